Background: an optimization exercise with open tools, aiming at small area. Do not read the settings as production practice.
RTL that was checked went through simulation tests only; none was proved equivalent to the original.
Runs are listed by start time; runs that overlapped did not see each other's results, and the first one shown may already differ from the original design.
Not every run is shown, and edits may drop behaviour that the tests do not exercise.
Function not checked in run 9: the RTL went through the layout flow alone.
Power is estimated from default activity; no workload was simulated.

==> flow/design.v <==
module alu(
   A,    
   B,    
   op,    
   imm,    
   Out    
   );
   input [16-1:0] A,B;
   input [2:0] op;
   input [3:0] imm;
   output [16-1:0] Out;
   reg [16-1:0] Out; 
   reg [2*16 -1:0] tmp;       
always @(A or B or op or imm)
begin
   case(op)
       3'b000: Out = A + B;
       3'b001: Out = A - B;
       3'b010: Out = A & B;
       3'b011:  Out = A | B;
       3'b100: Out = A << imm;
       3'b101: Out = A >> imm;
       3'b110: Out = $signed(A) >>> imm;
       3'b111:  begin
              tmp = {A, A} << imm;
              Out = tmp[2*16 -1:16];              
             end
       default: Out = 0;              
   endcase
end
endmodule
module Reg_File (
	input Clock,
	input Reset,
	input Wen,
	input [4-1:0] RAddr1, 
	input [4-1:0] RAddr2, 
	input [4-1:0] WAddr, 
	input [16-1:0] WData, 
	output [16-1:0] RData1,
	output [16-1:0] RData2
	);
	reg [16-1:0] RegFile[0:15];
	always@(posedge Clock or negedge Reset)
		if(!Reset)
			begin
				RegFile[0]  <= 0;
				RegFile[1]  <= 0;
				RegFile[2]  <= 0;
				RegFile[3]  <= 0;
				RegFile[4]  <= 0;
				RegFile[5]  <= 0;
				RegFile[6]  <= 0;
				RegFile[7]  <= 0;
				RegFile[8]  <= 0;
				RegFile[9]  <= 0;
				RegFile[10]  <= 0;
				RegFile[11]  <= 0;
				RegFile[12]  <= 0;
				RegFile[13]  <= 0;
				RegFile[14]  <= 0;
				RegFile[15]  <= 0;
			end
		else
			RegFile[WAddr] <= ((Wen == 1) && (WAddr != 0)) ? WData : RegFile[WAddr];
	assign RData1 = RegFile[RAddr1];
	assign RData2 = RegFile[RAddr2];
endmodule  
module Control(
  control_input, 
  WriteEn,
  ALUOp
  );
  input [3:0] control_input;
  output WriteEn;
  output [2:0] ALUOp;
  reg WriteEn;
  reg [2:0] ALUOp;
  always@(control_input)
  begin
    WriteEn = control_input[3];
    ALUOp = control_input[2:0];
  end
endmodule
module datapath (
	input		  clk,
	input		  rst,
	input  [16-1:0] Instruction,
	input  [16-1:0] DataInit,
	input		  InitSel,
	output [16-1:0] ALUOut
);
wire		WriteEn;
wire [2:0]	ALUOp;
wire [16-1:0] RData1;
wire [16-1:0] RData2;
wire [16-1:0] WData;
assign WData = InitSel ? ALUOut : DataInit;
Control Control_inst (
		.control_input(Instruction[15:12]),
		.ALUOp(ALUOp),
		.WriteEn(WriteEn)
);
alu alu_inst (
		.A(RData1),
		.B(RData2),
		.op(ALUOp),
		.imm(Instruction[3:0]),
		.Out(ALUOut)
);
Reg_File Reg_File_inst (
		.Clock(clk),
		.Reset(rst),
		.Wen(WriteEn),
		.RAddr1(Instruction[7:4]),
		.RAddr2(Instruction[3:0]),
		.WAddr(Instruction[11:8]),
		.WData(WData),
		.RData1(RData1),
		.RData2(RData2)
);
endmodule  
==> flow/run.sh <==
#!/bin/bash
# synth_recipe.tcl (not shown) runs the flow's synth.tcl, then flattens the netlist and writes it again
# the make line also repeats each setting of config.mk as NAME=value (left out here)
make -C /OpenROAD-flow-scripts/flow DESIGN_CONFIG=/design/flow/config.mk WORK_HOME=/design/flow/orfs CLKGATE_MAP_FILE= SYNTH_SCRIPT=/design/flow/synth_recipe.tcl finish
==> flow/config.mk <==
export PLATFORM = sky130hd
export DESIGN_NAME = datapath
export DESIGN_NICKNAME = datapath
export VERILOG_FILES = /design/flow/design.v
export SDC_FILE = /design/flow/constraint.sdc
export NUM_CORES = 4
export LEC_CHECK = 0
export CAP_MARGIN = 20
export CORE_MARGIN = 2
export CORE_UTILIZATION = 40
export PLACE_DENSITY = 0.55
export SLEW_MARGIN = 20
==> flow/constraint.sdc <==
create_clock -name core_clock -period 12.0 [get_ports {clk}]
set_input_delay 2.4000 -clock core_clock [delete_from_list [all_inputs] [get_ports {clk}]]
set_output_delay 2.4000 -clock core_clock [all_outputs]
set_load 0.01 [all_outputs]
==> notes.md, run 1 <==
- P per Cell Area: 169 mW/mm2
- Final WS setup: 0.881 ns
- Final Hold Fails: 0
- Largest registers: Reg_File_inst.RegFile x256
- Worst reg2reg endpoint: Reg_File_inst.RegFile[1][13]
- Core footprint: 0.0515 mm2
- Total congestion overflow: 0
- Finished Layout Cells: 3,242
- Setup violators final: 0
- Slew margin rel.: 0.144
- Clock slew at reported path FFs: 0.07 ns
- GRT Total Usage: 0.447
- Reg with most FFs: Reg_File_inst.RegFile
- CTS resizes: 0
- Hold Crit Class: reg2reg
- Post-Synthesis Cells: 2,600
- Inst Count DP: 3,185
- Die Ht: 233 um
- Die extent in x: 233 um
- Fin area: 0.0231 mm2
- WP data required: 9.60 ns
- Hold_sp: Reg_File_inst.RegFile[0][5]
- Worst R2R Start: Reg_File_inst.RegFile[9][0]
- Antenna violations before repair: 2
- WS Path Type: in2out
- Syn Nets: 2,650
- Proportion of synthesized flip-flops having asynchronous set or reset: 1.00
- TritonCTS Buffers: 28
- Synth Register Bits: 256
- Avg Cell Area, Syn: 8.05 um2
- Synth area leader: dfrtp_1
- Via Count: 24,000
- I/O pins: 51
- Final core occ: 0.448
- R2R depth: 20
- Syn. warnings: 4
- Initial drt markers: 3,972
- First-pass GRT wire length: 173 mm
- Actual slew at the worst max-slew pin: 1.28 ns
- Worst hold margin: 0.481 ns
- Initial core utilization: 0.406
- Site Rows: 83
- DRT Pass-1 Iters: 5
- Yosys top cell area share: 0.306
- Worst reg2reg setup slack: 5.51 ns
- Largest register FFs: 256
- PortBufs: 50
- Top cells by area, synth: dfrtp_1 31%, a21oi_1 5.8%, nor2_1 5.5%
- Library cells used by synthesis: 102
- # nets final: 2,588
- Crit. End Element: output pin
- Max Slew Vio Count: 0
- Worst-Skew Late Latency: 0.62 ns
- P_leak: 8.91 nW
- Clk_skew: 0.0250 ns
- H-tree depth: 1
- RSZ-0062 raised after global routing: no
- Hold Path Depth: 0
- Worst-path fanout max: 46
- Top_reg_cell synth: dfrtp_1
- Routed WL: 123 mm
- Vias in the first global route: 22,500
- DPL Wire Length: 90.4 mm
- Hold endpoint: Reg_File_inst.RegFile[0][5]
- DRC: 0
- CP startpoint kind: input port
- Max-cap violation count: 0
- Share of cells above drive strength 1: 0.129
- Worst IR Drop VDD: 0.000143 V
- Mapped Area: 0.0209 mm2
- Clock Root Buffer: clkbuf_16
- Dpl ws: 1.13 ns
- GP Congestion: 1.11
- Die area: 0.0542 mm2
- Setup TNS Final: 0 ns
- DR vias/cell: 7.41
- Register area share after synthesis: 0.306
- Status: complete, no violations
- Clock Path Buffers: 3
- Clock sinks: 256
- Number of synthesized flops with an enable pin: 0
- Period utilization: 0.927
- TritonCTS clock tree: yes
- Pin count of the biggest net entering global routing: 114
- # Post-CTS Setup Buffers: 0
- DRT antenna net count: 0
- Fmax: 89.9 MHz
- Placed inst area: 0.0220 mm2
- Layout area overhead: 10.3%
- Fin crit period: 11.12 ns
- WL/cell: 37.8 um
- Synth top cells by count: 305 x nor2_1, 256 x dfrtp_1, 244 x a21oi_1
- Most frequent cell after synthesis: nor2_1
- Power Total: 3.89 mW
- CTS Hold Buffers Added: 0
- Critical Path AT: 8.72 ns
-- placed cells by master, fill, tap and decap left out, types with 26 or more instances in the layout --
master	count
a211oi_1	55
a21oi_1	240
a221oi_1	29
a22o_1	28
a22oi_1	132
a31oi_1	57
buf_4	113
clkbuf_16	28
clkdlybuf4s50_1	41
dfrtp_1	256
inv_1	28
mux2_2	46
mux2i_1	65
nand2_1	162
nand2b_1	26
nand3_1	98
nand3b_1	41
nand4_1	35
nor2_1	295
nor2b_1	28
nor3_1	49
o21ai_0	129
o22ai_1	29
-- how the worst max path moves through the flow --
stage	slack [ns]	start	end
after detailed placement	1.13	Instruction[1]	ALUOut[15]
after CTS	1.09	Instruction[1]	ALUOut[15]
after global placement	1.17	Instruction[1]	ALUOut[15]
after floorplan	2.83	Instruction[3]	ALUOut[15]
final	0.88	Instruction[1]	ALUOut[15]
after global routing	0.80	Instruction[1]	ALUOut[15]
-- worst max-delay path, stage by stage --
cell,delay [ns]
buf_4,0.46
buf_4,0.34
nor3b_1,0.08
buf_4,0.21
a32o_1,0.23
nor4_1,0.49
a21oi_1,0.41
a2111oi_4,0.45
or4b_4,0.55
or2_2,0.35
o21ai_0,0.20
xor2_1,0.17
ha_1,0.31
a21o_1,0.22
a21o_1,0.18
a21oi_1,0.20
o2111a_1,0.21
a211oi_1,0.07
xnor2_1,0.40
a211o_1,0.20
clkdlybuf4s50_1,0.53
-- power by group --
group	switching, mW	total (mW)	internal [mW]
clock	0.401	0.906	0.505
sequential	0.391	1.46	1.07
combinational	0.963	1.52	0.560
-- layout make-up --
type,count,area [um2]
clock buffer,36,781
multi-input combinational,2056,13400
inverter,33,124
clock inverter,15,163
sequential,256,6410
antenna,3,7.51
fill,5203,28400
timing repair buffer,163,1360
tap,680,851
-- layer usage --
layer,share of wire,vias up,track usage
met5,0.000098,-,0
met4,0.074,2,0.273
met3,0.12,474,0.121
met2,0.41,1991,0.643
met1,0.39,11700,0.594
li1,-,9822,-
-- kinds of logic (layout without fill, tap and decap cells) --
kind of cell | count (synthesis) | count (layout) | share of synthesized area
xor gates and xnor gates | 24 | 24 | 0.0100
other | 0 | 3 | 0
and+or+nand+nor | 891 | 891 | 0.212
buffers and inverters | 288 | 247 | 0.0626
AOI/OAI and AO/OA | 992 | 992 | 0.327
adders and majority gates | 24 | 24 | 0.0136
muxes | 125 | 125 | 0.0686
DFF | 256 | 256 | 0.306
==> inputs of run 2 (changes only) <==
==> flow/design.v (replaced) <==
module alu(
   input  [15:0] A,      
   input  [15:0] B,      
   input  [2:0]  op,     
   input  [3:0]  imm,    
   output reg [15:0] Out
   );
   reg [31:0] tmp;
always @(*)
begin
   tmp = 32'd0;
   case(op)
       3'd0: Out = A + B;
       3'd1: Out = A - B;
       3'd2: Out = A & B;
       3'd3: Out = A | B;
       3'd4: Out = A << imm;
       3'd5: Out = A >> imm;
       3'd6: Out = $signed(A) >>> imm;
       default: begin
              tmp = {A, A} << imm;
              Out = tmp[31:16];
             end
   endcase
end
endmodule
module Reg_File (
	input         Clock,
	input         Reset,
	input         Wen,
	input  [3:0]  RAddr1,
	input  [3:0]  RAddr2,
	input  [3:0]  WAddr,
	input  [15:0] WData,
	output [15:0] RData1,
	output [15:0] RData2
	);
	reg  [15:0] R [1:15];
	reg  [15:1] valid;
	wire [15:1] wsel;
	wire [15:0] rd1 [0:15];
	wire [15:0] rd2 [0:15];
	assign rd1[0] = 16'd0;
	assign rd2[0] = 16'd0;
	genvar i;
	generate
		for (i = 1; i < 16; i = i + 1) begin : g_reg
			assign wsel[i] = Wen & (WAddr == i);
			always @(posedge Clock or negedge Reset)
				if (!Reset)
					valid[i] <= 1'b0;
				else if (wsel[i])
					valid[i] <= 1'b1;
			always @(posedge Clock)
				if (wsel[i])
					R[i] <= WData;
			assign rd1[i] = rd1[i-1] | ({16{valid[i] & (RAddr1 == i)}} & R[i]);
			assign rd2[i] = rd2[i-1] | ({16{valid[i] & (RAddr2 == i)}} & R[i]);
		end
	endgenerate
	assign RData1 = rd1[15];
	assign RData2 = rd2[15];
endmodule
module Control(
  input  [3:0] control_input,
  output       WriteEn,
  output [2:0] ALUOp
  );
  assign WriteEn = control_input[3];
  assign ALUOp   = control_input[2:0];
endmodule
module datapath (
	input         clk,
	input         rst,
	input  [15:0] Instruction,
	input  [15:0] DataInit,
	input         InitSel,
	output [15:0] ALUOut
);
wire        WriteEn;
wire [2:0]  ALUOp;
wire [15:0] RData1;
wire [15:0] RData2;
wire [15:0] WData;
assign WData = InitSel ? ALUOut : DataInit;
Control Control_inst (
		.control_input(Instruction[15:12]),
		.ALUOp(ALUOp),
		.WriteEn(WriteEn)
);
alu alu_inst (
		.A(RData1),
		.B(RData2),
		.op(ALUOp),
		.imm(Instruction[3:0]),
		.Out(ALUOut)
);
Reg_File Reg_File_inst (
		.Clock(clk),
		.Reset(rst),
		.Wen(WriteEn),
		.RAddr1(Instruction[7:4]),
		.RAddr2(Instruction[3:0]),
		.WAddr(Instruction[11:8]),
		.WData(WData),
		.RData1(RData1),
		.RData2(RData2)
);
endmodule
==> run 2 against run 1 <==
Wire length is 43% lower. Sequential cell count shrank 1. Sequential power down 28%. Worst setup slack worse by 0.14 ns. Cell count shrank 39%. Core utilization rose by 1.4 points. Fmax decreased by 1.3%. Non-clock buffer count shrank 54. First-iteration DRC count is 28% lower. Largest cell class is now registers.
==> notes.md, run 2 <==
- Status: complete, no violations
- Yosys top cell area share: 0.467 (+0.161)
- Pin count of the biggest net entering global routing: 38 (-67%)
- P per Cell Area: 149 mW/mm2 (-11%)
- Avg Cell Area, Syn: 11.0 um2 (+36%)
- GP Congestion: 1.01 (-8.4%)
- CTS resizes: 0 (unchanged)
- Initial core utilization: 0.408 (+0.00154)
- Clock Root Buffer: clkbuf_16
- Top_reg_cell synth: edfxtp_1
- Power Total: 2.61 mW (-33%)
- Synth Register Bits: 255 (-0.39%)
- Fmax: 88.8 MHz (-1.3%)
- Synth area leader: edfxtp_1
- DRT Pass-1 Iters: 6 (+1)
- CP startpoint kind: input port
- Proportion of synthesized flip-flops having asynchronous set or reset: 0.0588 (-0.941)
- Worst-path fanout max: 22 (-52%)
- Library cells used by synthesis: 90 (-12%)
- Setup violators final: 0 (unchanged)
- I/O pins: 51 (unchanged)
- DRC: 0 (unchanged)
- Number of synthesized flops with an enable pin: 240 (+240)
- Die Ht: 200 um (-14%)
- Syn. warnings: 3 (-1)
- Reg with most FFs: Reg_File_inst.R
- PortBufs: 50 (unchanged)
- First-pass GRT wire length: 99.8 mm (-42%)
- GRT Total Usage: 0.341 (-0.106)
- TritonCTS Buffers: 26 (-7.1%)
- Most frequent cell after synthesis: edfxtp_1
- R2R depth: 19 (-5.0%)
- Met2 Usage GRT: 0.523 (-0.120)
- Hold Crit Class: reg2reg
- Met1 usage in global routing: 0.445 (-0.150)
- Hold Path Depth: 1 (+1)
- Critical Path Start: Instruction[4]
- H-tree depth: 1 (unchanged)
- WP data required: 9.60 ns (about the same)
- RSZ-0062 raised after global routing: no
- Worst IR Drop VDD: 0.0000940 V (-34%)
- Final Hold Fails: 0 (unchanged)
- Clock sinks: 255 (-0.39%)
- Vias in the first global route: 13,600 (-39%)
- WS Path Type: in2out
- Period utilization: 0.939 (+0.0120)
- Largest register FFs: 240 (-6.3%)
- Max Slew Vio Count: 0 (unchanged)
- Core footprint: 0.0378 mm2 (-27%)
- Hold_sp: Reg_File_inst.valid[14]
- Fin crit period: 11.26 ns (+0.144 ns)
- Synth top cells by count: 240 x edfxtp_1, 127 x a22oi_1, 109 x nand2_1
- Syn Nets: 1,459 (-45%)
- Worst reg2reg setup slack: 5.75 ns (+0.24 ns)
- Slew margin rel.: 0.181 (+0.0378)
- P_leak: 6.16 nW (-31%)
- Post-Synthesis Cells: 1,405 (-46%)
- Total congestion overflow: 0 (unchanged)
- Layout area overhead: 13.4%
- Setup TNS Final: 0 ns (unchanged)
- Share of cells above drive strength 1: 0.150 (+0.0202)
- Fill cells: 3,551 (-32%)
- Worst reg2reg endpoint: Reg_File_inst.R[12][7]
- Die area: 0.0402 mm2 (-26%)
- DPL Wire Length: 49.0 mm (-46%)
- DR vias/cell: 7.12 (-3.8%)
- Commonest non-fill, non-tap cell in the layout: edfxtp_1
- Hold endpoint: Reg_File_inst.valid[14]
- TritonCTS clock tree: yes
- Clk_skew: 0.0211 ns (-0.00385 ns)
- Finished Layout Cells: 1,970 (-39%)
- Inst Count DP: 1,921 (-40%)
- Clock slew at reported path FFs: 0.06 ns (about the same)
- Register area share after synthesis: 0.491 (+0.185)
- Most Crowded Layer GR: met2
- Die extent in x: 200 um (-14%)
- CTS Hold Buffers Added: 0 (unchanged)
- Actual slew at the worst max-slew pin: 1.21 ns (-0.0655 ns)
- Site Rows: 71 (-14%)
- WL/cell: 35.5 um (-6.2%)
- Worst-Skew Late Latency: 0.55 ns (-0.07 ns)
- # Post-CTS Setup Buffers: 0 (unchanged)
- Largest registers: Reg_File_inst.R x240, Reg_File_inst.valid x15
- Crit. End Element: output pin
- Antenna violations before repair: 3 (+1)
- Mapped Area: 0.0154 mm2 (-26%)
- Initial drt markers: 2,850 (-28%)
- Via Count: 14,000 (-42%)
- Critical Path AT: 8.86 ns (+0.14 ns)
- Top cells by area, synth: edfxtp_1 47%, a22oi_1 6.2%, mux4_2 4.5%
- # nets final: 1,492 (-42%)
- Clock Path Buffers: 3 (unchanged)
- DRT antenna net count: 0 (unchanged)
- Worst R2R Start: Reg_File_inst.valid[13]
- Max-cap violation count: 0 (unchanged)
- Grt met3 use: 0.0907 (-0.0307)
- Most frequent cells in the layout: 240 x edfxtp_1, 127 x a22oi_1, 109 x nand2_1
- Routed WL: 69.9 mm (-43%)
-- run 2: logic make-up after synthesis --
family                   after synthesis  share of synthesized area
AND/OR/NAND/NOR                      527                      0.188
AO/OA/AOI/OAI                        382                      0.185
flip-flops                           255                      0.491
buffers and inverters                130                     0.0357
multiplexers                          64                     0.0682
XOR/XNOR                              24                     0.0136
adder cells (fa/ha/maj)               23                     0.0185
-- run 2: through the flow --
step                      setup slack, ns  instance area (um2)  hold slack, ns  utilization
after floorplan                      2.98                15400           0.447            -
after global placement               1.29                16600           0.515        0.440
after detailed placement             1.01                16600           0.506        0.440
after CTS                           0.986                17500           0.522        0.462
after global routing                0.457                17500           0.534        0.462
final                               0.736                17500           0.541        0.462
-- run 2: worst max-delay path by stage --
stage               depth (start not counted)  slack (ns)         end
finish                                     18        0.74  ALUOut[15]
global route                               18        0.46  ALUOut[15]
CTS                                        19        0.99  ALUOut[12]
detailed placement                         18        1.01  ALUOut[15]
global placement                           20        1.29  ALUOut[12]
floorplan                                  23        2.98  ALUOut[15]
-- run 2: power by group --
part           internal (mW)  leakage (nW)  switching (mW)  total [mW]
Sequential              1.03          2.34          0.0251        1.05
Combinational          0.262          3.41           0.478       0.739
Clock                  0.450         0.416           0.368       0.818
Total                   1.74          6.16           0.871        2.61
-- run 2: critical path, stage by stage --
cell,delay [ns]
clkdlybuf4s50_1,0.91
nor4bb_1,1.02
and2_1,0.69
a22oi_1,0.19
nand4_1,0.32
or2_1,0.33
ha_1,0.29
nor2b_1,0.13
o21a_1,0.17
o21ai_0,0.40
a211oi_1,0.17
o31ai_1,0.44
o21ai_0,0.13
a31oi_1,0.21
or2_2,0.13
mux2i_1,0.08
o31ai_1,0.24
clkdlybuf4s50_1,0.59
-- run 2: final cells by class --
cell class                      instances  area, um2  share of cell area
Antenna cell                            1       2.50            0.000143
Clock buffer                           30        707              0.0404
Clock inverter                         18        149             0.00851
Inverter                               26       97.6             0.00558
Multi-Input combinational cell       1020       7390               0.423
Sequential cell                       255       7580               0.433
Tap cell                              511        639              0.0365
Timing Repair Buffer                  109        923              0.0528
-- run 2: metal layers --
metal  vias up  routed length [um]
li1       5720                   -
met1      6820               26100
met2      1192               30400
met3       302                8870
met4         2                4590
met5         -                  13
==> inputs of run 3 (changes only) <==
--- a/flow/design.v
+++ b/flow/design.v
@@ -5,22 +5,38 @@
    input  [3:0]  imm,    
-   output reg [15:0] Out
+   output [15:0] Out
    );
-   reg [31:0] tmp;
-always @(*)
-begin
-   tmp = 32'd0;
-   case(op)
-       3'd0: Out = A + B;
-       3'd1: Out = A - B;
-       3'd2: Out = A & B;
-       3'd3: Out = A | B;
-       3'd4: Out = A << imm;
-       3'd5: Out = A >> imm;
-       3'd6: Out = $signed(A) >>> imm;
-       default: begin
-              tmp = {A, A} << imm;
-              Out = tmp[31:16];
-             end
-   endcase
-end
+   wire        sub = op[0];
+   wire [15:0] bx  = B ^ {16{sub}};
+   wire [15:0] sum = A + bx + {15'd0, sub};
+   wire right = op[1] ^ op[0];           
+   wire rot   = op[1] & op[0];           
+   wire fill  = op[1] & ~op[0] & A[15];  
+   wire [15:0] x0, x1, x2, x3, x4, y;
+   genvar i;
+   generate
+      for (i = 0; i < 16; i = i + 1) begin : g_rev
+         assign x0[i] = right ? A[15-i] : A[i];
+         assign y[i]  = right ? x4[15-i] : x4[i];
+      end
+   endgenerate
+   function [15:0] stage(input [15:0] x, input en, input integer s,
+                         input r, input f);
+      integer k;
+      begin
+         for (k = 0; k < 16; k = k + 1)
+            if (!en)
+               stage[k] = x[k];
+            else if (k >= s)
+               stage[k] = x[k-s];
+            else
+               stage[k] = r ? x[k-s+16] : f;
+      end
+   endfunction
+   assign x1 = stage(x0, imm[0], 1, rot, fill);
+   assign x2 = stage(x1, imm[1], 2, rot, fill);
+   assign x3 = stage(x2, imm[2], 4, rot, fill);
+   assign x4 = stage(x3, imm[3], 8, rot, fill);
+   assign Out = op[2]          ? y :
+                (op[1:0] == 2'd2) ? (A & B) :
+                (op[1:0] == 2'd3) ? (A | B) : sum;
 endmodule
==> run 3 against run 2 <==
Die area is 6.7% lower. Critical path type unchanged. Non-clock buffer count down 1. First-iteration DRC count is 28% lower. Register-to-register slack gained 0.51 ns. Clock power is essentially flat. Wire length decreased by 19%. Sequential share of layout area grew 3.0 points. Largest power group unchanged. Hold slack improved by 0.0064 ns. Via count is 13% lower. Sequential power about the same. Total power decreased by 5.8%.
==> notes.md, run 3 <==
- Clock Root Buffer: clkbuf_16
- Actual slew at the worst max-slew pin: 1.06 ns (-0.155 ns)
- Top_reg_cell synth: edfxtp_1
- Fill cells: 3,203 (-9.8%)
- Setup TNS Final: 0 ns (unchanged)
- Clock slew at reported path FFs: 0.06 ns (about the same)
- Final Hold Fails: 0 (unchanged)
- Syn. warnings: 3 (unchanged)
- Die Ht: 194 um (-3.4%)
- Share of cells above drive strength 1: 0.149 (-0.000935)
- Most frequent cells in the layout: 240 x edfxtp_1, 159 x a22oi_1, 63 x nand2_1
- Library cells used by synthesis: 88 (-2.2%)
- # nets final: 1,304 (-13%)
- Synth top cells by count: 240 x edfxtp_1, 159 x a22oi_1, 63 x nand2_1
- Initial core utilization: 0.405 (-0.00259)
- Hold Crit Class: reg2reg
- Core footprint: 0.0355 mm2 (-6.2%)
- Yosys top cell area share: 0.501 (+0.0343)
- Mapped Area: 0.0144 mm2 (-6.8%)
- P per Cell Area: 150 mW/mm2 (+0.74%)
- Worst-path fanout max: 15 (-32%)
- CTS Hold Buffers Added: 0 (unchanged)
- Clock Path Buffers: 3 (unchanged)
- GRT Total Usage: 0.296 (-0.0451)
- WL/cell: 32.8 um (-7.7%)
- Post-Synthesis Cells: 1,209 (-14%)
- WS Path Type: in2out
- Simple logic cell fraction of the synthesized area: 0.148 (-0.0398)
- DRT Pass-1 Iters: 8 (+2)
- Antenna cells: 0 (-1)
- Layout area overhead: 13.7%
- Via Count: 12,200 (-13%)
- TritonCTS Buffers: 27 (+3.8%)
- Syn Nets: 1,261 (-14%)
- Synth Register Bits: 255 (unchanged)
- Top cells by area, synth: edfxtp_1 50%, a22oi_1 8.3%, mux4_2 2.7%
- WP data required: 9.60 ns (about the same)
- Antenna violations before repair: 0 (-3)
- Total congestion overflow: 0 (unchanged)
- PortBufs: 50 (unchanged)
- Reg area: 0.00758 mm2 (unchanged)
- DRT antenna net count: 0 (unchanged)
- Number of synthesized flops with an enable pin: 240 (unchanged)
- Avg Cell Area, Syn: 11.9 um2 (+8.3%)
- Fmax: 90.0 MHz (+1.3%)
- Pin count of the biggest net entering global routing: 27 (-29%)
- Power Total: 2.46 mW (-5.8%)
- Mux cell area share after synthesis: 0.0554 (-0.0128)
- Multi-input logic area: 0.00631 mm2 (-15%)
- Max-cap violation count: 0 (unchanged)
- CTS resizes: 0 (unchanged)
- RSZ-0062 raised after global routing: no
- Crit. End Element: output pin
- Clock sinks: 255 (unchanged)
- Critical Path AT: 8.71 ns (-0.15 ns)
- Die extent in x: 194 um (-3.4%)
- Vias in the first global route: 11,700 (-14%)
- Status: complete, no violations
- Slew margin rel.: 0.296 (+0.114)
- Clk_skew: 0.0155 ns (-0.00558 ns)
- Worst-Skew Late Latency: 0.56 ns (about the same)
- Compound-Gate Fraction of Synth Area: 0.199 (+0.0138)
- Site Rows: 69 (-2.8%)
- Final core occ: 0.461 (-0.00133)
- I/O pins: 51 (unchanged)
- Setup violators final: 0 (unchanged)
- Synth area leader: edfxtp_1
- P_leak: 5.46 nW (-11%)
- Largest register FFs: 240 (unchanged)
- Max Slew Vio Count: 0 (unchanged)
- DRC: 0 (unchanged)
- Adder-Cell Fraction of Synth Area: 0.0153 (-0.00317)
- Period utilization: 0.926 (-0.0125)
- DR vias/cell: 7.04 (-1.2%)
- Worst IR Drop VDD: 0.000106 V (+12%)
- DPL Wire Length: 38.4 mm (-22%)
- GP Congestion: 0.957 (-5.4%)
- Reg with most FFs: Reg_File_inst.R
- Die area: 0.0375 mm2 (-6.7%)
- Fin crit period: 11.11 ns (-0.150 ns)
- CP startpoint kind: input port
- Initial drt markers: 2,059 (-28%)
- First-pass GRT wire length: 81.6 mm (-18%)
- Proportion of synthesized flip-flops having asynchronous set or reset: 0.0588 (unchanged)
- Commonest non-fill, non-tap cell in the layout: edfxtp_1
- TritonCTS clock tree: yes
- Largest family of logic cells by synthesized area: compound AO/OA/AOI/OAI gates
- Register area share after synthesis: 0.527 (+0.0360)
- # Post-CTS Setup Buffers: 0 (unchanged)
- H-tree depth: 1 (unchanged)
- Most frequent cell after synthesis: edfxtp_1
- Routed WL: 56.8 mm (-19%)
- Post-synthesis xor/xnor area fraction: 0.0158 (+0.00222)
- Largest registers: Reg_File_inst.R x240, Reg_File_inst.valid x15
==> run 3: cell count changes after synthesis, moves of 17 or more <==
cell / delta
nand2_1: -46
nor2_1: -39
and3_1: -38
a22oi_1: +32
o22ai_1: -17
==> run 3: area by class of cell <==
| cell class | instances | area share |
|---|---|---|
| Sequential cell | 255 | 0.464 |
| Multi-Input combinational cell | 837 | 0.386 |
| Timing Repair Buffer | 108 | 0.0572 |
| Clock buffer | 33 | 0.0427 |
| Tap cell | 461 | 0.0353 |
| Clock inverter | 16 | 0.00994 |
| Inverter | 23 | 0.00528 |
==> run 3: path summary, 6_finish.rpt <==
check,start,to,slack [ns],depth (start not counted)
max in group asynchronous,rst,Reg_File_inst.valid[3],9.27,1
hold / removal,Reg_File_inst.valid[11],Reg_File_inst.valid[11],0.55,1
hold reg to reg,Reg_File_inst.valid[11],Reg_File_inst.valid[11],0.55,1
setup / recovery,Instruction[1],ALUOut[15],0.89,21
setup reg to reg,Reg_File_inst.valid[7],Reg_File_inst.R[6][10],6.26,17
min in group asynchronous,rst,Reg_File_inst.valid[14],2.28,1
==> run 3: worst max-delay path: stages <==
cell,delay [ns]
clkdlybuf4s50_1,0.87
buf_4,0.33
and2_1,0.27
and3_1,0.84
buf_4,0.30
a222oi_1,0.09
nand4_1,0.24
xnor2_1,0.10
ha_1,0.39
a21o_1,0.22
o21bai_1,0.15
a21boi_0,0.21
o21ai_0,0.16
nor3_1,0.22
o311a_1,0.27
nor2_1,0.09
o311ai_1,0.36
mux2i_1,0.12
a311oi_1,0.46
nor2_1,0.11
clkdlybuf4s50_1,0.50
==> run 3: through the flow <==
step	instance area, um2	hold slack, ns	setup WS, ns	instances
final	16400	0.548	0.886	1733
after CTS	16400	0.535	1.04	1733
after global routing	16400	0.569	0.521	1733
after detailed placement	15500	0.523	1.05	1684
after global placement	15500	0.529	1.12	1684
after floorplan	14400	0.455	3.01	1209
==> run 3: logic make-up (layout without fill, tap and decap cells) <==
| logic type | Yosys count | count (layout) |
|---|---|---|
| simple gates | 376 | 376 |
| compound gates | 363 | 363 |
| flops | 255 | 255 |
| buf+inv | 117 | 180 |
| mux | 55 | 55 |
| xor+xnor | 26 | 26 |
| fa+ha+maj | 17 | 17 |
==> run 3: per-layer routing <==
metal | up-vias | track usage | wire (um)
met1 | 6010 | 0.406 | 22400
met4 | 0 | 0.135 | 2910
met5 | - | 0 | 0
met2 | 953 | 0.446 | 24700
met3 | 206 | 0.0687 | 6840
li1 | 5028 | - | -
==> run 3: power breakdown <==
| part | internal, mW | switching [mW] | leakage [nW] |
|---|---|---|---|
| Combinational | 0.221 | 0.371 | 2.71 |
| Clock | 0.477 | 0.340 | 0.417 |
| Sequential | 1.02 | 0.0258 | 2.33 |
==> inputs of run 4 (changes only) <==
--- a/flow/config.mk
+++ b/flow/config.mk
@@ -10,2 +10,3 @@
 export CORE_UTILIZATION = 40
+export CTS_BUF_LIST = sky130_fd_sc_hd__clkbuf_4
 export PLACE_DENSITY = 0.55
==> run 4 against run 3 <==
Critical path type unchanged. Global-route usage increased by 0.48 points. Still clean. Clock-buffer cell count rose by 62. Fmax barely moved. Synthesized cell count did not move.
==> notes.md, run 4 <==
- Top cells by area, synth: edfxtp_1 50%, a22oi_1 8.3%, mux4_2 2.7%
- Clock Path Buffers: 3 (unchanged)
- # Post-CTS Setup Buffers: 0 (unchanged)
- Library cells used by synthesis: 88 (unchanged)
- Initial core utilization: 0.405 (unchanged)
- Final Hold Fails: 0 (unchanged)
- Routed WL: 57.4 mm (+1.1%)
- Fin crit period: 11.11 ns (-0.00676 ns)
- Vias in the first global route: 12,000 (+2.5%)
- GP Congestion: 0.957 (unchanged)
- Proportion of synthesized flip-flops having asynchronous set or reset: 0.0588 (unchanged)
- Clock Root Buffer: clkbuf_4
- Via Count: 12,400 (+1.5%)
- Clock slew at reported path FFs: 0.06 ns (about the same)
- GRT Total Usage: 0.301 (+0.00482)
- Worst-path fanout max: 15 (unchanged)
- Largest register FFs: 240 (unchanged)
- Top_reg_cell synth: edfxtp_1
- H-tree depth: 3 (+2)
- Setup TNS Final: 0 ns (unchanged)
- TritonCTS clock tree: yes
- Most frequent cell after synthesis: edfxtp_1
- Slew margin rel.: 0.254 (-0.0416)
- Layout area overhead: 13.1%
- Finished Layout Cells: 1,793 (+3.5%)
- Actual slew at the worst max-slew pin: 1.12 ns (+0.0625 ns)
- Status: complete, no violations
- # nets final: 1,343 (+3.0%)
- Reg area: 0.00758 mm2 (unchanged)
- RSZ-0062 raised after global routing: no
- Most frequent cells in the layout: 240 x edfxtp_1, 159 x a22oi_1, 95 x clkbuf_4
- Register area share after synthesis: 0.527 (unchanged)
- First-pass GRT wire length: 82.6 mm (+1.2%)
- Site Rows: 69 (unchanged)
- Worst IR Drop VDD: 0.0000620 V (-41%)
- Final core occ: 0.458 (-0.00261)
- Slowest-stage cell, CP: clkdlybuf4s50_1
- Mapped Area: 0.0144 mm2 (unchanged)
- TritonCTS Buffers: 66 (+140%)
- Pin count of the biggest net entering global routing: 27 (unchanged)
- Syn Nets: 1,261 (unchanged)
- PortBufs: 50 (unchanged)
- Die extent in x: 194 um (unchanged)
- DRT Pass-1 Iters: 7 (-1)
- Power Internal: 1.61 mW (-6.8%)
- Synth top cells by count: 240 x edfxtp_1, 159 x a22oi_1, 63 x nand2_1
- Worst-Skew Late Latency: 0.71 ns (+0.15 ns)
- Clock sinks: 255 (unchanged)
- Number of synthesized flops with an enable pin: 240 (unchanged)
- Inst Count DP: 1,684 (unchanged)
- Reported net switching power: 748 uW (+1.5%)
- Reg power frac: 0.446 (+0.019)
- Crit. End Element: output pin
- Post-Synthesis Cells: 1,209 (unchanged)
- Synth area leader: edfxtp_1
- DPL Wire Length: 38.4 mm (unchanged)
- Fmax: 90.0 MHz (about the same)
- Total congestion overflow: 0 (unchanged)
- Largest registers: Reg_File_inst.R x240, Reg_File_inst.valid x15
- Largest stage delay, worst path: 0.86 ns (about the same)
- Antenna violations before repair: 2 (+2)
- DRC: 0 (unchanged)
- Yosys top cell area share: 0.501 (unchanged)
- Syn. warnings: 3 (unchanged)
- Logic pwr share: 0.252 (+0.011)
- Share of cells above drive strength 1: 0.189 (+0.0401)
- CTS resizes: 0 (unchanged)
- Initial drt markers: 2,156 (+4.7%)
- Core footprint: 0.0355 mm2 (unchanged)
- Critical Path AT: 8.71 ns (about the same)
- Synth Register Bits: 255 (unchanged)
- Worst hold margin: 0.554 ns (+0.00581 ns)
- Reg with most FFs: Reg_File_inst.R
- WP data required: 9.60 ns (about the same)
- Sw frac: 0.318 (+0.0182)
- Clock power frac: 0.302 (-0.030)
- P_leak: 5.51 nW (+0.98%)
- Max Slew Vio Count: 0 (unchanged)
- Setup violators final: 0 (unchanged)
- Die Ht: 194 um (unchanged)
- WL/cell: 32.0 um (-2.3%)
- Period utilization: 0.926 (about the same)
- Commonest non-fill, non-tap cell in the layout: edfxtp_1
- I/O pins: 51 (unchanged)
- CTS Hold Buffers Added: 0 (unchanged)
- CP startpoint kind: input port
- Max-cap violation count: 0 (unchanged)
- Multi-input logic area: 0.00631 mm2 (unchanged)
- Ordered cell list for the critical path: clkdlybuf4s50_1 -> buf_4 -> and2_1 -> and3_1 -> buf_4 -> a222oi_1 -> nand4_1 -> xnor2_1 -> ha_1 -> a21o_1 -> o21bai_1 -> a21boi_0 -> o21ai_0 -> nor3_1 -> o311a_1 -> nor2_1 -> o311ai_1 -> mux2i_1 -> a311oi_1 -> nor2_1 -> clkdlybuf4s50_1
- Hold Crit Class: reg2reg
- DRT antenna net count: 0 (unchanged)
- Die area: 0.0375 mm2 (unchanged)
- WS Path Type: in2out
- P per Cell Area: 145 mW/mm2 (-3.8%)
- Avg Cell Area, Syn: 11.9 um2 (unchanged)
- Fill cells: 3,246 (+1.3%)
- Clk_skew: 0.0472 ns (+0.0316 ns)
- DR vias/cell: 6.91 (-1.9%)
-- run 4: cell counts after synthesis --
No cell type changed its count.
-- run 4: metrics by stage --
stage          instance area [um2]  power (mW)  setup slack [ns]
2_1_floorplan                14400        1.42              3.01
3_3_place_gp                 15500        1.64              1.12
3_5_place_dp                 15500        1.64              1.05
4_1_cts                      16300        2.35              1.04
5_1_grt                      16300        2.45             0.503
6_report                     16300        2.35             0.893
-- run 4: layout make-up --
| cell class | count | area share |
|---|---|---|
| Antenna cell | 2 | 0.000308 |
| Clock buffer | 95 | 0.0439 |
| Clock inverter | 12 | 0.00308 |
| Inverter | 23 | 0.00531 |
| Multi-Input combinational cell | 837 | 0.388 |
| Sequential cell | 255 | 0.466 |
| Tap cell | 461 | 0.0355 |
| Timing Repair Buffer | 108 | 0.0575 |
-- run 4: path summary, 6_finish.rpt --
| kind | cells past startpoint | endpoint | slack, ns | from |
|---|---|---|---|---|
| min reg2reg | 1 | Reg_File_inst.valid[11] | 0.55 | Reg_File_inst.valid[11] |
| min | 1 | Reg_File_inst.valid[11] | 0.55 | Reg_File_inst.valid[11] |
| max reg2reg | 17 | Reg_File_inst.R[7][10] | 6.30 | Reg_File_inst.valid[7] |
| max in group asynchronous | 1 | Reg_File_inst.valid[14] | 9.40 | rst |
| max | 21 | ALUOut[15] | 0.89 | Instruction[1] |
| min in group asynchronous | 1 | Reg_File_inst.valid[3] | 2.12 | rst |
-- run 4: power groups by stage --
stage	clock network (mW)	logic, mW	registers [mW]
floorplan	0	0.370	1.05
global placement	0	0.574	1.07
detailed placement	0	0.576	1.07
CTS	0.721	0.578	1.05
global route	0.768	0.631	1.05
finish	0.711	0.593	1.05
-- run 4: cell families after synthesis --
kind of cell | synth area share
and+or+nand+nor | 0.148
DFF | 0.527
buffers and inverters | 0.0394
adders and majority gates | 0.0153
xor gates and xnor gates | 0.0158
muxes | 0.0554
AOI/OAI and AO/OA | 0.199
-- run 4: worst max-delay path: cells and delay by family --
family / cells / cell delay [ns]
AOI/OAI and AO/OA: 8 / 1.89
buffers and inverters: 4 / 1.99
xor gates and xnor gates: 1 / 0.10
adders and majority gates: 1 / 0.39
muxes: 1 / 0.12
and+or+nand+nor: 6 / 1.78
-- run 4: metal layers --
metal | part of all wire | track usage
met2 | 0.43 | 0.446
met1 | 0.39 | 0.407
met5 | 0 | 0
met3 | 0.13 | 0.0839
met4 | 0.051 | 0.145
==> inputs of run 5 (changes only) <==
==> flow/flow/run.sh (new file) <==
#!/bin/bash
# Standard synthesis, then an area-oriented re-mapping of the combinational
# logic (registers untouched), then the standard layout with smaller port
# buffers and a clock tree without dummy loads.
set -euo pipefail
W=$(pwd)
R=$W/orfs/results/$FLOW_PLATFORM/datapath/base
LIB=$FLOW_HOME/platforms/$FLOW_PLATFORM/lib/sky130_fd_sc_hd__tt_025C_1v80.lib

bash standard.sh synth > $W/flow_synth.log 2>&1

cp $R/1_2_yosys.v $W/std_synth.v
DU=$(grep -o 'sky130_fd_sc_hd__lpflow[a-z0-9_]*\|sky130_fd_sc_hd__probe[a-z0-9_]*' $FLOW_HOME/platforms/$FLOW_PLATFORM/config.mk | sed 's/^/-dont_use /' | tr '\n' ' ')
sed -e "s#LIBFILE#$LIB#g" -e "s#NETIN#$W/std_synth.v#" -e "s#NETOUT#$W/remap.v#" \
    -e "s#TOPNAME#$FLOW_TOP#g" -e "s#ABCSCRIPT#$W/flow/area.abc#" -e "s#DONTUSE#$DU#" \
    flow/remap.ys > $W/remap_run.ys
yosys -s $W/remap_run.ys > $W/remap_yosys.log 2>&1

cp $W/remap.v $R/1_2_yosys.v
rm -f $R/1_synth.odb $R/1_synth.sdc
touch $R/1_2_yosys.sdc

bash standard.sh finish \
  "BUFFER_PORTS_ARGS=-buffer_cell sky130_fd_sc_hd__buf_2" \
  "CTS_ARGS=-sink_clustering_enable -repair_clock_nets -dont_use_dummy_load" \
  > $W/flow_finish.log 2>&1
==> flow/flow/area.abc (new file) <==
&get -n; &st; &synch2; &nf -a -R 1000; &put
==> flow/flow/remap.ys (new file) <==
# Re-map the combinational logic of the standard synthesis netlist for area.
# Registers are left untouched (same instances, names and cell types).
read_liberty -ignore_miss_func LIBFILE
read_verilog NETIN
hierarchy -top TOPNAME
setattr -mod -set keep_hierarchy 1 sky130_fd_sc_hd__df* sky130_fd_sc_hd__edf* sky130_fd_sc_hd__sdf* sky130_fd_sc_hd__sedf* sky130_fd_sc_hd__dl*
flatten
opt_clean
abc -liberty LIBFILE DONTUSE -script ABCSCRIPT
opt_clean -purge
setundef -zero
splitnets
hilomap -singleton -hicell sky130_fd_sc_hd__conb_1 HI -locell sky130_fd_sc_hd__conb_1 LO
opt_clean -purge
select TOPNAME
stat -liberty LIBFILE
write_verilog -selected -noattr -noexpr -nohex -nodec NETOUT
==> flow/standard.sh (new file) <==
#!/bin/bash
# synth_recipe.tcl (not shown) runs the flow's synth.tcl, then flattens the netlist and writes it again
# the make line also repeats each setting of config.mk as NAME=value (left out here)
make -C /OpenROAD-flow-scripts/flow DESIGN_CONFIG=/design/flow/config.mk WORK_HOME=/design/flow/orfs CLKGATE_MAP_FILE= SYNTH_SCRIPT=/design/flow/synth_recipe.tcl "${@:-finish}"
--- a/flow/config.mk
+++ b/flow/config.mk
@@ -10,3 +10,2 @@
 export CORE_UTILIZATION = 40
-export CTS_BUF_LIST = sky130_fd_sc_hd__clkbuf_4
 export PLACE_DENSITY = 0.55
removed: flow/run.sh
==> run 5 against run 4 <==
Still clean. Wire length is 9.8% lower. Fmax is 1.3% lower. Total power is 7.2% lower. Final area is 8.7% lower. Largest cell class unchanged.
==> notes.md, run 5 <==
- First-pass GRT wire length: 73.7 mm (-11%)
- Met1 usage in global routing: 0.410 (+0.00355)
- Hold endpoint: Reg_File_inst.valid[10]
- Sw frac: 0.290 (-0.0277)
- # Post-CTS Setup Buffers: 0 (unchanged)
- DRT antenna net count: 0 (unchanged)
- R2R depth: 23 (+6)
- Crit. End Element: output pin
- PortBufs: 50 (unchanged)
- Dpl ws: 0.940 ns (-0.112 ns)
- Met2 Usage GRT: 0.474 (+0.0272)
- Antenna cells: 0 (-2)
- Slew margin rel.: 0.232 (-0.0222)
- Site Rows: 65 (-5.8%)
- DRT Pass-1 Iters: 6 (-1)
- CP startpoint kind: input port
- Post-Synthesis Cells: 1,085 (-10%)
- Most frequent cells in the layout: 240 x edfxtp_1, 111 x a22oi_1, 102 x nor2_1
- Die extent in x: 184 um (-5.0%)
- Layout area overhead: 14.6%
- Worst reg2reg setup slack: 5.67 ns (-0.63 ns)
- Status: complete, no violations
- # nets final: 1,251 (-6.9%)
- Share of cells above drive strength 1: 0.121 (-0.0676)
- Logic pwr share: 0.213 (-0.039)
- P per Cell Area: 147 mW/mm2 (+1.7%)
- Worst R2R Start: Reg_File_inst.valid[10]
- Max-cap violation count: 0 (unchanged)
- CTS resizes: 0 (unchanged)
- Worst-Skew Late Latency: 0.54 ns (-0.17 ns)
- WS Path Type: in2out
- Max Slew Vio Count: 0 (unchanged)
- Reg with most FFs: Reg_File_inst.R
- Clock slew at reported path FFs: 0.06 ns (about the same)
- RSZ-0062 raised after global routing: no
- Worst IR Drop VDD: 0.000117 V (+88%)
- Actual slew at the worst max-slew pin: 1.14 ns (+0.0212 ns)
- Total congestion overflow: 0 (unchanged)
- GP Congestion: 0.980 (+2.4%)
- Clock power frac: 0.310 (+0.008)
- Fmax: 88.9 MHz (-1.3%)
- GRT Total Usage: 0.304 (+0.00339)
- Most Crowded Layer GR: met2
- DPL Wire Length: 34.6 mm (-9.9%)
- Syn Nets: 1,120 (-11%)
- Clock sinks: 255 (unchanged)
- Syn. warnings: 3 (unchanged)
- Die area: 0.0338 mm2 (-9.7%)
- DRC: 0 (unchanged)
- Fin crit period: 11.25 ns (+0.145 ns)
- Setup TNS Final: 0 ns (unchanged)
- Commonest non-fill, non-tap cell in the layout: edfxtp_1
- Fin area: 0.0148 mm2 (-8.7%)
- Clk_skew: 0.0343 ns (-0.0129 ns)
- Setup violators final: 0 (unchanged)
- Worst-path fanout max: 22 (+7)
- Grt met3 use: 0.0644 (-0.0195)
- Vias in the first global route: 10,600 (-12%)
- TritonCTS clock tree: yes
- Hold Crit Class: reg2reg
- Via Count: 11,200 (-9.4%)
- Worst hold margin: 0.520 ns (-0.0335 ns)
- WL/cell: 32.0 um (+0.13%)
- Critical Path AT: 8.85 ns (+0.14 ns)
- CTS Hold Buffers Added: 0 (unchanged)
- Final Hold Fails: 0 (unchanged)
- H-tree depth: 1 (-2)
- Initial core utilization: 0.408 (+0.00313)
- Die Ht: 184 um (-5.0%)
- Hold_sp: Reg_File_inst.valid[10]
- Largest register FFs: 240 (unchanged)
- Largest registers: Reg_File_inst.R x240, Reg_File_inst.valid x15
- Hold Path Depth: 1 (unchanged)
- Antenna violations before repair: 4 (+2)
- Reported net switching power: 634 uW (-15%)
- Core footprint: 0.0317 mm2 (-11%)
- Final WS setup: 0.748 ns (-0.145 ns)
- Pin count of the biggest net entering global routing: 38 (+41%)
- DR vias/cell: 6.94 (+0.52%)
- TritonCTS Buffers: 26 (-61%)
- Worst reg2reg endpoint: Reg_File_inst.R[5][14]
- P_leak: 4.96 nW (-10%)
- Period utilization: 0.938 (+0.0121)
- Fill cells: 2,883 (-11%)
- Placed inst area: 0.0142 mm2 (-8.4%)
- Initial drt markers: 2,108 (-2.2%)
- Clock Path Buffers: 3 (unchanged)
- Mapped Area: 0.0130 mm2 (-9.9%)
- Clock Root Buffer: clkbuf_16
- Avg Cell Area, Syn: 11.9 um2 (+0.37%)
- Routed WL: 51.8 mm (-9.8%)
- Power Internal: 1.55 mW (-3.4%)
- I/O pins: 51 (unchanged)
- WP data required: 9.60 ns (about the same)
- Reg power frac: 0.477 (+0.031)
## run 5: metal layers
| layer | wire length, um | share of wire |
|---|---|---|
| met2 | 23200 | 0.45 |
| met4 | 2410 | 0.047 |
| met3 | 5990 | 0.12 |
| met5 | 0 | 0 |
| met1 | 20200 | 0.39 |
## run 5: area by class of cell
class                      count  area [um2]  share of cell area
multi-input combinational    818        5420               0.365
sequential                   255        7580               0.511
clock buffer                  26         651              0.0438
timing repair buffer         103         648              0.0437
inverter                      12        45.0             0.00303
tap                          402         503              0.0339
## run 5: worst max-delay path by stage
stage,from,end,slack (ns)
final,Instruction[0],ALUOut[14],0.75
after global routing,Instruction[1],ALUOut[14],0.38
after CTS,Instruction[1],ALUOut[14],0.93
after detailed placement,Instruction[1],ALUOut[14],0.94
after global placement,Instruction[1],ALUOut[14],1.05
after floorplan,Instruction[6],ALUOut[14],2.38
## run 5: worst max-delay path: stages
cell and delay [ns]:
buf_2 0.33, clkinv_1 0.48, nor2_1 0.40, and3_1 0.77, buf_4 0.29, a221oi_1 0.09
nand3_1 0.24, xnor2_1 0.17, and2_0 0.23, nor2_1 0.11, and2_0 0.19, nor2b_1 0.16
a21oi_1 0.20, nand2_1 0.08, a31oi_1 0.21, nor2_1 0.08, nor2_1 0.17, o32a_1 0.23
clkinv_1 0.10, maj3_1 0.42, nand2_1 0.12, nand2_1 0.07, a2111oi_0 0.43, a21oi_1 0.08
a21boi_0 0.53, buf_2 0.24
## run 5: metrics by stage
| step | util | instances | total power [mW] |
|---|---|---|---|
| finish | 0.468 | 1616 | 2.18 |
| global route | 0.468 | 1616 | 2.26 |
| CTS | 0.468 | 1616 | 2.18 |
| detailed placement | 0.447 | 1590 | 1.51 |
| global placement | 0.447 | 1590 | 1.51 |
| floorplan | - | 1085 | 1.33 |
## run 5: power groups by stage
stage	Sequential, mW	Clock, mW	Combinational, mW
6_report	1.04	0.678	0.464
5_1_grt	1.04	0.716	0.502
4_1_cts	1.04	0.684	0.454
3_5_place_dp	1.06	0	0.453
3_3_place_gp	1.06	0	0.453
2_1_floorplan	1.05	0	0.284
==> inputs of run 6 (changes only) <==
--- a/flow/design.v
+++ b/flow/design.v
@@ -55,7 +55,3 @@
 	reg  [15:1] valid;
-	wire [15:1] wsel;
-	wire [15:0] rd1 [0:15];
-	wire [15:0] rd2 [0:15];
-	assign rd1[0] = 16'd0;
-	assign rd2[0] = 16'd0;
+	wire [15:1] wsel, s1, s2;
 	genvar i;
@@ -64,2 +60,4 @@
 			assign wsel[i] = Wen & (WAddr == i);
+			assign s1[i]   = valid[i] & (RAddr1 == i);
+			assign s2[i]   = valid[i] & (RAddr2 == i);
 			always @(posedge Clock or negedge Reset)
@@ -72,8 +70,19 @@
 					R[i] <= WData;
-			assign rd1[i] = rd1[i-1] | ({16{valid[i] & (RAddr1 == i)}} & R[i]);
-			assign rd2[i] = rd2[i-1] | ({16{valid[i] & (RAddr2 == i)}} & R[i]);
 		end
 	endgenerate
-	assign RData1 = rd1[15];
-	assign RData2 = rd2[15];
+	function [15:0] rd(input [15:1] s);
+		integer g;
+		reg [15:0] grp;
+		begin
+			rd = 16'd0;
+			for (g = 0; g < 5; g = g + 1) begin
+				grp = ({16{s[3*g+1]}} & R[3*g+1]) |
+				      ({16{s[3*g+2]}} & R[3*g+2]) |
+				      ({16{s[3*g+3]}} & R[3*g+3]);
+				rd = rd | grp;
+			end
+		end
+	endfunction
+	assign RData1 = rd(s1);
+	assign RData2 = rd(s2);
 endmodule
==> flow/flow/run.sh (replaced) <==
#!/bin/bash
# ORFS synthesis with an area-oriented abc script (registers as in the
# standard synthesis), then the standard layout with smaller port buffers
# and a clock tree without dummy loads. Each tool's output goes to its own
# log in this folder (and ORFS's per-step logs under orfs/logs).
set -euo pipefail
W=$(pwd)

bash standard.sh synth \
  SYNTH_SCRIPT=$W/flow/synth.tcl MY_ABC_SCRIPT=$W/flow/area.abc \
  > $W/flow_synth.log 2>&1

bash standard.sh finish \
  "BUFFER_PORTS_ARGS=-buffer_cell sky130_fd_sc_hd__buf_2" \
  "CTS_ARGS=-sink_clustering_enable -repair_clock_nets -dont_use_dummy_load" \
  > $W/flow_finish.log 2>&1
==> flow/flow/synth.tcl (new file) <==
proc synth {args} { yosys synth -nofsm -noshare {*}$args }
proc abc {args} {
  set i [lsearch -exact $args -script]
  if { $i >= 0 && [info exists ::env(MY_ABC_SCRIPT)] } { lset args [expr {$i + 1}] $::env(MY_ABC_SCRIPT) }
  yosys abc {*}$args
}
source $::env(SCRIPTS_DIR)/synth.tcl
# left out here: clear keep_hierarchy, flatten, clean up, hide names made inside functions, write 1_2_yosys.v
removed: flow/flow/remap.ys
==> run 6 against run 5 <==
Still clean on timing, DRC and antenna. Total power increased by 0.20%. Register-to-register slack better by 0.95 ns. Global-route usage decreased by 5.5 points. Clock power is 2% higher. Clock skew is 0.0052 ns lower. Fmax up 11%. Worst setup slack better by 1.1 ns. Sequential power hardly changed. Core utilization fell by 0.69 points. Cell count fell by 12%. First-iteration DRC count fell by 17%. Combinational power is 1% lower. Largest power group unchanged.
==> notes.md, run 6 <==
- Site Rows: 64 (-1.5%)
- Layout area overhead: 13.4%
- Hold Path Depth: 1 (unchanged)
- RSZ-0062 raised after global routing: no
- Antenna violations before repair: 0 (-4)
- Dpl ws: 1.90 ns (+0.962 ns)
- DRC: 0 (unchanged)
- Synth top cells by count: 240 x edfxtp_1, 159 x a222oi_1, 62 x and3_1
- First-pass GRT wire length: 60.8 mm (-17%)
- Share of cells above drive strength 1: 0.111 (-0.0103)
- TritonCTS Buffers: 27 (+3.8%)
- Clk_skew: 0.0291 ns (-0.00520 ns)
- Slew margin rel.: 0.267 (+0.0353)
- P_leak: 4.72 nW (-4.9%)
- DR vias/cell: 6.91 (-0.53%)
- Most frequent cells in the layout: 240 x edfxtp_1, 159 x a222oi_1, 62 x and3_1
- Clock slew at reported path FFs: 0.06 ns (about the same)
- Most frequent cell after synthesis: edfxtp_1
- Most frequent CP cell: a21oi_1
- Fin area: 0.0141 mm2 (-5.0%)
- CTS resizes: 0 (unchanged)
- Number of synthesized flops with an enable pin: 240
- Synth Register Bits: 255
- Worst reg2reg endpoint: Reg_File_inst.R[9][14]
- Register area share after synthesis: 0.609
- Setup violators final: 0 (unchanged)
- Syn. warnings: 3 (unchanged)
- Setup TNS Final: 0 ns (unchanged)
- Final core occ: 0.461 (-0.00686)
- Actual slew at the worst max-slew pin: 1.10 ns (-0.0421 ns)
- Ordered cell list for the critical path: buf_2 -> clkinv_1 -> nor2_1 -> and3_1 -> a222oi_1 -> nand3_1 -> a211oi_1 -> and2_0 -> a21oi_1 -> fa_1 -> o21ai_0 -> a21oi_1 -> nor2_1 -> a211oi_1 -> o21ai_0 -> a21oi_1 -> xnor2_1 -> nor3_1 -> a2111oi_0 -> a21o_1 -> buf_2
- I/O pins: 51 (unchanged)
- Max-cap violation count: 0 (unchanged)
- # Post-CTS Setup Buffers: 0 (unchanged)
- Worst-Skew Late Latency: 0.54 ns (about the same)
- Reg with most FFs: Reg_File_inst.R
- Avg Cell Area, Syn: 13.5 um2 (+13%)
- Largest register FFs: 240 (unchanged)
- Fmax: 98.5 MHz (+11%)
- Crit. End Element: output pin
- TritonCTS clock tree: yes
- Critical Path AT: 7.76 ns (-1.09 ns)
- Period utilization: 0.846 (-0.0913)
- Clock Path Buffers: 3 (unchanged)
- Clock sinks: 255 (unchanged)
- Largest registers: Reg_File_inst.R x240, Reg_File_inst.valid x15
- Final Hold Fails: 0 (unchanged)
- Worst reg2reg setup slack: 6.62 ns (+0.95 ns)
- CTS Hold Buffers Added: 0 (unchanged)
- Largest stage delay, worst path: 0.79 ns (+0.02 ns)
- Fill cells: 2,732 (-5.2%)
- Total congestion overflow: 0 (unchanged)
- PortBufs: 50 (unchanged)
- Post-Synthesis Cells: 922 (-15%)
- Hold_sp: Reg_File_inst.valid[12]
- Placed inst area: 0.0134 mm2 (-5.6%)
- WS Path Type: in2out
- Final WS setup: 1.84 ns (+1.10 ns)
- Library cells used by synthesis: 38
- Mapped Area: 0.0124 mm2 (-3.9%)
- WL/cell: 29.6 um (-7.6%)
- Top_reg_cell synth: edfxtp_1
- Routed WL: 42.0 mm (-19%)
- Proportion of synthesized flip-flops having asynchronous set or reset: 0.0588
- Hold endpoint: Reg_File_inst.valid[12]
- Core footprint: 0.0306 mm2 (-3.6%)
- Via Count: 9,792 (-13%)
- Slowest-stage cell, CP: and3_1
- # nets final: 1,074 (-14%)
- GRT Total Usage: 0.249 (-0.0551)
- Initial core utilization: 0.407 (-0.00158)
- Worst IR Drop VDD: 0.0000771 V (-34%)
- Fin crit period: 10.16 ns (-1.10 ns)
- Commonest non-fill, non-tap cell in the layout: edfxtp_1
- GP Congestion: 0.906 (-7.6%)
- CP startpoint kind: input port
- Die Ht: 180 um (-1.9%)
- WP data required: 9.60 ns (about the same)
- Initial drt markers: 1,753 (-17%)
- H-tree depth: 1 (unchanged)
- Die area: 0.0325 mm2 (-3.8%)
- Status: complete, no violations
- Syn Nets: 974 (-13%)
- Clock Root Buffer: clkbuf_16
- Worst-path fanout max: 16 (-27%)
- Top cells by area, synth: edfxtp_1 58%, a222oi_1 13%, mux2i_1 4.5%
- DRT antenna net count: 0 (unchanged)
- P per Cell Area: 155 mW/mm2 (+5.4%)
- Vias in the first global route: 9,381 (-11%)
- Max Slew Vio Count: 0 (unchanged)
- R2R depth: 19 (-17%)
- Die extent in x: 180 um (-1.9%)
- Yosys top cell area share: 0.579
- DPL Wire Length: 27.6 mm (-20%)
- Worst R2R Start: Reg_File_inst.valid[9]
- Hold Crit Class: reg2reg
- Pin count of the biggest net entering global routing: 34 (-11%)
- Synth area leader: edfxtp_1
- DRT Pass-1 Iters: 10 (+4)
## run 6: worst max-delay path by stage
stage | start | endpoint | slack, ns | cells past startpoint
2_1_floorplan | Instruction[0] | ALUOut[14] | 3.43 | 19
3_3_place_gp | Instruction[0] | ALUOut[14] | 2.03 | 21
3_5_place_dp | Instruction[0] | ALUOut[14] | 1.90 | 21
4_1_cts | Instruction[0] | ALUOut[14] | 1.90 | 21
5_1_grt | Instruction[0] | ALUOut[14] | 1.37 | 21
6_report | Instruction[0] | ALUOut[14] | 1.84 | 21
## run 6: routing by layer
metal / global-route usage / vias up / routed length (um)
met2: 0.391 / 599 / 19100
met1: 0.351 / 4869 / 17600
met4: 0.0784 / 0 / 1170
li1: - / 4244 / -
met5: 0 / - / 0
met3: 0.0465 / 80 / 4210
## run 6: cell type report
cell class,instances,area [um2],share of cell area
diodes,2,5.00,0.000355
clock buffers,27,676,0.0479
inverters,7,26.3,0.00186
multi-input cells,660,4900,0.348
flip-flops and latches,255,7580,0.537
well taps,396,495,0.0351
repair buffers,71,419,0.0297
## run 6: through the flow
step	hold slack, ns	std cells	power, mW
floorplan	0.449	922	1.34
global placement	0.466	1387	1.50
detailed placement	0.472	1388	1.51
CTS	0.487	1415	2.19
global route	0.511	1416	2.28
finish	0.482	1418	2.19
## run 6: kinds of logic after synthesis
logic type,count (synthesis),share of synthesized area
AOI/OAI and AO/OA,276,0.182
xor gates and xnor gates,30,0.0211
adders and majority gates,17,0.0177
buffers and inverters,7,0.00211
DFF,255,0.609
muxes,75,0.0622
and+or+nand+nor,262,0.106
## run 6: power by group
| part | internal [mW] | leakage (nW) | total (mW) | switching, mW |
|---|---|---|---|---|
| sequential | 1.03 | 2.33 | 1.04 | 0.0115 |
| combinational | 0.151 | 2.06 | 0.459 | 0.308 |
| clock | 0.391 | 0.333 | 0.692 | 0.301 |
## run 6: critical path: cells and delay by family
family	cells	cell delay (ns)
buffers and inverters	3	0.79
adders and majority gates	1	0.29
AOI/OAI and AO/OA	10	2.45
xor gates and xnor gates	1	0.14
and+or+nand+nor	6	1.72
==> inputs of run 7 (changes only) <==
--- a/flow/flow/run.sh
+++ b/flow/flow/run.sh
@@ -13,4 +13,4 @@
 bash standard.sh finish \
-  "BUFFER_PORTS_ARGS=-buffer_cell sky130_fd_sc_hd__buf_2" \
-  "CTS_ARGS=-sink_clustering_enable -repair_clock_nets -dont_use_dummy_load" \
+  "BUFFER_PORTS_ARGS=-buffer_cell sky130_fd_sc_hd__buf_1" \
+  "CTS_ARGS=-sink_clustering_enable -repair_clock_nets -dont_use_dummy_load -buf_list sky130_fd_sc_hd__clkbuf_8 -sink_clustering_size 16 -sink_clustering_max_diameter 60" \
   > $W/flow_finish.log 2>&1
--- a/flow/config.mk
+++ b/flow/config.mk
@@ -7,3 +7,3 @@
 export LEC_CHECK = 0
-export CAP_MARGIN = 20
+export CAP_MARGIN = 10
 export CORE_MARGIN = 2
@@ -11,2 +11,2 @@
 export PLACE_DENSITY = 0.55
-export SLEW_MARGIN = 20
+export SLEW_MARGIN = 10
==> run 7 against run 6 <==
Sequential cell count is the same. Cell count shrank 0.42%. Die area is the same. Total power is 11% lower. Final area decreased by 3.3%. Via count down 1.6%. Critical path depth did not move. Critical endpoint unchanged.
==> notes.md, run 7 <==
- Status: complete, no violations
- Slowest-stage cell, CP: and3_1
- P_leak: 4.40 nW (-6.8%)
- Initial drt markers: 1,591 (-9.2%)
- Worst path buffer plus inverter count: 3 (unchanged)
- Reg with most FFs: Reg_File_inst.R
- Critical Path AT: 8.16 ns (+0.40 ns)
- WS Path Type: in2out
- Yosys top cell area share: 0.579 (unchanged)
- Met1 usage in global routing: 0.339 (-0.0120)
- Family with the most delay on the worst path: compound AO/OA/AOI/OAI gates
- Die Ht: 180 um (unchanged)
- # Post-CTS Setup Buffers: 0 (unchanged)
- PortBufs: 50 (unchanged)
- Most frequent cell after synthesis: edfxtp_1
- Commonest non-fill, non-tap cell in the layout: edfxtp_1
- WL/cell: 29.3 um (-0.98%)
- Fmax: 94.7 MHz (-3.8%)
- Largest registers: Reg_File_inst.R x240, Reg_File_inst.valid x15
- CTS Hold Buffers Added: 0 (unchanged)
- Layout area overhead: 9.67%
- Core footprint: 0.0306 mm2 (unchanged)
- Initial core utilization: 0.407 (unchanged)
- Site Rows: 64 (unchanged)
- Clk_skew: 0.0806 ns (+0.0515 ns)
- Synth area leader: edfxtp_1
- DRT antenna net count: 0 (unchanged)
- P per Cell Area: 142 mW/mm2 (-8.4%)
- Top cells by area, synth: edfxtp_1 58%, a222oi_1 13%, mux2i_1 4.5%
- Max Slew Vio Count: 0 (unchanged)
- Actual slew at the worst max-slew pin: 1.24 ns (+0.143 ns)
- Setup violators final: 0 (unchanged)
- CTS resizes: 0 (unchanged)
- Syn. warnings: 3 (unchanged)
- Worst-path fanout max: 16 (unchanged)
- Finished Layout Cells: 1,412 (-0.42%)
- Antenna violations before repair: 0 (unchanged)
- GRT Total Usage: 0.247 (-0.00233)
- Clock Path Buffers: 3 (unchanged)
- Most frequent CP cell: a21oi_1
- Max-cap violation count: 0 (unchanged)
- Clock slew at reported path FFs: 0.06 ns (about the same)
- GP Congestion: 0.897 (-0.98%)
- DR vias/cell: 6.83 (-1.2%)
- Top_reg_cell synth: edfxtp_1
- First-pass GRT wire length: 60.1 mm (-1.1%)
- Routed WL: 41.4 mm (-1.4%)
- Syn Nets: 974 (unchanged)
- DRC: 0 (unchanged)
- Synth top cells by count: 240 x edfxtp_1, 159 x a222oi_1, 62 x and3_1
- Crit. End Element: output pin
- Largest stage delay, worst path: 0.83 ns (+0.04 ns)
- Met2 Usage GRT: 0.401 (+0.0108)
- Worst IR Drop VDD: 0.0000685 V (-11%)
- TritonCTS Buffers: 24 (-11%)
- Share of cells above drive strength 1: 0.0571 (-0.0536)
- TritonCTS clock tree: yes
- Fin crit period: 10.56 ns (+0.406 ns)
- Register area share after synthesis: 0.609 (unchanged)
- Period utilization: 0.880 (+0.0338)
- Total congestion overflow: 0 (unchanged)
- RSZ-0062 raised after global routing: no
- H-tree depth: 1 (unchanged)
- CP startpoint kind: input port
- Proportion of synthesized flip-flops having asynchronous set or reset: 0.0588 (unchanged)
- WP data required: 9.60 ns (about the same)
- Worst-Skew Late Latency: 0.58 ns (+0.04 ns)
- Vias in the first global route: 9,259 (-1.3%)
- Most frequent cells in the layout: 240 x edfxtp_1, 159 x a222oi_1, 62 x and3_1
- Clock sinks: 255 (unchanged)
- Worst reg2reg setup slack: 6.51 ns (-0.11 ns)
- Mapped Area: 0.0124 mm2 (unchanged)
- Inst Count DP: 1,387 (-0.072%)
- Library cells used by synthesis: 38 (unchanged)
- Hold Crit Class: reg2reg
- Synth Register Bits: 255 (unchanged)
- Most Crowded Layer GR: met2
- Setup TNS Final: 0 ns (unchanged)
- Via Count: 9,638 (-1.6%)
- Pin count of the biggest net entering global routing: 34 (unchanged)
- Clock Root Buffer: clkbuf_8
- Post-Synthesis Cells: 922 (unchanged)
- I/O pins: 51 (unchanged)
- DRT Pass-1 Iters: 10 (unchanged)
- Die area: 0.0325 mm2 (unchanged)
- Number of synthesized flops with an enable pin: 240 (unchanged)
- Avg Cell Area, Syn: 13.5 um2 (unchanged)
- Final Hold Fails: 0 (unchanged)
- Largest register FFs: 240 (unchanged)
- Grt met3 use: 0.0424 (-0.00404)
- DPL Wire Length: 27.5 mm (-0.23%)
- Die extent in x: 180 um (unchanged)
- # nets final: 1,069 (-0.47%)
- Slew margin rel.: 0.172 (-0.0954)
- Fill cells: 2,829 (+3.6%)
- Worst hold margin: 0.487 ns (+0.00424 ns)
- Ordered cell list for the critical path: buf_1 -> clkinv_1 -> nor2_1 -> and3_1 -> a222oi_1 -> nand3_1 -> a211oi_1 -> and2_0 -> a21oi_1 -> fa_1 -> o21ai_0 -> a21oi_1 -> nor2_1 -> a211oi_1 -> o21ai_0 -> a21oi_1 -> xnor2_1 -> nor3_1 -> a2111oi_0 -> a21o_1 -> buf_1
==> run 7: metrics by stage <==
| stage | power (mW) | cell area, um2 | setup WS [ns] | utilization |
|---|---|---|---|---|
| 2_1_floorplan | 1.34 | 12400 | 3.43 | - |
| 3_3_place_gp | 1.50 | 13300 | 1.80 | 0.435 |
| 3_5_place_dp | 1.50 | 13300 | 1.60 | 0.435 |
| 4_1_cts | 1.94 | 13600 | 1.57 | 0.446 |
| 5_1_grt | 2.02 | 13600 | 0.932 | 0.446 |
| 6_report | 1.94 | 13600 | 1.44 | 0.446 |
==> run 7: final cells by class <==
type | count | area [um2] | share of cell area
sequential | 255 | 7580 | 0.556
multi-input combinational | 660 | 4880 | 0.358
tap | 396 | 495 | 0.0363
clock buffer | 24 | 330 | 0.0242
timing repair buffer | 69 | 330 | 0.0242
inverter | 7 | 26.3 | 0.00193
antenna | 1 | 2.50 | 0.000183
==> run 7: logic make-up after synthesis <==
group,Yosys count,synth area share
AO/OA/AOI/OAI,276,0.182
XOR/XNOR,30,0.0211
adder cells (fa/ha/maj),17,0.0177
buffers and inverters,7,0.00211
flip-flops,255,0.609
multiplexers,75,0.0622
AND/OR/NAND/NOR,262,0.106
==> run 7: where the power goes <==
part           total [mW]  switching (mW)  internal (mW)
combinational       0.456           0.309          0.147
clock               0.448           0.270          0.178
sequential           1.04          0.0116           1.02
total                1.94           0.591           1.35
==> run 7: worst paths after layout <==
kind,cells past startpoint,end,from
max,21,ALUOut[14],Instruction[0]
min,1,Reg_File_inst.valid[10],Reg_File_inst.valid[10]
max reg2reg,19,Reg_File_inst.R[11][14],Reg_File_inst.valid[9]
max in group asynchronous,1,Reg_File_inst.valid[13],rst
min reg2reg,1,Reg_File_inst.valid[10],Reg_File_inst.valid[10]
min in group asynchronous,1,Reg_File_inst.valid[8],rst
==> run 7: routing by layer <==
metal / part of all wire / vias up
li1: - / 4220
met1: 0.41 / 4822
met2: 0.46 / 531
met3: 0.10 / 65
met4: 0.028 / 0
met5: 0 / -
==> inputs of run 8 (changes only) <==
--- a/flow/design.v
+++ b/flow/design.v
@@ -7,36 +7,43 @@
    );
-   wire        sub = op[0];
+   wire        sub = ~op[1] & op[0];
    wire [15:0] bx  = B ^ {16{sub}};
    wire [15:0] sum = A + bx + {15'd0, sub};
-   wire right = op[1] ^ op[0];           
-   wire rot   = op[1] & op[0];           
-   wire fill  = op[1] & ~op[0] & A[15];  
-   wire [15:0] x0, x1, x2, x3, x4, y;
-   genvar i;
+   wire [15:0] lg  = op[0] ? (A | B) : (A & B);
+   wire right = op[1] ^ op[0];
+   wire left  = ~right;
+   wire rl    = op[1] & op[0];
+   wire fill  = op[1] & ~op[0] & A[15];
+   wire [15:0] d [0:4];
+   assign d[0] = A;
+   genvar s, i;
    generate
-      for (i = 0; i < 16; i = i + 1) begin : g_rev
-         assign x0[i] = right ? A[15-i] : A[i];
-         assign y[i]  = right ? x4[15-i] : x4[i];
+      for (s = 0; s < 4; s = s + 1) begin : g_st
+         localparam integer SH = 1 << s;
+         localparam Q = s & 1;                  
+         wire n  = ~imm[s];
+         wire l  = left  & imm[s];
+         wire r  = right & imm[s];
+         wire lr = rl    & imm[s];
+         for (i = 0; i < 16; i = i + 1) begin : g_bit
+            wire dl, dr, sl;
+            if (i >= SH) begin
+               assign dl = d[s][i-SH];
+               assign sl = l;
+            end else if (Q == 0) begin
+               assign dl = d[s][i-SH+16];       
+               assign sl = lr;
+            end else begin
+               assign dl = d[s][i-SH+16] | ~rl;  
+               assign sl = l;
+            end
+            if (i + SH <= 15)
+               assign dr = d[s][i+SH];
+            else
+               assign dr = fill ^ Q;            
+            assign d[s+1][i] = ~((n & d[s][i]) | (sl & dl) | (r & dr));
+         end
       end
    endgenerate
-   function [15:0] stage(input [15:0] x, input en, input integer s,
-                         input r, input f);
-      integer k;
-      begin
-         for (k = 0; k < 16; k = k + 1)
-            if (!en)
-               stage[k] = x[k];
-            else if (k >= s)
-               stage[k] = x[k-s];
-            else
-               stage[k] = r ? x[k-s+16] : f;
-      end
-   endfunction
-   assign x1 = stage(x0, imm[0], 1, rot, fill);
-   assign x2 = stage(x1, imm[1], 2, rot, fill);
-   assign x3 = stage(x2, imm[2], 4, rot, fill);
-   assign x4 = stage(x3, imm[3], 8, rot, fill);
-   assign Out = op[2]          ? y :
-                (op[1:0] == 2'd2) ? (A & B) :
-                (op[1:0] == 2'd3) ? (A | B) : sum;
+   wire s_sh = op[2], s_lg = ~op[2] & op[1], s_sum = ~op[2] & ~op[1];
+   assign Out = ~(({16{s_sh}} & ~d[4]) | ({16{s_lg}} & ~lg) | ({16{s_sum}} & ~sum));
 endmodule
--- a/flow/flow/run.sh
+++ b/flow/flow/run.sh
@@ -14,3 +14,3 @@
   "BUFFER_PORTS_ARGS=-buffer_cell sky130_fd_sc_hd__buf_1" \
-  "CTS_ARGS=-sink_clustering_enable -repair_clock_nets -dont_use_dummy_load -buf_list sky130_fd_sc_hd__clkbuf_8 -sink_clustering_size 16 -sink_clustering_max_diameter 60" \
+  "CTS_ARGS=-sink_clustering_enable -repair_clock_nets -dont_use_dummy_load -buf_list sky130_fd_sc_hd__clkbuf_4 -sink_clustering_size 10 -sink_clustering_max_diameter 40" \
   > $W/flow_finish.log 2>&1
==> flow/flow/area.abc (replaced) <==
&get -n; &st; &nf -a -R 1000; &put
==> run 8 against run 7 <==
Die area decreased by 1.5%. Critical path depth decreased by 5. Highest routed layer unchanged. Core utilization decreased by 1.1 points. Synthesized area decreased by 1.5%. Hold slack improved by 0.0014 ns. Largest power group unchanged. Still clean on timing, DRC and antenna. Clock power decreased by about 10%.
==> notes.md, run 8 <==
- DRT Pass-1 Iters: 13 (+3)
- TritonCTS clock tree: yes
- Vias in the first global route: 9,005 (-2.7%)
- Power Total: 1.87 mW (-3.7%)
- DRC: 0 (unchanged)
- Crit. End Element: output pin
- Library cells used by synthesis: 32 (-16%)
- WL/cell: 31.0 um (+5.8%)
- Hold Crit Class: reg2reg
- Worst IR Drop VDD: 0.0000539 V (-21%)
- Total congestion overflow: 0 (unchanged)
- Worst-path fanout max: 20 (+4)
- Synth Register Bits: 255 (unchanged)
- Register area share after synthesis: 0.619 (+0.00939)
- WP data required: 9.60 ns (about the same)
- Yosys top cell area share: 0.588 (+0.00893)
- CP startpoint kind: input port
- Post-synthesis xor/xnor area fraction: 0.0222 (+0.00104)
- GRT Total Usage: 0.257 (+0.0104)
- Dpl ws: 2.18 ns (+0.579 ns)
- Slew margin rel.: 0.209 (+0.0374)
- Antenna violations before repair: 1 (+1)
- Adder-Cell Fraction of Synth Area: 0.0321 (+0.0144)
- Largest stage delay, worst path: 0.80 ns (-0.03 ns)
- Fin crit period: 10.02 ns (-0.540 ns)
- Max-cap violation count: 0 (unchanged)
- Worst-Skew Late Latency: 0.64 ns (+0.06 ns)
- Synth top cells by count: 240 x edfxtp_1, 200 x a222oi_1, 78 x and3_1
- Initial drt markers: 2,037 (+28%)
- Compound-Gate Fraction of Synth Area: 0.219 (+0.0371)
- Period utilization: 0.835 (-0.0450)
- WS Path Type: in2out
- DR vias/cell: 7.27 (+6.5%)
- Clk_skew: 0.0584 ns (-0.0222 ns)
- Mapped Area: 0.0123 mm2 (-1.5%)
- Final Hold Fails: 0 (unchanged)
- Fill cells: 2,796 (-1.2%)
- Worst hold margin: 0.488 ns (+0.00137 ns)
- Core footprint: 0.0303 mm2 (-0.79%)
- Post-Synthesis Cells: 848 (-8.0%)
- Clock slew at reported path FFs: 0.07 ns (about the same)
- P per Cell Area: 142 mW/mm2 (-0.41%)
- CTS Hold Buffers Added: 0 (unchanged)
- Setup violators final: 0 (unchanged)
- TritonCTS Buffers: 35 (+46%)
- Initial core utilization: 0.404 (-0.00301)
- Clock sinks: 255 (unchanged)
- Number of synthesized flops with an enable pin: 240 (unchanged)
- Largest registers: Reg_File_inst.R x240, Reg_File_inst.valid x15
- Most frequent cells in the layout: 240 x edfxtp_1, 200 x a222oi_1, 78 x and3_1
- Top cells by area, synth: edfxtp_1 59%, a222oi_1 16%, and3_1 4.0%
- RSZ-0062 raised after global routing: no
- Slowest-stage cell, CP: and3_1
- Commonest non-fill, non-tap cell in the layout: edfxtp_1
- Reg with most FFs: Reg_File_inst.R
- CTS resizes: 0 (unchanged)
- Via Count: 9,670 (+0.33%)
- # Post-CTS Setup Buffers: 0 (unchanged)
- Setup TNS Final: 0 ns (unchanged)
- PortBufs: 50 (unchanged)
- Critical Path AT: 7.62 ns (-0.54 ns)
- DRT antenna net count: 0 (unchanged)
- Avg Cell Area, Syn: 14.5 um2 (+7.1%)
- Max Slew Vio Count: 0 (unchanged)
- GP Congestion: 0.934 (+4.0%)
- I/O pins: 51 (unchanged)
- Proportion of synthesized flip-flops having asynchronous set or reset: 0.0588 (unchanged)
- # nets final: 988 (-7.6%)
- Status: complete, no violations
- Die Ht: 179 um (-0.75%)
- Die area: 0.0321 mm2 (-1.5%)
- Clock Path Buffers: 3 (unchanged)
- Mux cell area share after synthesis: 0.0155 (-0.0467)
- Top_reg_cell synth: edfxtp_1
- Final core occ: 0.435 (-0.0111)
- Die extent in x: 179 um (-0.75%)
- Pin count of the biggest net entering global routing: 21 (-38%)
- Share of cells above drive strength 1: 0.0375 (-0.0196)
- Clock Root Buffer: clkbuf_4
- Ordered cell list for the critical path: buf_1 -> clkinv_1 -> nor2_1 -> and3_1 -> a222oi_1 -> and3_1 -> nand3_1 -> xor2_1 -> ha_1 -> nand2_1 -> o21ai_0 -> a21oi_1 -> o41ai_1 -> xnor2_1 -> a221oi_1 -> buf_1
- Syn. warnings: 3 (unchanged)
- P_leak: 4.09 nW (-7.1%)
- Syn Nets: 901 (-7.5%)
- Largest family of logic cells by synthesized area: compound AO/OA/AOI/OAI gates
- Actual slew at the worst max-slew pin: 1.19 ns (-0.0548 ns)
- Routed WL: 41.2 mm (-0.39%)
- Layout area overhead: 7.74%
- H-tree depth: 2 (+1)
- Synth area leader: edfxtp_1
- First-pass GRT wire length: 59.1 mm (-1.7%)
- DPL Wire Length: 27.2 mm (-1.2%)
- Simple logic cell fraction of the synthesized area: 0.0896 (-0.0161)
- Fmax: 99.8 MHz (+5.4%)
- Largest register FFs: 240 (unchanged)
- Final WS setup: 1.98 ns (+0.540 ns)
- Most frequent cell after synthesis: edfxtp_1
- Site Rows: 64 (unchanged)
run 8: final timing paths:
kind	from	end	slack (ns)	cells after the start
worst max-delay path	Instruction[1]	ALUOut[15]	1.98	16
worst max register to register	Reg_File_inst.valid[9]	Reg_File_inst.R[15][5]	6.78	13
worst min-delay path	Reg_File_inst.valid[7]	Reg_File_inst.valid[7]	0.49	1
max in group asynchronous	rst	Reg_File_inst.valid[7]	9.60	1
min in group asynchronous	rst	Reg_File_inst.valid[6]	1.83	1
worst min register to register	Reg_File_inst.valid[7]	Reg_File_inst.valid[7]	0.49	1
run 8: power by group:
group	total (mW)	internal, mW	switching [mW]
combinational	0.435	0.135	0.300
clock	0.402	0.135	0.267
sequential	1.03	1.02	0.0115
run 8: layer usage:
metal	GRT usage	part of all wire
met3	0.0517	0.10
met2	0.423	0.47
met4	0.0938	0.036
met1	0.337	0.39
met5	0	0
run 8: final cells by class:
class | instances | area [um2] | area share
antenna | 1 | 2.50 | 0.000190
multi-input combinational | 583 | 4630 | 0.351
sequential | 255 | 7580 | 0.574
timing repair buffer | 50 | 188 | 0.0142
tap | 396 | 495 | 0.0375
inverter | 10 | 37.5 | 0.00284
clock buffer | 35 | 263 | 0.0199
run 8: critical path, delay by kind of cell:
kind | cells | cell delay (ns)
compound gates | 5 | 1.86
simple gates | 5 | 1.82
buf+inv | 3 | 0.84
fa+ha+maj | 1 | 0.46
xor+xnor | 2 | 0.24
run 8: per-stage QoR:
stage | std cells | area (um2)
5_1_grt | 1330 | 13200
3_3_place_gp | 1294 | 12900
4_1_cts | 1329 | 13200
6_report | 1330 | 13200
3_5_place_dp | 1294 | 12900
2_1_floorplan | 848 | 12300
run 8: cell families after synthesis:
family                     count (synthesis)
DFF                                      255
AOI/OAI and AO/OA                        297
xor gates and xnor gates                  31
muxes                                     17
adders and majority gates                 34
and+or+nand+nor                          204
buffers and inverters                     10
==> inputs of run 9 (changes only) <==
--- a/flow/design.v
+++ b/flow/design.v
@@ -9,3 +9,21 @@
    wire [15:0] bx  = B ^ {16{sub}};
-   wire [15:0] sum = A + bx + {15'd0, sub};
+   wire [15:0] g = A & bx, p = A ^ bx;
+   wire [3:0]  bg, bp;
+   wire [4:0]  bc;
+   wire [15:0] c;
+   assign bc[0] = sub;
+   genvar j, m;
+   generate
+      for (j = 0; j < 4; j = j + 1) begin : g_blk
+         assign bg[j] = g[4*j+3] | (p[4*j+3] & (g[4*j+2] | (p[4*j+2] &
+                        (g[4*j+1] | (p[4*j+1] & g[4*j])))));
+         assign bp[j] = p[4*j+3] & p[4*j+2] & p[4*j+1] & p[4*j];
+         assign bc[j+1] = bg[j] | (bp[j] & bc[j]);
+         assign c[4*j] = bc[j];
+         for (m = 1; m < 4; m = m + 1) begin : g_in
+            assign c[4*j+m] = g[4*j+m-1] | (p[4*j+m-1] & c[4*j+m-1]);
+         end
+      end
+   endgenerate
+   wire [15:0] sum = p ^ c;
    wire [15:0] lg  = op[0] ? (A | B) : (A & B);
==> run 9 against run 8 <==
Non-clock buffer count increased by 21. Synthesized cell count is 5.3% lower. Clock-buffer cell count up 4. Core utilization grew 1.1 points. Combinational power shrank 11%. Synthesized area fell by 1.0%. Register-to-register slack worse by 1.0 ns. Total power is 0.99% lower. Hold slack gained 0.019 ns. Critical path type unchanged. Largest cell class unchanged.
==> notes.md, run 9 <==
- Antenna violations before repair: 1 (unchanged)
- Actual slew at the worst max-slew pin: 1.21 ns (+0.0191 ns)
- I/O pins: 51 (unchanged)
- Total congestion overflow: 0 (unchanged)
- Avg Cell Area, Syn: 15.1 um2 (+4.5%)
- Site Rows: 63 (-1.6%)
- Worst hold margin: 0.507 ns (+0.0186 ns)
- Slew margin rel.: 0.197 (-0.0127)
- Core footprint: 0.0297 mm2 (-2.1%)
- Clock sinks: 255 (unchanged)
- Status: complete, no violations
- Vias in the first global route: 9,077 (+0.80%)
- Share of cells above drive strength 1: 0.0657 (+0.0282)
- Setup violators final: 0 (unchanged)
- Top cells by area, synth: edfxtp_1 59%, a222oi_1 17%, and3_1 4.1%
- Library cells used by synthesis: 27 (-16%)
- Clock Root Buffer: clkbuf_4
- Reg power frac: 0.559 (+0.007)
- Syn. warnings: 3 (unchanged)
- Critical Path AT: 8.65 ns (+1.03 ns)
- Worst reg2reg setup slack: 5.75 ns (-1.03 ns)
- Top_reg_cell synth: edfxtp_1
- Worst-path fanout max: 19 (-5.0%)
- P per Cell Area: 140 mW/mm2 (-1.5%)
- DRT antenna net count: 0 (unchanged)
- Final Hold Fails: 0 (unchanged)
- WS Path Type: in2out
- Finished Layout Cells: 1,308 (-1.7%)
- CTS Hold Buffers Added: 0 (unchanged)
- Inst Count DP: 1,264 (-2.3%)
- PortBufs: 50 (unchanged)
- Max-cap violation count: 0 (unchanged)
- Mapped Area: 0.0121 mm2 (-1.0%)
- Pin count of the biggest net entering global routing: 21 (unchanged)
- Fmax: 90.5 MHz (-9.3%)
- P_leak: 4.29 nW (+5.0%)
- Initial core utilization: 0.408 (+0.00437)
- DRT Pass-1 Iters: 14 (+1)
- WP data required: 9.60 ns (about the same)
- Reported net switching power: 554 uW (-4.2%)
- Largest registers: Reg_File_inst.R x240, Reg_File_inst.valid x15
- H-tree depth: 2 (unchanged)
- Die extent in x: 178 um (-0.50%)
- Synth Register Bits: 255 (unchanged)
- Reg with most FFs: Reg_File_inst.R
- Yosys top cell area share: 0.594 (+0.00607)
- Setup TNS Final: 0 ns (unchanged)
- Max Slew Vio Count: 0 (unchanged)
- Routed WL: 41.1 mm (-0.33%)
- # Post-CTS Setup Buffers: 0 (unchanged)
- Period utilization: 0.921 (+0.0858)
- Fin crit period: 11.05 ns (+1.03 ns)
- Via Count: 9,492 (-1.8%)
- CTS resizes: 0 (unchanged)
- GP Congestion: 0.891 (-4.6%)
- Post-Synthesis Cells: 803 (-5.3%)
- RSZ-0062 raised after global routing: no
- DRC: 0 (unchanged)
- TritonCTS Buffers: 39 (+11%)
- TritonCTS clock tree: yes
- Clock power frac: 0.231 (+0.016)
- Clock Path Buffers: 3 (unchanged)
- GRT Total Usage: 0.260 (+0.00244)
- Most frequent cells in the layout: 240 x edfxtp_1, 209 x a222oi_1, 79 x and3_1
- DR vias/cell: 7.26 (-0.19%)
- Commonest non-fill, non-tap cell in the layout: edfxtp_1
- Power Total: 1.85 mW (-0.99%)
- Clock slew at reported path FFs: 0.10 ns (+0.03 ns)
- Die Ht: 178 um (-0.50%)
- # nets final: 976 (-1.2%)
- Syn Nets: 864 (-4.1%)
- Hold Crit Class: reg2reg
- Register area share after synthesis: 0.625 (+0.00638)
- DPL Wire Length: 27.7 mm (+1.9%)
- Clk_skew: 0.0909 ns (+0.0326 ns)
- First-pass GRT wire length: 59.8 mm (+1.1%)
- Synth top cells by count: 240 x edfxtp_1, 209 x a222oi_1, 79 x and3_1
- Synth area leader: edfxtp_1
- Worst IR Drop VDD: 0.0000637 V (+18%)
- Proportion of synthesized flip-flops having asynchronous set or reset: 0.0588 (unchanged)
- CP startpoint kind: input port
- Layout area overhead: 9.39%
- Die area: 0.0317 mm2 (-1.0%)
- Sw frac: 0.299 (-0.00997)
- WL/cell: 31.4 um (+1.3%)
- Power Internal: 1.30 mW (+0.44%)
- Crit. End Element: output pin
- Initial drt markers: 1,982 (-2.7%)
- Largest register FFs: 240 (unchanged)
- Logic pwr share: 0.210 (-0.023)
- Worst-Skew Late Latency: 0.66 ns (+0.02 ns)
- Number of synthesized flops with an enable pin: 240 (unchanged)
- Most frequent cell after synthesis: edfxtp_1
[run 9: cell count changes after synthesis, sizes merged, moves of 7 or more]
cell,before,now
a21oi,25,3
xor2,22,15
a221oi,25,10
o21a,10,0
fa,1,11
a222oi,200,209
[run 9: cell type report]
class | instances | area [um2]
multi-input combinational | 534 | 4490
timing repair buffer | 71 | 345
inverter | 14 | 52.6
sequential | 255 | 7580
tap | 390 | 488
clock buffer | 39 | 293
antenna | 5 | 12.5
fill | 2690 | 16400
[run 9: cell families after synthesis]
logic type	count (synthesis)	share of synthesized area
AOI/OAI and AO/OA	257	0.202
DFF	255	0.625
and+or+nand+nor	196	0.0895
adders and majority gates	42	0.0468
xor gates and xnor gates	22	0.0159
muxes	17	0.0158
buffers and inverters	14	0.00433
[run 9: power groups by stage]
stage	Combinational, mW	Sequential, mW	Clock (mW)
after CTS	0.381	1.03	0.436
after global routing	0.421	1.04	0.472
final	0.389	1.03	0.427
after floorplan	0.238	1.05	0
after global placement	0.380	1.05	0
after detailed placement	0.380	1.05	0
[run 9: worst max-delay path, stage by stage]
cell      delay, ns
buf_1          0.18
clkinv_1       0.44
nor2_1         0.43
and3_1         0.76
a222oi_1       0.24
and3_1         0.21
nand3_1        0.17
xor2_1         0.27
ha_1           0.30
a21o_1         0.18
a21o_1         0.17
a221o_1        0.37
a221o_1        0.37
a221o_1        0.35
fa_1           0.43
fa_1           0.40
clkinv_1       0.07
fa_1           0.40
a221oi_1       0.32
buf_1          0.19
[run 9: final timing paths]
path / startpoint / end / cells after the start
min: Reg_File_inst.valid[7] / Reg_File_inst.valid[7] / 1
max in group asynchronous: rst / Reg_File_inst.valid[8] / 1
max: Instruction[0] / ALUOut[14] / 20
max reg2reg: Reg_File_inst.valid[5] / Reg_File_inst.R[14][14] / 16
min in group asynchronous: rst / Reg_File_inst.valid[9] / 1
min reg2reg: Reg_File_inst.valid[7] / Reg_File_inst.valid[7] / 1
[run 9: layer usage]
metal / global-route usage / vias to the layer above / wire length, um
met1: 0.355 / 4747 / 16300
met3: 0.0529 / 79 / 4610
li1: - / 3992 / -
met5: 0 / - / 0
met4: 0.0984 / 0 / 1190
met2: 0.408 / 674 / 19000
[run 9: metrics by stage]
| stage | area (um2) | worst slack (ns) | utilization |
|---|---|---|---|
| floorplan | 12100 | 2.20 | - |
| global placement | 13000 | 1.17 | 0.436 |
| detailed placement | 13000 | 1.04 | 0.436 |
| CTS | 13300 | 1.03 | 0.446 |
| global route | 13300 | 0.526 | 0.446 |
| finish | 13300 | 0.949 | 0.446 |
==> inputs of run 10 (changes only) <==
--- a/flow/design.v
+++ b/flow/design.v
@@ -28,3 +28,3 @@
    wire [15:0] sum = p ^ c;
-   wire [15:0] lg  = op[0] ? (A | B) : (A & B);
+   wire [15:0] lg  = g | ({16{op[0]}} & p);    
    wire right = op[1] ^ op[0];
@@ -81,8 +81,19 @@
 	wire [15:1] wsel, s1, s2;
+	wire [3:0] wlo, whi, r1lo, r1hi, r2lo, r2hi;
 	genvar i;
 	generate
+		for (i = 0; i < 4; i = i + 1) begin : g_pre
+			assign wlo[i]  = (WAddr[1:0] == i);
+			assign whi[i]  = Wen & (WAddr[3:2] == i);
+			assign r1lo[i] = (RAddr1[1:0] == i);
+			assign r1hi[i] = (RAddr1[3:2] == i);
+			assign r2lo[i] = (RAddr2[1:0] == i);
+			assign r2hi[i] = (RAddr2[3:2] == i);
+		end
+	endgenerate
+	generate
 		for (i = 1; i < 16; i = i + 1) begin : g_reg
-			assign wsel[i] = Wen & (WAddr == i);
-			assign s1[i]   = valid[i] & (RAddr1 == i);
-			assign s2[i]   = valid[i] & (RAddr2 == i);
+			assign wsel[i] = wlo[i%4] & whi[i/4];
+			assign s1[i]   = valid[i] & r1lo[i%4] & r1hi[i/4];
+			assign s2[i]   = valid[i] & r2lo[i%4] & r2hi[i/4];
 			always @(posedge Clock or negedge Reset)
--- a/flow/config.mk
+++ b/flow/config.mk
@@ -10,2 +10,3 @@
 export CORE_UTILIZATION = 40
+export GPL_TIMING_DRIVEN = 0
 export PLACE_DENSITY = 0.55
==> run 10 against run 9 <==
Highest routed layer unchanged. Still clean on timing, DRC and antenna. Critical path depth grew 1. Via count grew 0.18%. Register-to-register slack lost 0.47 ns. Sequential share of layout area shrank 0.31 points.
==> notes.md, run 10 <==
- Final Hold Fails: 0 (unchanged)
- Post-Synthesis Cells: 792 (-1.4%)
- Top_reg_cell synth: edfxtp_1
- Reg power frac: 0.560 (about the same)
- Yosys top cell area share: 0.598 (+0.00407)
- Largest stage delay, worst path: 0.85 ns (+0.09 ns)
- Crit. End Element: output pin
- Synth top cells by count: 240 x edfxtp_1, 205 x a222oi_1, 63 x and3_1
- Proportion of synthesized flip-flops having asynchronous set or reset: 0.0588 (unchanged)
- Initial drt markers: 1,831 (-7.6%)
- Syn. warnings: 3 (unchanged)
- Vias in the first global route: 9,028 (-0.54%)
- Finished Layout Cells: 1,290 (-1.4%)
- Pin count of the biggest net entering global routing: 21 (unchanged)
- Worst reg2reg setup slack: 5.28 ns (-0.47 ns)
- Setup violators final: 0 (unchanged)
- RSZ-0062 raised after global routing: no
- Syn Nets: 857 (-0.81%)
- Family with the most delay on the worst path: compound AO/OA/AOI/OAI gates
- Setup TNS Final: 0 ns (unchanged)
- Hold Path Depth: 1 (unchanged)
- R2R depth: 18 (+2)
- Mapped Area: 0.0120 mm2 (-0.68%)
- Power Internal: 1.31 mW (+0.64%)
- Antenna violations before repair: 1 (unchanged)
- Worst IR Drop VDD: 0.0000464 V (-27%)
- DRT Pass-1 Iters: 11 (-3)
- DR vias/cell: 7.37 (+1.6%)
- Worst R2R Start: Reg_File_inst.valid[1]
- P per Cell Area: 139 mW/mm2 (-0.55%)
- Slowest-stage cell, CP: and3_1
- P_leak: 4.26 nW (-0.70%)
- Status: complete, no violations
- H-tree depth: 2 (unchanged)
- Ordered cell list for the critical path: buf_1 -> clkinv_1 -> nor2_1 -> and3_1 -> a222oi_1 -> and3_1 -> nand3_1 -> xor2_1 -> ha_1 -> a21o_1 -> a21o_1 -> a221o_1 -> a221o_1 -> a221o_1 -> fa_1 -> fa_1 -> fa_1 -> xor2_1 -> nor2_1 -> a221oi_1 -> buf_1
- Layout area overhead: 10.7%
- # nets final: 966 (-1.0%)
- Largest register FFs: 240 (unchanged)
- Number of synthesized flops with an enable pin: 240 (unchanged)
- Most frequent cells in the layout: 240 x edfxtp_1, 205 x a222oi_1, 62 x and3_1
- Reg with most FFs: Reg_File_inst.R
- Slew margin rel.: 0.201 (+0.00423)
- Worst path buffer plus inverter count: 3 (-1)
- Library cells used by synthesis: 25 (-7.4%)
- Site Rows: 63 (unchanged)
- Top cells by area, synth: edfxtp_1 60%, a222oi_1 17%, and3_1 3.3%
- Die extent in x: 178 um (-0.33%)
- Initial core utilization: 0.406 (-0.00170)
- Placed inst area: 0.0130 mm2 (+0.62%)
- Inst Count DP: 1,250 (-1.1%)
- Share of cells above drive strength 1: 0.0812 (+0.0155)
- Fmax: 85.8 MHz (-5.2%)
- Routed WL: 39.9 mm (-3.0%)
- DRT antenna net count: 0 (unchanged)
- WP data required: 9.60 ns (about the same)
- Commonest non-fill, non-tap cell in the layout: edfxtp_1
- Hold Crit Class: reg2reg
- Fin area: 0.0133 mm2 (+0.54%)
- Synth Register Bits: 255 (unchanged)
- Actual slew at the worst max-slew pin: 1.20 ns (-0.00634 ns)
- Fin crit period: 11.66 ns (+0.609 ns)
- Clock sinks: 255 (unchanged)
- Logic pwr share: 0.211 (about the same)
- Synth area leader: edfxtp_1
- First-pass GRT wire length: 57.9 mm (-3.1%)
- Clock slew at reported path FFs: 0.06 ns (-0.04 ns)
- Die Ht: 178 um (-0.33%)
- Via Count: 9,509 (+0.18%)
- TritonCTS Buffers: 39 (unchanged)
- Sw frac: 0.295 (-0.00462)
- Max-cap violation count: 0 (unchanged)
- Clock Path Buffers: 3 (unchanged)
- Clk_skew: 0.103 ns (+0.0121 ns)
- GRT Total Usage: 0.251 (-0.00890)
- Critical Path AT: 9.26 ns (+0.61 ns)
- Hold_sp: Reg_File_inst.valid[5]
- Worst-path fanout max: 20 (+1)
- Period utilization: 0.972 (+0.0508)
- Die area: 0.0315 mm2 (-0.67%)
- Worst reg2reg endpoint: Reg_File_inst.R[10][15]
- Clock Root Buffer: clkbuf_4
- Most frequent cell after synthesis: edfxtp_1
- Stages on worst setup path: 21 (+5.0%)
- Total congestion overflow: 0 (unchanged)
- WS Path Type: in2out
- I/O pins: 51 (unchanged)
- Avg Cell Area, Syn: 15.2 um2 (+0.70%)
- Register area share after synthesis: 0.629 (+0.00429)
- Worst-Skew Late Latency: 0.65 ns (about the same)
- Reported net switching power: 546 uW (-1.6%)
- Clock power frac: 0.229 (-0.002)
- DRC: 0 (unchanged)
- Core footprint: 0.0296 mm2 (-0.27%)
- GP Congestion: 0.898 (+0.73%)
- Power Total: 1.85 mW (about the same)
- Hold endpoint: Reg_File_inst.valid[5]
- PortBufs: 50 (unchanged)
- TritonCTS clock tree: yes
- Max Slew Vio Count: 0 (unchanged)
- CP startpoint kind: input port
- DPL Wire Length: 26.2 mm (-5.4%)
- Largest registers: Reg_File_inst.R x240, Reg_File_inst.valid x15
- # Post-CTS Setup Buffers: 0 (unchanged)
- WL/cell: 30.9 um (-1.6%)
## run 10: worst max path at each step
stage | start | to | slack [ns]
final | Instruction[3] | ALUOut[15] | 0.34
after global routing | Instruction[3] | ALUOut[15] | 0.02
after CTS | Instruction[3] | ALUOut[15] | 0.37
after detailed placement | Instruction[3] | ALUOut[15] | 0.39
after global placement | Instruction[3] | ALUOut[15] | 0.38
after floorplan | Instruction[3] | ALUOut[15] | 2.11
## run 10: metrics by stage
stage / utilization / setup WS (ns) / hold slack [ns]
after floorplan: - / 2.11 / 0.449
after global placement: 0.429 / 0.377 / 0.469
after detailed placement: 0.440 / 0.387 / 0.474
after CTS: 0.450 / 0.365 / 0.491
after global routing: 0.450 / 0.0171 / 0.511
final: 0.450 / 0.340 / 0.491
## run 10: layout make-up
type	count	area [um2]
Antenna cell	1	2.50
Clock buffer	39	293
Fill cell	2698	16300
Inverter	10	37.5
Multi-Input combinational cell	527	4470
Sequential cell	255	7580
Tap cell	390	488
Timing Repair Buffer	68	463
## run 10: cell families (layout without fill, tap and decap cells)
family	Yosys count	in the layout	share of synthesized area
AOI/OAI and AO/OA	270	270	0.213
buffers and inverters	10	117	0.00312
and+or+nand+nor	189	189	0.0855
other	0	1	0
DFF	255	255	0.629
xor gates and xnor gates	21	21	0.0153
muxes	17	17	0.0159
adders and majority gates	30	30	0.0380
## run 10: power groups by stage
| stage | logic, mW | registers [mW] | clock network (mW) |
|---|---|---|---|
| 2_1_floorplan | 0.245 | 1.05 | 0 |
| 3_3_place_gp | 0.376 | 1.06 | 0 |
| 3_5_place_dp | 0.381 | 1.06 | 0 |
| 4_1_cts | 0.383 | 1.04 | 0.431 |
| 5_1_grt | 0.426 | 1.04 | 0.468 |
| 6_report | 0.391 | 1.04 | 0.423 |
## run 10: metal layers
metal,vias up,global-route usage,share of wire
li1,3961,-,-
met3,88,0.0476,0.11
met5,-,0,0
met1,4787,0.346,0.40
met4,0,0.0786,0.027
met2,673,0.401,0.46
## run 10: timing repair
action / 4_1_cts / 5_1_grt
setup endpoints to repair: 0 / 1
hold buffers: 0 / 0
gates resized for setup: 0 / 1
==> inputs of run 11 (changes only) <==
--- a/flow/config.mk
+++ b/flow/config.mk
@@ -10,3 +10,2 @@
 export CORE_UTILIZATION = 40
-export GPL_TIMING_DRIVEN = 0
 export PLACE_DENSITY = 0.55
==> run 11 against run 10 <==
Global-route usage grew 0.62 points. Synthesized area is the same. Cell count is 1.0% higher. Fmax is 5.4% higher. Die area unchanged. Core utilization is 0.16 points lower. Register-to-register slack better by 0.24 ns. Worst setup slack improved by 0.60 ns. Via count shrank 1.5%. Synthesized cell count unchanged. Clock skew increased by 0.042 ns.
==> notes.md, run 11 <==
- Initial drt markers: 1,861 (+1.6%)
- Worst-Skew Late Latency: 0.70 ns (+0.05 ns)
- Worst IR Drop VDD: 0.0000802 V (+73%)
- Avg Cell Area, Syn: 15.2 um2 (unchanged)
- Clk_skew: 0.145 ns (+0.0422 ns)
- Top cells by area, synth: edfxtp_1 60%, a222oi_1 17%, and3_1 3.3%
- Die Ht: 178 um (unchanged)
- Die extent in x: 178 um (unchanged)
- Synth Register Bits: 255 (unchanged)
- Status: complete, no violations
- Most frequent cell after synthesis: edfxtp_1
- Worst path buffer plus inverter count: 3 (unchanged)
- Largest registers: Reg_File_inst.R x240, Reg_File_inst.valid x15
- Syn Nets: 857 (unchanged)
- Largest stage delay, worst path: 0.56 ns (-0.29 ns)
- Routed WL: 40.7 mm (+2.0%)
- Number of synthesized flops with an enable pin: 240 (unchanged)
- Final Hold Fails: 0 (unchanged)
- Fin crit period: 11.06 ns (-0.599 ns)
- Clock Root Buffer: clkbuf_4
- Actual slew at the worst max-slew pin: 1.21 ns (+0.0139 ns)
- Top_reg_cell synth: edfxtp_1
- Die area: 0.0315 mm2 (unchanged)
- Crit. End Element: output pin
- Hold Crit Class: reg2reg
- Worst-path fanout max: 20 (unchanged)
- Clock slew at reported path FFs: 0.09 ns (+0.03 ns)
- Layout area overhead: 10.3%
- Worst hold margin: 0.517 ns (+0.0262 ns)
- Initial core utilization: 0.406 (unchanged)
- Mapped Area: 0.0120 mm2 (unchanged)
- WP data required: 9.60 ns (about the same)
- GRT Total Usage: 0.257 (+0.00621)
- P per Cell Area: 140 mW/mm2 (+1.2%)
- Synth top cells by count: 240 x edfxtp_1, 205 x a222oi_1, 63 x and3_1
- Fmax: 90.4 MHz (+5.4%)
- DRC: 0 (unchanged)
- Reg area: 0.00758 mm2 (unchanged)
- Vias in the first global route: 8,915 (-1.3%)
- H-tree depth: 2 (unchanged)
- Pin count of the biggest net entering global routing: 21 (unchanged)
- Setup violators final: 0 (unchanged)
- Share of cells above drive strength 1: 0.0922 (+0.0110)
- DR vias/cell: 7.19 (-2.5%)
- Max-cap violation count: 0 (unchanged)
- Register area share after synthesis: 0.629 (unchanged)
- P_leak: 4.29 nW (+0.63%)
- Site Rows: 63 (unchanged)
- CTS Hold Buffers Added: 0 (unchanged)
- DRT Pass-1 Iters: 14 (+3)
- Slew margin rel.: 0.191 (-0.0101)
- Via Count: 9,363 (-1.5%)
- Clock sinks: 255 (unchanged)
- I/O pins: 51 (unchanged)
- Library cells used by synthesis: 25 (unchanged)
- TritonCTS Buffers: 38 (-2.6%)
- # Post-CTS Setup Buffers: 0 (unchanged)
- # nets final: 978 (+1.2%)
- Slowest-stage cell, CP: and3_1
- WS Path Type: in2out
- Fin area: 0.0133 mm2 (-0.37%)
- CP startpoint kind: input port
- Clock Path Buffers: 3 (unchanged)
- Syn. warnings: 3 (unchanged)
- RSZ-0062 raised after global routing: no
- Antenna violations before repair: 1 (unchanged)
- Period utilization: 0.922 (-0.0499)
- DPL Wire Length: 27.8 mm (+6.0%)
- Yosys top cell area share: 0.598 (unchanged)
- Core footprint: 0.0296 mm2 (unchanged)
- Proportion of synthesized flip-flops having asynchronous set or reset: 0.0588 (unchanged)
- Synth area leader: edfxtp_1
- Worst reg2reg setup slack: 5.52 ns (+0.24 ns)
- Max Slew Vio Count: 0 (unchanged)
- Multi-input logic area: 0.00447 mm2 (about the same)
- Placed inst area: 0.0130 mm2 (-0.33%)
- Commonest non-fill, non-tap cell in the layout: edfxtp_1
- GP Congestion: 0.895 (-0.31%)
- Fill cells: 2,731 (+1.2%)
- Total congestion overflow: 0 (unchanged)
- DRT antenna net count: 0 (unchanged)
- Critical Path AT: 8.66 ns (-0.60 ns)
- Post-Synthesis Cells: 792 (unchanged)
- WL/cell: 31.2 um (+1.0%)
- Largest register FFs: 240 (unchanged)
- TritonCTS clock tree: yes
- Setup TNS Final: 0 ns (unchanged)
- Family with the most delay on the worst path: compound AO/OA/AOI/OAI gates
- CTS resizes: 0 (unchanged)
- Reg with most FFs: Reg_File_inst.R
- Ordered cell list for the critical path: buf_1 -> clkinv_1 -> nor2_1 -> and3_1 -> a222oi_1 -> and3_1 -> nand3_1 -> xor2_1 -> ha_1 -> a21o_1 -> a21o_1 -> a221o_1 -> a221o_1 -> a221o_1 -> fa_1 -> fa_1 -> fa_1 -> xor2_1 -> nor2_1 -> a221oi_1 -> buf_1
- Most frequent cells in the layout: 240 x edfxtp_1, 205 x a222oi_1, 63 x and3_1
- PortBufs: 50 (unchanged)
- First-pass GRT wire length: 58.8 mm (+1.5%)
==> run 11: cell types whose count changed in the layout (fill, tap and decap cells not counted) <==
cell	delta
and3_1	+1
diode_2	+1
buf_8	-8
buf_4	+25
and3_2	-1
clkbuf_4	-1
buf_16	-4
==> run 11: worst register-to-register path: cells and delay by family (launching register included) <==
family          cells  cell delay, ns
compound gates      7            2.01
flops               1            0.40
fa+ha+maj           4            1.62
simple gates        4            1.37
mux                 1            0.60
xor+xnor            1            0.17
==> run 11: per-layer routing <==
| metal | part of all wire | global-route usage | vias up |
|---|---|---|---|
| met5 | 0 | 0 | - |
| met2 | 0.48 | 0.416 | 611 |
| met1 | 0.39 | 0.348 | 4686 |
| met3 | 0.10 | 0.0465 | 76 |
| li1 | - | - | 3990 |
| met4 | 0.030 | 0.0891 | 0 |
==> run 11: path summary, 6_finish.rpt <==
path,startpoint,end,depth (start not counted)
setup / recovery,Instruction[2],ALUOut[15],21
hold / removal,Reg_File_inst.valid[5],Reg_File_inst.valid[5],1
setup reg to reg,Reg_File_inst.valid[8],Reg_File_inst.R[7][15],17
hold reg to reg,Reg_File_inst.valid[5],Reg_File_inst.valid[5],1
max in group asynchronous,rst,Reg_File_inst.valid[15],1
min in group asynchronous,rst,Reg_File_inst.valid[9],1
==> run 11: cell type report <==
class	instances	share of cell area
Sequential cell	255	0.571
Multi-Input combinational cell	527	0.336
Tap cell	390	0.0367
Clock buffer	38	0.0215
Timing Repair Buffer	81	0.0316
Inverter	10	0.00282
Antenna cell	2	0.000377
==> run 11: through the flow <==
step                      worst slack (ns)  power (mW)  instances  utilization
after floorplan                       2.11        1.30        792            -
after global placement                1.20        1.45       1263        0.439
after detailed placement              1.12        1.45       1263        0.439
after CTS                             1.12        1.87       1301        0.448
after global routing                 0.596        1.94       1302        0.448
final                                0.939        1.87       1303        0.448
==> run 11: power breakdown <==
part	switching (mW)	internal (mW)
clock	0.280	0.146
sequential	0.0141	1.03
combinational	0.270	0.130
==> run 11: cells by family (layout without fill, tap and decap cells) <==
| logic type | after synthesis | in the layout | synth area share |
|---|---|---|---|
| and+or+nand+nor | 189 | 189 | 0.0855 |
| DFF | 255 | 255 | 0.629 |
| muxes | 17 | 17 | 0.0159 |
| AOI/OAI and AO/OA | 270 | 270 | 0.213 |
| adders and majority gates | 30 | 30 | 0.0380 |
| buffers and inverters | 10 | 129 | 0.00312 |
| xor gates and xnor gates | 21 | 21 | 0.0153 |
| other | 0 | 2 | 0 |
==> inputs of run 12 (changes only) <==
--- a/flow/design.v
+++ b/flow/design.v
@@ -81,19 +81,8 @@
 	wire [15:1] wsel, s1, s2;
-	wire [3:0] wlo, whi, r1lo, r1hi, r2lo, r2hi;
 	genvar i;
 	generate
-		for (i = 0; i < 4; i = i + 1) begin : g_pre
-			assign wlo[i]  = (WAddr[1:0] == i);
-			assign whi[i]  = Wen & (WAddr[3:2] == i);
-			assign r1lo[i] = (RAddr1[1:0] == i);
-			assign r1hi[i] = (RAddr1[3:2] == i);
-			assign r2lo[i] = (RAddr2[1:0] == i);
-			assign r2hi[i] = (RAddr2[3:2] == i);
-		end
-	endgenerate
-	generate
 		for (i = 1; i < 16; i = i + 1) begin : g_reg
-			assign wsel[i] = wlo[i%4] & whi[i/4];
-			assign s1[i]   = valid[i] & r1lo[i%4] & r1hi[i/4];
-			assign s2[i]   = valid[i] & r2lo[i%4] & r2hi[i/4];
+			assign wsel[i] = Wen & (WAddr == i);
+			assign s1[i]   = valid[i] & (RAddr1 == i);
+			assign s2[i]   = valid[i] & (RAddr2 == i);
 			always @(posedge Clock or negedge Reset)
--- a/flow/config.mk
+++ b/flow/config.mk
@@ -10,2 +10,3 @@
 export CORE_UTILIZATION = 40
+export GPL_TIMING_DRIVEN = 0
 export PLACE_DENSITY = 0.55
==> run 12 against run 11 <==
Fmax is 6.3% lower. Clock power barely moved. Cell count is 2.5% lower. Largest power group unchanged.
==> notes.md, run 12 <==
- Status: complete, no violations
- Adder-Cell Fraction of Synth Area: 0.0379 (-0.000110)
- DR vias/cell: 7.34 (+2.2%)
- Share of cells above drive strength 1: 0.0421 (-0.0501)
- Initial drt markers: 1,738 (-6.6%)
- P_leak: 4.19 nW (-2.3%)
- Clock Path Buffers: 3 (unchanged)
- CP startpoint kind: input port
- Fmax: 84.7 MHz (-6.3%)
- P per Cell Area: 141 mW/mm2 (+0.58%)
- Setup violators final: 0 (unchanged)
- Via Count: 9,327 (-0.38%)
- Slowest-stage cell, CP: and3_1
- First-pass GRT wire length: 56.5 mm (-3.8%)
- Clock sinks: 255 (unchanged)
- Reg with most FFs: Reg_File_inst.R
- Antenna violations before repair: 1 (unchanged)
- Setup TNS Final: 0 ns (unchanged)
- Largest stage delay, worst path: 0.89 ns (+0.33 ns)
- Commonest non-fill, non-tap cell in the layout: edfxtp_1
- DRC: 0 (unchanged)
- PortBufs: 50 (unchanged)
- Max Slew Vio Count: 0 (unchanged)
- WS Path Type: in2out
- Synth area leader: edfxtp_1
- CTS resizes: 0 (unchanged)
- Total congestion overflow: 0 (unchanged)
- Vias in the first global route: 8,867 (-0.54%)
- Avg Cell Area, Syn: 15.3 um2 (+0.29%)
- Worst-path fanout max: 20 (unchanged)
- Post-Synthesis Cells: 792 (unchanged)
- Clk_skew: 0.114 ns (-0.0308 ns)
- Crit. End Element: output pin
- Max-cap violation count: 0 (unchanged)
- Post-synthesis xor/xnor area fraction: 0.0152 (-0.0000443)
- Synth top cells by count: 240 x edfxtp_1, 205 x a222oi_1, 78 x and3_1
- Final WS setup: 0.189 ns (-0.750 ns)
- Yosys top cell area share: 0.597 (-0.00173)
- Critical Path AT: 9.41 ns (+0.75 ns)
- Hold Crit Class: reg2reg
- Fin crit period: 11.81 ns (+0.750 ns)
- Initial core utilization: 0.407 (about the same)
- # Post-CTS Setup Buffers: 0 (unchanged)
- Dpl ws: 0.310 ns (-0.810 ns)
- WL/cell: 30.8 um (-1.4%)
- Layout area overhead: 7.91%
- Final Hold Fails: 0 (unchanged)
- Worst IR Drop VDD: 0.0000494 V (-38%)
- Most frequent cells in the layout: 240 x edfxtp_1, 205 x a222oi_1, 78 x and3_1
- Site Rows: 63 (unchanged)
- H-tree depth: 2 (unchanged)
- Largest registers: Reg_File_inst.R x240, Reg_File_inst.valid x15
- Die area: 0.0316 mm2 (+0.28%)
- Die Ht: 178 um (+0.14%)
- Mux cell area share after synthesis: 0.0158 (-0.0000461)
- I/O pins: 51 (unchanged)
- Pin count of the biggest net entering global routing: 21 (unchanged)
- Worst-Skew Late Latency: 0.67 ns (-0.03 ns)
- Slew margin rel.: 0.211 (+0.0206)
- Die extent in x: 178 um (+0.14%)
- Largest family of logic cells by synthesized area: compound AO/OA/AOI/OAI gates
- Syn. warnings: 3 (unchanged)
- Clock Root Buffer: clkbuf_4
- Proportion of synthesized flip-flops having asynchronous set or reset: 0.0588 (unchanged)
- WP data required: 9.60 ns (about the same)
- Period utilization: 0.984 (+0.0625)
- GP Congestion: 0.909 (+1.6%)
- DRT antenna net count: 0 (unchanged)
- GRT Total Usage: 0.245 (-0.0124)
- Simple logic cell fraction of the synthesized area: 0.0881 (+0.00265)
- Mapped Area: 0.0121 mm2 (+0.29%)
- TritonCTS Buffers: 37 (-2.6%)
- RSZ-0062 raised after global routing: no
- Ordered cell list for the critical path: buf_1 -> clkinv_1 -> nor2_1 -> and3_1 -> a222oi_1 -> and3_1 -> nand3_1 -> xor2_1 -> ha_1 -> a21o_1 -> a21o_1 -> a221o_1 -> a221o_1 -> a221o_1 -> fa_1 -> fa_1 -> fa_1 -> xor2_1 -> nor2_1 -> a221oi_1 -> buf_1
- CTS Hold Buffers Added: 0 (unchanged)
- Compound-Gate Fraction of Synth Area: 0.212 (-0.000617)
- Clock slew at reported path FFs: 0.06 ns (-0.03 ns)
- Synth Register Bits: 255 (unchanged)
- Routed WL: 39.1 mm (-3.9%)
- DPL Wire Length: 25.0 mm (-10%)
- DRT Pass-1 Iters: 11 (-3)
- Syn Nets: 857 (unchanged)
- Actual slew at the worst max-slew pin: 1.18 ns (-0.0296 ns)
- Core footprint: 0.0297 mm2 (+0.27%)
- Top_reg_cell synth: edfxtp_1
- Largest register FFs: 240 (unchanged)
- Library cells used by synthesis: 23 (-8.0%)
- # nets final: 946 (-3.3%)
- Most frequent cell after synthesis: edfxtp_1
- Number of synthesized flops with an enable pin: 240 (unchanged)
- Top cells by area, synth: edfxtp_1 60%, a222oi_1 17%, and3_1 4.0%
- Worst hold margin: 0.488 ns (-0.0290 ns)
- Register area share after synthesis: 0.628 (-0.00183)
- TritonCTS clock tree: yes
## run 12: metrics by stage
stage | std cells | power [mW] | cell area [um2] | util
floorplan | 792 | 1.30 | 12100 | -
global placement | 1232 | 1.43 | 12800 | 0.429
detailed placement | 1232 | 1.43 | 12800 | 0.429
CTS | 1269 | 1.84 | 13000 | 0.439
global route | 1270 | 1.91 | 13000 | 0.439
finish | 1270 | 1.84 | 13000 | 0.439
## run 12: power by group
part	internal (mW)	leakage (nW)	switching [mW]
logic	0.126	1.69	0.255
clock network	0.142	0.170	0.280
registers	1.03	2.32	0.0113
## run 12: layer usage
| metal | vias to the layer above | routed length (um) | track usage |
|---|---|---|---|
| li1 | 3933 | - | - |
| met4 | 0 | 874 | 0.0772 |
| met1 | 4697 | 15700 | 0.332 |
| met5 | - | 0 | 0 |
| met2 | 621 | 18000 | 0.388 |
| met3 | 76 | 4440 | 0.0587 |
## run 12: critical path: cells and delay by family
kind	cells	cell delay (ns)
buffers and inverters	3	0.95
adder cells (fa/ha/maj)	4	1.60
AND/OR/NAND/NOR	5	1.89
AO/OA/AOI/OAI	7	2.12
XOR/XNOR	2	0.42
## run 12: cell type report
class / count / area (um2)
repair buffers: 50 / 188
well taps: 390 / 488
flip-flops and latches: 255 / 7580
fillers: 2699 / 16700
multi-input cells: 527 / 4460
diodes: 1 / 2.50
inverters: 10 / 37.5
clock buffers: 37 / 278
## run 12: cell families (layout without fill, tap and decap cells)
| group | after synthesis | after routing |
|---|---|---|
| fa+ha+maj | 30 | 30 |
| xor+xnor | 21 | 21 |
| simple gates | 189 | 189 |
| buf+inv | 10 | 97 |
| flops | 255 | 255 |
| mux | 17 | 17 |
| compound gates | 270 | 270 |
| other cells | 0 | 1 |
## run 12: final timing paths
check	cells past startpoint	slack, ns	startpoint	end
min reg2reg	1	0.49	Reg_File_inst.valid[5]	Reg_File_inst.valid[5]
max in group asynchronous	1	9.63	rst	Reg_File_inst.valid[5]
max reg2reg	18	5.25	Reg_File_inst.valid[9]	Reg_File_inst.R[10][15]
min in group asynchronous	1	1.83	rst	Reg_File_inst.valid[7]
min	1	0.49	Reg_File_inst.valid[5]	Reg_File_inst.valid[5]
max	21	0.19	Instruction[3]	ALUOut[15]
==> inputs of run 13 (changes only) <==
--- a/flow/config.mk
+++ b/flow/config.mk
@@ -9,5 +9,5 @@
 export CORE_MARGIN = 2
-export CORE_UTILIZATION = 40
+export CORE_UTILIZATION = 55
 export GPL_TIMING_DRIVEN = 0
-export PLACE_DENSITY = 0.55
+export PLACE_DENSITY = 0.65
 export SLEW_MARGIN = 10
==> run 13 against run 12 <==
Largest power group unchanged. Sequential share of layout area grew 0.64 points. Die area is 27% lower. Final area fell by 1.1%. First-iteration DRC count grew 17%. Clock-buffer cell count fell by 1. Via count up 1.9%. Still clean on timing, DRC and antenna.
==> notes.md, run 13 <==
- P_leak: 4.18 nW (-0.15%)
- DRC: 0 (unchanged)
- # Post-CTS Setup Buffers: 0 (unchanged)
- Reported net switching power: 540 uW (-1.3%)
- Setup violators final: 0 (unchanged)
- DRT antenna net count: 0 (unchanged)
- Core footprint: 0.0217 mm2 (-27%)
- Max-cap violation count: 0 (unchanged)
- Yosys top cell area share: 0.597 (unchanged)
- Reg with most FFs: Reg_File_inst.R
- Final WS setup: 0.279 ns (+0.0896 ns)
- Initial core utilization: 0.557 (+0.151)
- DRT Pass-1 Iters: 13 (+2)
- Site Rows: 54 (-14%)
- Power Internal: 1.29 mW (-0.22%)
- Clock Path Buffers: 3 (unchanged)
- Max Slew Vio Count: 0 (unchanged)
- Placed inst area: 0.0126 mm2 (-1.1%)
- Setup TNS Final: 0 ns (unchanged)
- Die area: 0.0232 mm2 (-27%)
- GRT Total Usage: 0.325 (+0.0801)
- Finished Layout Cells: 1,159 (-8.7%)
- DPL Wire Length: 24.8 mm (-0.90%)
- Final core occ: 0.595 (+0.156)
- Avg Cell Area, Syn: 15.3 um2 (unchanged)
- Largest family of logic cells by synthesized area: compound AO/OA/AOI/OAI gates
- Critical Path AT: 9.32 ns (-0.09 ns)
- Fmax: 85.3 MHz (+0.76%)
- Layout area overhead: 6.74%
- Reg power frac: 0.567 (+0.004)
- TritonCTS Buffers: 36 (-2.7%)
- RSZ-0062 raised after global routing: no
- Adder-Cell Fraction of Synth Area: 0.0379 (unchanged)
- Library cells used by synthesis: 23 (unchanged)
- TritonCTS clock tree: yes
- Power Total: 1.83 mW (-0.55%)
- PortBufs: 50 (unchanged)
- Die Ht: 152 um (-14%)
- Period utilization: 0.977 (-0.00747)
- Vias in the first global route: 9,400 (+6.0%)
- Fin area: 0.0129 mm2 (-1.1%)
- Logic pwr share: 0.213 (+0.006)
- Clock power frac: 0.221 (-0.009)
- WL/cell: 33.3 um (+8.3%)
- Routed WL: 38.6 mm (-1.2%)
- Final Hold Fails: 0 (unchanged)
- Mux cell area share after synthesis: 0.0158 (unchanged)
- Pin count of the biggest net entering global routing: 21 (unchanged)
- Total congestion overflow: 0 (unchanged)
- Synth Register Bits: 255 (unchanged)
- Largest registers: Reg_File_inst.R x240, Reg_File_inst.valid x15
- Syn. warnings: 3 (unchanged)
- Top cells by area, synth: edfxtp_1 60%, a222oi_1 17%, and3_1 4.0%
- Worst hold margin: 0.486 ns (-0.00203 ns)
- Compound-Gate Fraction of Synth Area: 0.212 (unchanged)
- Status: complete, no violations
- Post-synthesis xor/xnor area fraction: 0.0152 (unchanged)
- P per Cell Area: 142 mW/mm2 (+0.54%)
- Worst IR Drop VDD: 0.0000903 V (+83%)
- Fin crit period: 11.72 ns (-0.0896 ns)
- Syn Nets: 857 (unchanged)
- Top_reg_cell synth: edfxtp_1
- Slew margin rel.: 0.200 (-0.0118)
- Sw frac: 0.295 (-0.00232)
- Crit. End Element: output pin
- Via Count: 9,502 (+1.9%)
- Register area share after synthesis: 0.628 (unchanged)
- Die extent in x: 152 um (-14%)
- Clock Root Buffer: clkbuf_4
- Worst-path fanout max: 20 (unchanged)
- Inst Count DP: 1,122 (-8.9%)
- Post-Synthesis Cells: 792 (unchanged)
- I/O pins: 51 (unchanged)
- WP data required: 9.60 ns (about the same)
- GP Congestion: 0.943 (+3.8%)
- Actual slew at the worst max-slew pin: 1.20 ns (+0.0177 ns)
- Mapped Area: 0.0121 mm2 (unchanged)
- Clock sinks: 255 (unchanged)
- Worst-Skew Late Latency: 0.67 ns (about the same)
- CP startpoint kind: input port
- Most frequent cell after synthesis: edfxtp_1
- Simple logic cell fraction of the synthesized area: 0.0881 (unchanged)
- Share of cells above drive strength 1: 0.0444 (+0.00233)
- Clk_skew: 0.126 ns (+0.0112 ns)
- Proportion of synthesized flip-flops having asynchronous set or reset: 0.0588 (unchanged)
- Synth top cells by count: 240 x edfxtp_1, 205 x a222oi_1, 78 x and3_1
- Dpl ws: 0.442 ns (+0.132 ns)
- Synth area leader: edfxtp_1
- WS Path Type: in2out
- First-pass GRT wire length: 56.7 mm (+0.24%)
- # nets final: 945 (-0.11%)
- Clock slew at reported path FFs: 0.05 ns (about the same)
- Antenna violations before repair: 1 (unchanged)
- Hold Crit Class: reg2reg
- Most frequent cells in the layout: 240 x edfxtp_1, 205 x a222oi_1, 75 x and3_1
- Commonest non-fill, non-tap cell in the layout: edfxtp_1
- Largest register FFs: 240 (unchanged)
- Initial drt markers: 2,034 (+17%)
- Number of synthesized flops with an enable pin: 240 (unchanged)
- DR vias/cell: 8.20 (+12%)
- CTS Hold Buffers Added: 0 (unchanged)
- H-tree depth: 2 (unchanged)
==> run 13: metal layers <==
metal,vias up,routed length (um),global-route usage
met2,774,18100,0.531
met1,4673,14200,0.424
met4,0,1730,0.150
met5,-,0,0
li1,3925,-,-
met3,130,4580,0.0623
==> run 13: layout make-up <==
cell class / count / area, um2
multi-input cells: 527 / 4470
repair buffers: 50 / 188
diodes: 1 / 2.50
clock buffers: 36 / 270
well taps: 280 / 350
inverters: 10 / 37.5
flip-flops and latches: 255 / 7580
fillers: 1712 / 8790
==> run 13: kinds of logic (layout without fill, tap and decap cells) <==
| group | Yosys count | in the layout |
|---|---|---|
| AOI/OAI and AO/OA | 270 | 270 |
| adders and majority gates | 30 | 30 |
| muxes | 17 | 17 |
| other | 0 | 1 |
| DFF | 255 | 255 |
| xor gates and xnor gates | 21 | 21 |
| and+or+nand+nor | 189 | 189 |
| buffers and inverters | 10 | 96 |
==> run 13: critical path, cell delays in order <==
cell and delay [ns]:
buf_1 0.21, clkinv_1 0.53, nor2_1 0.45, and3_1 0.83, a222oi_1 0.26, and3_1 0.28
nand3_1 0.12, xor2_1 0.27, ha_1 0.33, a21o_1 0.17, a21o_1 0.17, a221o_1 0.39
a221o_1 0.42, a221o_1 0.39, fa_1 0.44, fa_1 0.44, fa_1 0.47, xor2_1 0.17
nor2_1 0.05, a221oi_1 0.29, buf_1 0.21
==> run 13: timing repair <==
item | 4_1_cts | 5_1_grt
hold endpoints to repair | 0 | 0
resized for setup | 0 | 3
setup endpoints to repair | 0 | 1
==> run 13: worst paths after layout <==
path | startpoint | to | slack, ns | cells after the start
worst max register to register | Reg_File_inst.valid[1] | Reg_File_inst.R[11][15] | 5.34 | 18
min in group asynchronous | rst | Reg_File_inst.valid[4] | 1.86 | 1
worst min-delay path | Reg_File_inst.valid[13] | Reg_File_inst.valid[13] | 0.49 | 1
worst max-delay path | Instruction[0] | ALUOut[15] | 0.28 | 21
worst min register to register | Reg_File_inst.valid[13] | Reg_File_inst.valid[13] | 0.49 | 1
max in group asynchronous | rst | Reg_File_inst.valid[10] | 9.57 | 1
==> run 13: power by group through the flow <==
stage / clock (mW) / combinational [mW] / sequential, mW
2_1_floorplan: 0 / 0.245 / 1.05
3_3_place_gp: 0 / 0.364 / 1.05
3_5_place_dp: 0 / 0.375 / 1.06
4_1_cts: 0.408 / 0.377 / 1.04
5_1_grt: 0.438 / 0.418 / 1.04
6_report: 0.404 / 0.389 / 1.04

## static timing again, ports no longer ideal
Ports are ideal in the flow. The routed layouts listed here were re-timed in OpenROAD. Step 1, drivers: a clkbuf_16 drives clk and a buf_2 each remaining input, both assumed. Step 2 also shifts input and output timing later by t, the mid clock arrival at the registers, as if the neighbouring blocks saw the same clock. a / b / c = ideal ports / drivers / drivers and shift; a / b = the first two.
run | t (ns) | setup slack, ns | clock arrival spread, ns | slew at the worst register clock pin (ns) | worst data-port slew with drivers (ns)
run 1 | 0.671 | 0.881 / 0.855 / 0.855 | 0.025 / 0.025 | 0.07 / 0.07 | 0.10
run 2 | 0.591 | 0.736 / 0.712 / 0.712 | 0.021 / 0.021 | 0.08 / 0.08 | 0.04
run 3 | 0.601 | 0.886 / 0.853 / 0.853 | 0.016 / 0.015 | 0.06 / 0.06 | 0.05
run 4 | 0.738 | 0.893 / 0.860 / 0.860 | 0.048 / 0.048 | 0.08 / 0.08 | 0.05
run 5 | 0.575 | 0.748 / 0.717 / 0.717 | 0.035 / 0.034 | 0.06 / 0.06 | 0.03
run 6 | 0.576 | 1.844 / 1.807 / 1.807 | 0.029 / 0.029 | 0.06 / 0.06 | 0.04
run 7 | 0.591 | 1.438 / 1.398 / 1.398 | 0.081 / 0.081 | 0.11 / 0.11 | 0.04
run 8 | 0.660 | 1.979 / 1.954 / 1.954 | 0.059 / 0.058 | 0.12 / 0.12 | 0.05
run 9 | 0.665 | 0.949 / 0.891 / 0.891 | 0.091 / 0.091 | 0.11 / 0.11 | 0.06
run 10 | 0.652 | 0.340 / 0.308 / 0.308 | 0.103 / 0.103 | 0.11 / 0.11 | 0.04
run 11 | 0.668 | 0.939 / 0.905 / 0.905 | 0.145 / 0.146 | 0.11 / 0.11 | 0.05
run 12 | 0.657 | 0.189 / 0.161 / 0.161 | 0.115 / 0.114 | 0.12 / 0.12 | 0.04
run 13 | 0.652 | 0.279 / 0.245 / 0.245 | 0.126 / 0.125 | 0.11 / 0.11 | 0.04
After both steps setup and hold are still met in every run listed. The setup slack of run 9, which loses most, moves by -0.058 ns with the drivers and by -0.058 ns with both steps.
